Source: an optimization exercise on an open RTL-to-GDS flow (aim: small area, a short achievable clock period and few clock cycles per item). Production flows keep margins and buffers that such runs may drop.
Only simulation tests tie the RTL to the original design; equivalence was not proved.
Runs are listed by start time; runs that overlapped did not see each other's results, and the first one shown may already differ from the original design.
Not every run is shown, and edits may drop behaviour that the tests do not exercise.

[config.mk]
export PLATFORM = sky130hd
export DESIGN_NAME = mnist_head
export DESIGN_NICKNAME = mnist_head
export VERILOG_FILES = /design/flow/design.v
export SDC_FILE = /design/flow/constraint.sdc
export NUM_CORES = 4
export LEC_CHECK = 0
export CAP_MARGIN = 20
export CORE_MARGIN = 2
export CORE_UTILIZATION = 40
export SLEW_MARGIN = 20
[constraint.sdc]
create_clock -name core_clock -period 10.0 [get_ports {clk}]
set_input_delay 2.0000 -clock core_clock [delete_from_list [all_inputs] [get_ports {clk}]]
set_output_delay 2.0000 -clock core_clock [all_outputs]
set_load 0.01 [all_outputs]
[design.v]
module relu
#(
    parameter       DATA_WIDTH       = 16 ,
                    WEIGHT_INT_WIDTH = 4  
)
(
    input                               clk       ,
    input       [2*DATA_WIDTH-1:0]      data_in   ,
    output  reg [DATA_WIDTH-1:0]        data_out  
);
always @(posedge clk)
begin        
    if($signed(data_in) >= 0)
    begin   
        if(|data_in[2*DATA_WIDTH-1-:WEIGHT_INT_WIDTH+1])    
            data_out <= {1'b0,{(DATA_WIDTH-1){1'b1}}};  
        else     
            data_out <= data_in[2*DATA_WIDTH-1-WEIGHT_INT_WIDTH-:DATA_WIDTH];
    end
    else 
        data_out <= 0;      
end
endmodule
module weight_memory 
#(
    parameter   WEIGHT_NUM  = 3  ,           
                NEURON_NO   = 5  ,           
                LAYER_NO    = 1  ,           
                ADDR_WIDTH  = 10 ,           
                DATA_WIDTH  = 16 ,           
                WEIGHT_FILE = "w_1_15.mif"   
)   
(
    input       clk         , 
    input                        wr_en   ,       
    input       [ADDR_WIDTH-1:0] wr_addr ,       
    input       [DATA_WIDTH-1:0] wr_data ,       
    input                        rd_en   ,       
    input       [ADDR_WIDTH-1:0] rd_addr ,       
    output reg  [DATA_WIDTH-1:0] rd_data        
);
reg [DATA_WIDTH-1 :0] mem [WEIGHT_NUM-1 :0];    
generate
    if (NEURON_NO == 0) begin : g_rom0
        initial $readmemb("w_4_0.mem", mem);
    end
    if (NEURON_NO == 1) begin : g_rom1
        initial $readmemb("w_4_1.mem", mem);
    end
    if (NEURON_NO == 2) begin : g_rom2
        initial $readmemb("w_4_2.mem", mem);
    end
    if (NEURON_NO == 3) begin : g_rom3
        initial $readmemb("w_4_3.mem", mem);
    end
    if (NEURON_NO == 4) begin : g_rom4
        initial $readmemb("w_4_4.mem", mem);
    end
    if (NEURON_NO == 5) begin : g_rom5
        initial $readmemb("w_4_5.mem", mem);
    end
    if (NEURON_NO == 6) begin : g_rom6
        initial $readmemb("w_4_6.mem", mem);
    end
    if (NEURON_NO == 7) begin : g_rom7
        initial $readmemb("w_4_7.mem", mem);
    end
    if (NEURON_NO == 8) begin : g_rom8
        initial $readmemb("w_4_8.mem", mem);
    end
    if (NEURON_NO == 9) begin : g_rom9
        initial $readmemb("w_4_9.mem", mem);
    end
endgenerate
always @(posedge clk)
    begin
        if (rd_en)
        begin
            rd_data <= mem[rd_addr];
        end
    end 
endmodule
module neuron
#(
    parameter   LAYER_NO     = 0       ,     
                NEURON_NO    = 0       ,     
                WEIGHT_NUM   = 784     ,     
                DATA_WIDTH   = 16      ,     
                SIGMOID_SIZE = 5       ,     
                WEIGHT_INT_WIDTH = 4   ,     
                ACT_TYPE     = "RELU"  ,     
                BIAS_FILE    = ""      ,     
                WEIGHT_FILE  = ""            
)
(   
    input           clk         ,
    input           rst_n       ,
    input   [DATA_WIDTH-1:0]  my_input          ,
    input                     input_valid       ,
    input   [31:0]            weight_value      ,
    input                     weight_valid      ,
    input   [31:0]            bias_value        , 
    input                     bias_valid        ,
    input   [31:0]            config_layer_num  ,
    input   [31:0]            config_neuron_num ,
    output  [DATA_WIDTH-1:0]  my_output      ,
    output reg                output_valid
);
localparam ADDR_WIDTH = $clog2(WEIGHT_NUM);     
reg     [ADDR_WIDTH-1:0]    wr_addr     ;   
reg     [DATA_WIDTH-1:0]    weight_in   ; 
reg                         wr_en       ;
reg     [ADDR_WIDTH-1:0]    rd_addr     ;  
wire    [DATA_WIDTH-1:0]   weight_out  ;  
wire                        rd_en       ;
reg     [31:0]              bias_reg    [0:0];
reg     [DATA_WIDTH-1:0]    my_input_delay0     ;
reg                         weight_data_valid   ;    
reg                         mul_data_valid      ;    
reg                         sum_data_valid      ;    
reg                         sigmoid_in_valid    ;    
wire                        sum_data_down       ;    
reg     [2*DATA_WIDTH-1:0]  mul         ;       
reg     [2*DATA_WIDTH-1:0]  sum         ;
reg     [2*DATA_WIDTH-1:0]  bias        ;
wire    [2*DATA_WIDTH-1:0]  sum_temp    ;    
wire    [2*DATA_WIDTH-1:0]  bias_sum_temp   ;   
always @(posedge clk or negedge rst_n) begin
    if(~rst_n) begin
        wr_addr <= {ADDR_WIDTH{1'b1}};   
        wr_en   <= 1'b0;
    end
    else if (weight_valid &&
            (config_layer_num == LAYER_NO) &&
            (config_neuron_num == NEURON_NO))     
    begin
        weight_in <= weight_value ;
        wr_addr   <= wr_addr + 1  ;
        wr_en     <= 1'b1         ;
    end 
end
generate
    if (NEURON_NO == 0) begin : g_bias0
        initial $readmemb("b_4_0.mem", bias_reg);
    end
    if (NEURON_NO == 1) begin : g_bias1
        initial $readmemb("b_4_1.mem", bias_reg);
    end
    if (NEURON_NO == 2) begin : g_bias2
        initial $readmemb("b_4_2.mem", bias_reg);
    end
    if (NEURON_NO == 3) begin : g_bias3
        initial $readmemb("b_4_3.mem", bias_reg);
    end
    if (NEURON_NO == 4) begin : g_bias4
        initial $readmemb("b_4_4.mem", bias_reg);
    end
    if (NEURON_NO == 5) begin : g_bias5
        initial $readmemb("b_4_5.mem", bias_reg);
    end
    if (NEURON_NO == 6) begin : g_bias6
        initial $readmemb("b_4_6.mem", bias_reg);
    end
    if (NEURON_NO == 7) begin : g_bias7
        initial $readmemb("b_4_7.mem", bias_reg);
    end
    if (NEURON_NO == 8) begin : g_bias8
        initial $readmemb("b_4_8.mem", bias_reg);
    end
    if (NEURON_NO == 9) begin : g_bias9
        initial $readmemb("b_4_9.mem", bias_reg);
    end
endgenerate
    always @(posedge clk)
    begin
        bias <= {bias_reg[0][DATA_WIDTH-1:0],{DATA_WIDTH{1'b0}}};
    end
always @(posedge clk or negedge rst_n) begin
    if(~rst_n)  begin
        my_input_delay0 <= 0   ;
        weight_data_valid <= 1'b0;
        mul_data_valid    <= 1'b0;
        sum_data_valid    <= 1'b0;
        sigmoid_in_valid  <= 1'b0;
        output_valid      <= 1'b0;
    end
    else begin
        my_input_delay0   <= my_input          ;
        weight_data_valid <= input_valid       ;
        mul_data_valid    <= weight_data_valid ;
        sum_data_valid    <= mul_data_valid    ;
        sigmoid_in_valid  <= sum_data_down     ;
        output_valid      <= sigmoid_in_valid  ;
    end
end
always @(posedge clk ) begin
    if (~rst_n || output_valid)
        rd_addr <= 0;
    else if (input_valid)
        rd_addr <= rd_addr + 1'b1;
end
assign rd_en = input_valid;
weight_memory 
#(
    .WEIGHT_NUM  (WEIGHT_NUM) ,           
    .NEURON_NO   (NEURON_NO ) ,           
    .LAYER_NO    (LAYER_NO  ) ,           
    .ADDR_WIDTH  (ADDR_WIDTH) ,           
    .DATA_WIDTH  (DATA_WIDTH) ,           
    .WEIGHT_FILE (WEIGHT_FILE)   
)   
u_weight_memory
(
    .clk         (clk), 
    .wr_en       (wr_en     ),       
    .wr_addr     (wr_addr   ),       
    .wr_data     (weight_in ),       
    .rd_en       (rd_en      ),       
    .rd_addr     (rd_addr    ),       
    .rd_data     (weight_out )       
);
always @(posedge clk or negedge rst_n) begin
    if(~rst_n)
        mul <= 0;
    else if(weight_data_valid)
        mul <= $signed(my_input_delay0) * $signed(weight_out);
end
assign sum_temp = sum + mul ;
assign bias_sum_temp = bias + sum;
assign sum_data_down = ~mul_data_valid && sum_data_valid; 
always @(posedge clk or negedge rst_n) begin
    if(~rst_n)
        sum <= 0;
    else if (output_valid)
        sum <= 0;
    else if ((rd_addr == WEIGHT_NUM) & sum_data_down)begin
        if(!bias[2*DATA_WIDTH-1] && !sum[2*DATA_WIDTH-1] && bias_sum_temp[2*DATA_WIDTH-1]) 
        begin
            sum[2*DATA_WIDTH-1] <= 1'b0;
            sum[2*DATA_WIDTH-2:0] <= {2*DATA_WIDTH-1{1'b1}};
        end
        else if(bias[2*DATA_WIDTH-1] && sum[2*DATA_WIDTH-1] && !bias_sum_temp[2*DATA_WIDTH-1]) 
        begin
            sum[2*DATA_WIDTH-1] <= 1'b1;
            sum[2*DATA_WIDTH-2:0] <= {2*DATA_WIDTH-1{1'b0}};
        end
        else
            sum <= bias_sum_temp; 
    end
    else if (mul_data_valid) begin
        if(!mul[2*DATA_WIDTH-1] && !sum[2*DATA_WIDTH-1] && sum_temp[2*DATA_WIDTH-1])       
        begin    
            sum[2*DATA_WIDTH-1] <= 1'b0;
            sum[2*DATA_WIDTH-2:0] <= {2*DATA_WIDTH-1{1'b1}};
        end
        else if(mul[2*DATA_WIDTH-1] && sum[2*DATA_WIDTH-1] && !sum_temp[2*DATA_WIDTH-1])
        begin    
            sum[2*DATA_WIDTH-1] <= 1'b1;
            sum[2*DATA_WIDTH-2:0] <= {2*DATA_WIDTH-1{1'b0}};
        end
        else
            sum <= sum_temp; 
    end
end
generate
    if(1)
    begin:ReLUinst
        relu 
        #(
            .DATA_WIDTH(DATA_WIDTH),
            .WEIGHT_INT_WIDTH(WEIGHT_INT_WIDTH)
        ) 
        u_relu 
        (
        .clk(clk),
        .data_in(sum),
        .data_out(my_output)
        );
    end
endgenerate
endmodule
module layer4
#(
    parameter       NEURON_NUM = 30      ,       
                    WEIGHT_NUM = 784     ,       
                    DATA_WIDTH = 16      ,       
                    LAYER_NO   = 3       ,       
                    SIGMOID_SIZE = 10    ,       
                    WEIGHT_INT_WIDTH = 4 ,       
                    ACT_TYPE   = "relu"          
)                   
(
    input           clk         ,
    input           rst_n       ,
    input   [DATA_WIDTH-1:0]  layer4_input             ,
    input                     layer4_input_valid       ,
    input   [31:0]            weight_value      ,
    input                     weight_valid      ,
    input   [31:0]            bias_value        , 
    input                     bias_valid        ,
    input   [31:0]            config_layer_num  ,
    input   [31:0]            config_neuron_num ,
    output  [NEURON_NUM*DATA_WIDTH-1:0]  layer4_output       ,   
    output  [NEURON_NUM -1:0 ]             layer4_output_valid
);
neuron #(
    .LAYER_NO          (LAYER_NO)           ,                
    .NEURON_NO         (0)                  ,                
    .WEIGHT_NUM        (WEIGHT_NUM)         ,                
    .DATA_WIDTH        (DATA_WIDTH)         ,    
    .SIGMOID_SIZE      (SIGMOID_SIZE)       ,    
    .WEIGHT_INT_WIDTH  (WEIGHT_INT_WIDTH)   ,   
    .ACT_TYPE          (ACT_TYPE)           ,     
    .BIAS_FILE         ("b_4_0.mem")  ,    
    .WEIGHT_FILE       ("w_4_0.mem")     
)
neuron0 (   
    .clk               (clk)                ,
    .rst_n             (rst_n)              ,
    .my_input          (layer4_input)       ,
    .input_valid       (layer4_input_valid) ,
    .weight_value      (weight_value)       ,
    .weight_valid      (weight_valid)       ,      
    .bias_value        (bias_value)         , 
    .bias_valid        (bias_valid)         ,
    .config_layer_num  (config_layer_num)   ,
    .config_neuron_num (config_neuron_num)  ,
    .my_output         (layer4_output[0*DATA_WIDTH+:DATA_WIDTH]),
    .output_valid      (layer4_output_valid[0]));
neuron #(
    .LAYER_NO          (LAYER_NO)           ,                
    .NEURON_NO         (1)                  ,                
    .WEIGHT_NUM        (WEIGHT_NUM)         ,                
    .DATA_WIDTH        (DATA_WIDTH)         ,    
    .SIGMOID_SIZE      (SIGMOID_SIZE)       ,    
    .WEIGHT_INT_WIDTH  (WEIGHT_INT_WIDTH)   ,   
    .ACT_TYPE          (ACT_TYPE)           ,     
    .BIAS_FILE         ("b_4_1.mem")  ,    
    .WEIGHT_FILE       ("w_4_1.mem")     
)
neuron1 (   
    .clk               (clk)                ,
    .rst_n             (rst_n)              ,
    .my_input          (layer4_input)       ,
    .input_valid       (layer4_input_valid) ,
    .weight_value      (weight_value)       ,
    .weight_valid      (weight_valid)       ,      
    .bias_value        (bias_value)         , 
    .bias_valid        (bias_valid)         ,
    .config_layer_num  (config_layer_num)   ,
    .config_neuron_num (config_neuron_num)  ,
    .my_output         (layer4_output[1*DATA_WIDTH+:DATA_WIDTH]),
    .output_valid      (layer4_output_valid[1]));
neuron #(
    .LAYER_NO          (LAYER_NO)           ,                
    .NEURON_NO         (2)                  ,                
    .WEIGHT_NUM        (WEIGHT_NUM)         ,                
    .DATA_WIDTH        (DATA_WIDTH)         ,    
    .SIGMOID_SIZE      (SIGMOID_SIZE)       ,    
    .WEIGHT_INT_WIDTH  (WEIGHT_INT_WIDTH)   ,   
    .ACT_TYPE          (ACT_TYPE)           ,     
    .BIAS_FILE         ("b_4_2.mem")  ,    
    .WEIGHT_FILE       ("w_4_2.mem")     
)
neuron2 (   
    .clk               (clk)                ,
    .rst_n             (rst_n)              ,
    .my_input          (layer4_input)       ,
    .input_valid       (layer4_input_valid) ,
    .weight_value      (weight_value)       ,
    .weight_valid      (weight_valid)       ,      
    .bias_value        (bias_value)         , 
    .bias_valid        (bias_valid)         ,
    .config_layer_num  (config_layer_num)   ,
    .config_neuron_num (config_neuron_num)  ,
    .my_output         (layer4_output[2*DATA_WIDTH+:DATA_WIDTH]),
    .output_valid      (layer4_output_valid[2]));
neuron #(
    .LAYER_NO          (LAYER_NO)           ,                
    .NEURON_NO         (3)                  ,                
    .WEIGHT_NUM        (WEIGHT_NUM)         ,                
    .DATA_WIDTH        (DATA_WIDTH)         ,    
    .SIGMOID_SIZE      (SIGMOID_SIZE)       ,    
    .WEIGHT_INT_WIDTH  (WEIGHT_INT_WIDTH)   ,   
    .ACT_TYPE          (ACT_TYPE)           ,     
    .BIAS_FILE         ("b_4_3.mem")  ,    
    .WEIGHT_FILE       ("w_4_3.mem")     
)
neuron3 (   
    .clk               (clk)                ,
    .rst_n             (rst_n)              ,
    .my_input          (layer4_input)       ,
    .input_valid       (layer4_input_valid) ,
    .weight_value      (weight_value)       ,
    .weight_valid      (weight_valid)       ,      
    .bias_value        (bias_value)         , 
    .bias_valid        (bias_valid)         ,
    .config_layer_num  (config_layer_num)   ,
    .config_neuron_num (config_neuron_num)  ,
    .my_output         (layer4_output[3*DATA_WIDTH+:DATA_WIDTH]),
    .output_valid      (layer4_output_valid[3]));
neuron #(
    .LAYER_NO          (LAYER_NO)           ,                
    .NEURON_NO         (4)                  ,                
    .WEIGHT_NUM        (WEIGHT_NUM)         ,                
    .DATA_WIDTH        (DATA_WIDTH)         ,    
    .SIGMOID_SIZE      (SIGMOID_SIZE)       ,    
    .WEIGHT_INT_WIDTH  (WEIGHT_INT_WIDTH)   ,   
    .ACT_TYPE          (ACT_TYPE)           ,     
    .BIAS_FILE         ("b_4_4.mem")  ,    
    .WEIGHT_FILE       ("w_4_4.mem")     
)
neuron4 (   
    .clk               (clk)                ,
    .rst_n             (rst_n)              ,
    .my_input          (layer4_input)       ,
    .input_valid       (layer4_input_valid) ,
    .weight_value      (weight_value)       ,
    .weight_valid      (weight_valid)       ,      
    .bias_value        (bias_value)         , 
    .bias_valid        (bias_valid)         ,
    .config_layer_num  (config_layer_num)   ,
    .config_neuron_num (config_neuron_num)  ,
    .my_output         (layer4_output[4*DATA_WIDTH+:DATA_WIDTH]),
    .output_valid      (layer4_output_valid[4]));
neuron #(
    .LAYER_NO          (LAYER_NO)           ,                
    .NEURON_NO         (5)                  ,                
    .WEIGHT_NUM        (WEIGHT_NUM)         ,                
    .DATA_WIDTH        (DATA_WIDTH)         ,    
    .SIGMOID_SIZE      (SIGMOID_SIZE)       ,    
    .WEIGHT_INT_WIDTH  (WEIGHT_INT_WIDTH)   ,   
    .ACT_TYPE          (ACT_TYPE)           ,     
    .BIAS_FILE         ("b_4_5.mem")  ,    
    .WEIGHT_FILE       ("w_4_5.mem")     
)
neuron5 (   
    .clk               (clk)                ,
    .rst_n             (rst_n)              ,
    .my_input          (layer4_input)       ,
    .input_valid       (layer4_input_valid) ,
    .weight_value      (weight_value)       ,
    .weight_valid      (weight_valid)       ,      
    .bias_value        (bias_value)         , 
    .bias_valid        (bias_valid)         ,
    .config_layer_num  (config_layer_num)   ,
    .config_neuron_num (config_neuron_num)  ,
    .my_output         (layer4_output[5*DATA_WIDTH+:DATA_WIDTH]),
    .output_valid      (layer4_output_valid[5]));
neuron #(
    .LAYER_NO          (LAYER_NO)           ,                
    .NEURON_NO         (6)                  ,                
    .WEIGHT_NUM        (WEIGHT_NUM)         ,                
    .DATA_WIDTH        (DATA_WIDTH)         ,    
    .SIGMOID_SIZE      (SIGMOID_SIZE)       ,    
    .WEIGHT_INT_WIDTH  (WEIGHT_INT_WIDTH)   ,   
    .ACT_TYPE          (ACT_TYPE)           ,     
    .BIAS_FILE         ("b_4_6.mem")  ,    
    .WEIGHT_FILE       ("w_4_6.mem")     
)
neuron6 (   
    .clk               (clk)                ,
    .rst_n             (rst_n)              ,
    .my_input          (layer4_input)       ,
    .input_valid       (layer4_input_valid) ,
    .weight_value      (weight_value)       ,
    .weight_valid      (weight_valid)       ,      
    .bias_value        (bias_value)         , 
    .bias_valid        (bias_valid)         ,
    .config_layer_num  (config_layer_num)   ,
    .config_neuron_num (config_neuron_num)  ,
    .my_output         (layer4_output[6*DATA_WIDTH+:DATA_WIDTH]),
    .output_valid      (layer4_output_valid[6]));
neuron #(
    .LAYER_NO          (LAYER_NO)           ,                
    .NEURON_NO         (7)                  ,                
    .WEIGHT_NUM        (WEIGHT_NUM)         ,                
    .DATA_WIDTH        (DATA_WIDTH)         ,    
    .SIGMOID_SIZE      (SIGMOID_SIZE)       ,    
    .WEIGHT_INT_WIDTH  (WEIGHT_INT_WIDTH)   ,   
    .ACT_TYPE          (ACT_TYPE)           ,     
    .BIAS_FILE         ("b_4_7.mem")  ,    
    .WEIGHT_FILE       ("w_4_7.mem")     
)
neuron7 (   
    .clk               (clk)                ,
    .rst_n             (rst_n)              ,
    .my_input          (layer4_input)       ,
    .input_valid       (layer4_input_valid) ,
    .weight_value      (weight_value)       ,
    .weight_valid      (weight_valid)       ,      
    .bias_value        (bias_value)         , 
    .bias_valid        (bias_valid)         ,
    .config_layer_num  (config_layer_num)   ,
    .config_neuron_num (config_neuron_num)  ,
    .my_output         (layer4_output[7*DATA_WIDTH+:DATA_WIDTH]),
    .output_valid      (layer4_output_valid[7]));
neuron #(
    .LAYER_NO          (LAYER_NO)           ,                
    .NEURON_NO         (8)                  ,                
    .WEIGHT_NUM        (WEIGHT_NUM)         ,                
    .DATA_WIDTH        (DATA_WIDTH)         ,    
    .SIGMOID_SIZE      (SIGMOID_SIZE)       ,    
    .WEIGHT_INT_WIDTH  (WEIGHT_INT_WIDTH)   ,   
    .ACT_TYPE          (ACT_TYPE)           ,     
    .BIAS_FILE         ("b_4_8.mem")  ,    
    .WEIGHT_FILE       ("w_4_8.mem")     
)
neuron8 (   
    .clk               (clk)                ,
    .rst_n             (rst_n)              ,
    .my_input          (layer4_input)       ,
    .input_valid       (layer4_input_valid) ,
    .weight_value      (weight_value)       ,
    .weight_valid      (weight_valid)       ,      
    .bias_value        (bias_value)         , 
    .bias_valid        (bias_valid)         ,
    .config_layer_num  (config_layer_num)   ,
    .config_neuron_num (config_neuron_num)  ,
    .my_output         (layer4_output[8*DATA_WIDTH+:DATA_WIDTH]),
    .output_valid      (layer4_output_valid[8]));
neuron #(
    .LAYER_NO          (LAYER_NO)           ,                
    .NEURON_NO         (9)                  ,                
    .WEIGHT_NUM        (WEIGHT_NUM)         ,                
    .DATA_WIDTH        (DATA_WIDTH)         ,    
    .SIGMOID_SIZE      (SIGMOID_SIZE)       ,    
    .WEIGHT_INT_WIDTH  (WEIGHT_INT_WIDTH)   ,   
    .ACT_TYPE          (ACT_TYPE)           ,     
    .BIAS_FILE         ("b_4_9.mem")  ,    
    .WEIGHT_FILE       ("w_4_9.mem")     
)
neuron9 (   
    .clk               (clk)                ,
    .rst_n             (rst_n)              ,
    .my_input          (layer4_input)       ,
    .input_valid       (layer4_input_valid) ,
    .weight_value      (weight_value)       ,
    .weight_valid      (weight_valid)       ,      
    .bias_value        (bias_value)         , 
    .bias_valid        (bias_valid)         ,
    .config_layer_num  (config_layer_num)   ,
    .config_neuron_num (config_neuron_num)  ,
    .my_output         (layer4_output[9*DATA_WIDTH+:DATA_WIDTH]),
    .output_valid      (layer4_output_valid[9]));
endmodule
module maxfinder
#(
    parameter       INPUT_NUM   =   10   ,
                    DATA_WIDTH  =   16   
)             
(
    input           clk         ,
    input           rst_n       ,
    input   [INPUT_NUM*DATA_WIDTH-1:0]  data_in     ,
    input                               data_valid  ,
    output  reg   [DATA_WIDTH-1:0]  output_data     ,
    output  reg                     output_valid    ,
    output  [INPUT_NUM*DATA_WIDTH-1:0]  output_scores   );
localparam  IDLE   =  1'b0,
            JUDGE  =  1'b1;
reg  state                       ;
reg  [DATA_WIDTH-1:0]   max      ;    
reg  [INPUT_NUM*DATA_WIDTH-1:0]  data_in_reg    ;    
reg  [15:0]     cnt;   
assign output_scores = data_in_reg;
always @(posedge clk or negedge rst_n) begin
    if(~rst_n) begin
        max <= 0;
        data_in_reg  <= 0;
        cnt <= 16'd0;
        state <= IDLE;
        output_data <= 0;
        output_valid <= 1'b0;
    end
    else begin
        case(state)
            IDLE: begin
                output_valid <= 1'b0;
                output_data <= 0;
                if(data_valid) begin
                    max <= data_in[DATA_WIDTH-1:0];
                    data_in_reg <= data_in;
                    cnt <= 16'd1;
                    state <= JUDGE;
                end 
            end
            JUDGE :begin
                cnt <= cnt + 1'b1   ;
                if (cnt == INPUT_NUM) begin
                    cnt <= 1'b0;
                    output_valid <= 1'b1;
                    state <= IDLE;
                end
                else if (data_in_reg[cnt*DATA_WIDTH+:DATA_WIDTH] > max)
                    begin
                        output_data <= cnt ;
                        max <= data_in_reg[cnt*DATA_WIDTH+:DATA_WIDTH];
                    end
            end
        endcase
    end
end
endmodule
module mnist_head(
    input               clk         ,
    input               rst_n       ,
    input  [16-1:0]      my_input      ,
    input                         input_valid   ,
    output [16:0]        output_data   ,
    output [10*16-1:0] output_scores ,
    output                        output_valid    );
wire    [10*16-1:0]  layer4_output          ;
wire    [10 -1:0]             layer4_output_valid    ;
wire    [16-1:0]                     max_index              ;
layer4 #(
    .NEURON_NUM         (10)      ,
    .WEIGHT_NUM         (10)      ,
    .DATA_WIDTH         (16)             ,
    .LAYER_NO           (4)                       ,
    .SIGMOID_SIZE       (10)           ,
    .WEIGHT_INT_WIDTH   (4)       ,
    .ACT_TYPE           ("relu")
)
layer_4
(    .clk        (clk) ,
    .rst_n       (rst_n) ,
    .layer4_input          (my_input)     ,
    .layer4_input_valid    (input_valid)  ,
    .weight_value      (32'd0),
    .weight_valid      (1'b0),
    .bias_value        (32'd0),
    .bias_valid        (1'b0),
    .config_layer_num  (32'd0),
    .config_neuron_num (32'd0),
    .layer4_output       (layer4_output),
    .layer4_output_valid (layer4_output_valid));
maxfinder
#(
    .INPUT_NUM   (10)   ,
    .DATA_WIDTH  (16)
)
u_maxfinder
(
    .clk    (clk)     ,
    .rst_n  (rst_n)     ,
    .data_in     (layer4_output),
    .data_valid  (layer4_output_valid[0]),
    .output_data    (max_index) ,
    .output_valid   (output_valid),
    .output_scores  (output_scores)     );
assign output_data = {1'b0, max_index};
endmodule
[b_4_0.mem]
1111111111010111
[b_4_1.mem]
111000
[b_4_2.mem]
1111111111010010
[b_4_3.mem]
11000
[b_4_4.mem]
1111111111010111
[b_4_5.mem]
1111111111011101
[b_4_6.mem]
110001
[b_4_7.mem]
10110
[b_4_8.mem]
1111111111100101
[b_4_9.mem]
11000
[w_4_0.mem]
100111010110
10100011010
1111111100101000
11010111001
1001111001
1111000111101110
1111000100110000
1111010101011111
1111110001111011
1111010100011000
[w_4_1.mem]
1111110010010010
1111001010110011
1111010100000110
1111111110110010
1110001110
1111011100111100
11011100111
10111010011
1111111010100100
110011011011
[w_4_2.mem]
100000011100
1111111010010101
1111110000101010
1111111101000101
1001000001
1111001101001110
1111010011100110
10011100100
110001110101
1111110011001010
[w_4_3.mem]
1111110010001001
1111101000010101
11000101010
1111101011010001
1111011110101001
11100010
100010001
110001001001
1111110110000011
1111001011100100
[w_4_4.mem]
1111010111001101
1111011100100111
11110010100
1111100010000011
101111000000
100110111
1111110101101011
11101110
10000111100
1111101111110101
[w_4_5.mem]
11000111
1000000001
100001000000
1111100101110001
1111100110101101
10100000101
100001000111
1111100011111100
1000000000
1111101011111000
[w_4_6.mem]
1111100011000101
101111111110
100010111
1111111011110110
1111111011000000
1111001010000111
1111010010100101
1111011011110001
110110011
1111111110100111
[w_4_7.mem]
101110010010
1111010010110010
1111011000100100
1111100101110001
100111010000
1111110110111100
1010010101
1000000101
1001010000
1111110000110011
[w_4_8.mem]
1111110100010010
1111101011111110
111010001
110100000100
1111011111010110
1000011011
1111011101000010
1001100101
1111011111001011
110010100
[w_4_9.mem]
1111110000000101
1111001010
1111011101010000
10100101001
10001000010
101111110100
1111010111110010
1111101100100100
10100111
1111011100100110
[run.sh]
#!/bin/bash
# synth_recipe.tcl (not shown) runs the flow's synth.tcl, then flattens the netlist and writes it again
# the make line also repeats each setting of config.mk as NAME=value (left out here)
make -C /OpenROAD-flow-scripts/flow DESIGN_CONFIG=/design/flow/config.mk WORK_HOME=/design/flow/orfs CLKGATE_MAP_FILE= SYNTH_SCRIPT=/design/flow/synth_recipe.tcl finish
==> flow_metrics.tcl, run 1 <==
set metrics [dict create \
    routed_wl_um 448000 \
    fp-row-count 233 \
    drt-met1-wl_um 193000 \
    synth_cells 17529 \
    dr.first_iter.drc_count 8352 \
    flow.area_growth_from_synthesis_pct 7.87 \
    dr_wl_met3_um 23600 \
    grt_start_max_net_pins 162 \
    setup_viol 0 \
    yosys-top-cells-count "3176 x inv_1, 2564 x fa_1, 2269 x nand2_1" \
    numCtsBuffers 152 \
    path_max_fanout 67 \
    post_cts_buffers 0 \
    reg2reg_depth 23 \
    cts_tree "built" \
    critPathArrivalTime_ps 8700 \
    grt_pass1_wl_um 719000 \
    clock_path_buffers 4 \
    wl_met2_um 211000 \
    min_path_cells 0 \
    clk_latency_ps 860 \
    antenna_found_initial 25 \
    htree_levels 4 \
    slew_headroom_pct 24.3 \
    gp_congestion 0.897 \
    report.final.slew_viol_count 0 \
    coreArea_mm2 0.402 \
    ys_types 104 \
    synth_area_leaders "fa_1 32%, dfrtp_1 14%, ha_1 9.8%" \
    cts_root_buffer "clkbuf_16" \
    synth_top_cell_area_share_pct 31.9 \
    outcome "complete, no violations" \
    yosysMostFrequentCell "inv_1" \
    drc 0 \
    cts.sinks 1199 \
    num_vias 118850 \
    pin_count 197 \
    place_area_mm2 0.168 \
    hold_path.class "flop to flop" \
    ys_async_sr_fraction_pct 72.6 \
    skew_ps 60.0 \
    fmax_ghz 0.125 \
    die-area_mm2 0.408 \
    wl_per_cell_um 19.7 \
    path_clk_slew_ps 70 \
    netlist_area_mm2 0.161 \
    hold_violations 0 \
    synth_edf_count 128 \
    worst-slew-pin-transition_ps 1130 \
    layout.cells.non_filler 22744 \
    period_needed_ps 7990 \
    overflow 0 \
    post_cts_resized 0 \
    grt_pass1_vias 124189 \
    required_ps 10710 \
    yosysWarningCount 22 \
    finalInstanceArea_mm2 0.174 \
    antenna_left 0 \
    rsz0062_at_grt "false" \
    cts_hold_buf 0 \
    final.period_utilization_pct 79.9 \
    synth_top_area_cell "fa_1" \
    die_height_um 638 \
    max_cap_violations 0 \
    portBuffers 195 \
    largest_reg_flops 160 \
    avgSynthCellArea_um2 9.19 \
    start_util_pct 40.1 \
    dr.max_layer_used "met5" \
    path_class "flop to flop" \
    whs_ps 348 \
    synth_seq_cells 1199 \
    startpoint_type "flop" \
    finalNetCount 21170 \
    drive_gt1_share_pct 4.64 \
    worstSetupEndpointType "flop" \
    place_inst 22456 \
    synthFlopType "dfrtp_1" \
    first_pass_iters 7 \
    finalSetupTns_ps 0 \
    grtUsageTotal_pct 22.5 \
    dp_hpwl_um 344000 \
    die_w_um 638 \
    ys_seq_area_share_pct 18.4 \
    routed_via_density 5.23 \
]
==> layout by cell type (no fill, tap or decap), types with 193 or more instances in the layout <==
| master | instances |
|---|---|
| inv_1 | 3176 |
| fa_1 | 2564 |
| nand2_1 | 2268 |
| ha_1 | 1264 |
| and2_1 | 950 |
| nor2_1 | 880 |
| dfrtp_1 | 852 |
| a21oi_1 | 813 |
| o21ai_0 | 601 |
| xnor2_1 | 465 |
| a21o_1 | 301 |
| mux2_2 | 250 |
| xor2_1 | 214 |
| dfxtp_1 | 200 |
| clkdlybuf4s50_1 | 193 |
==> logic make-up after synthesis <==
family                   count (synthesis)  share of synthesized area (%)
other                                    1                        0.00233
buffers and inverters                 3907                           9.13
AND/OR/NAND/NOR                       4912                           14.1
multiplexers                           364                           2.71
XOR/XNOR                               683                           3.71
adder cells (fa/ha/maj)               3829                           41.7
AO/OA/AOI/OAI                         2634                           10.3
flip-flops                            1199                           18.4
==> per-stage QoR <==
stage                     worst slack [ps]  utilization (%)
final                                 2010             43.2
after global routing                  1540             43.2
after CTS                             2010             43.2
after detailed placement              2030             41.9
after global placement                2090             41.9
after floorplan                       3090                -
==> area by class of cell <==
class	count	area (µm²)
antenna	19	47.5
clock buffer	198	4350
clock inverter	71	816
fill	39436	228000
inverter	3192	12000
multi-input combinational	12433	117000
sequential	1199	29700
tap	5287	6620
timing repair buffer	345	3310
==> metal layers <==
layer / vias up / global-route usage, %
li1: 54786 / -
met1: 60348 / 30.1
met2: 3022 / 37.2
met3: 684 / 2.64
met4: 10 / 8.75
met5: - / 0
==> worst max-delay path, stage by stage (launching register included) <==
cell and delay, ps:
dfrtp_4 860, buf_12 470, nand2_1 130, fa_1 480
fa_1 540, inv_1 50, fa_1 500, inv_1 60
fa_1 550, fa_1 430, fa_1 490, inv_1 40
ha_1 350, a21oi_1 170, o221ai_1 140, a211oi_1 370
o21ai_0 270, a211oi_1 560, o31ai_1 180, a2111oi_0 400
or3_1 200, o21ai_0 110, xor2_1 150, mux2_2 260
==> worst paths after layout <==
| kind | start | to | slack [ps] |
|---|---|---|---|
| max in group asynchronous | rst_n | layer_4.neuron7.mul[12]$_DFFE_PN0P_ | 6440 |
| worst max register to register | layer_4.neuron0.my_input_delay0[8]$_DFF_PN0_ | layer_4.neuron8.mul[30]$_DFFE_PN0P_ | 2010 |
| worst min-delay path | layer_4.neuron4.sigmoid_in_valid$_DFF_PN0_ | layer_4.neuron4.output_valid$_DFF_PN0_ | 350 |
| worst max-delay path | layer_4.neuron0.my_input_delay0[8]$_DFF_PN0_ | layer_4.neuron8.mul[30]$_DFFE_PN0P_ | 2010 |
| worst min register to register | layer_4.neuron4.sigmoid_in_valid$_DFF_PN0_ | layer_4.neuron4.output_valid$_DFF_PN0_ | 350 |
| min in group asynchronous | rst_n | layer_4.neuron2.mul[2]$_DFFE_PN0P_ | 1120 |
Testbench counts, summed over its fixed seeds: cycles 60,000, items 2,400.
Power of run 1 is left out: the tool's default activity adds up to more than one toggle a clock period on the data nets, which glitch-free logic cannot reach.
==> run 2: too many edits to list; what changed since run 1 <==
design.v: 653 -> 3618 lines; modules unchanged: 0
  mnist_head: edited, 49 -> 3618 lines, shown in part
  removed: relu, weight_memory, neuron, layer4, maxfinder
==> module mnist_head, changes in run 2, first 54 of 3666 lines <==
@@ -1,49 +1,3618 @@
 module mnist_head(
-    input               clk         ,
-    input               rst_n       ,
-    input  [16-1:0]      my_input      ,
-    input                         input_valid   ,
-    output [16:0]        output_data   ,
-    output [10*16-1:0] output_scores ,
-    output                        output_valid    );
-wire    [10*16-1:0]  layer4_output          ;
-wire    [10 -1:0]             layer4_output_valid    ;
-wire    [16-1:0]                     max_index              ;
-layer4 #(
-    .NEURON_NUM         (10)      ,
-    .WEIGHT_NUM         (10)      ,
-    .DATA_WIDTH         (16)             ,
-    .LAYER_NO           (4)                       ,
-    .SIGMOID_SIZE       (10)           ,
-    .WEIGHT_INT_WIDTH   (4)       ,
-    .ACT_TYPE           ("relu")
-)
-layer_4
-(    .clk        (clk) ,
-    .rst_n       (rst_n) ,
-    .layer4_input          (my_input)     ,
-    .layer4_input_valid    (input_valid)  ,
-    .weight_value      (32'd0),
-    .weight_valid      (1'b0),
-    .bias_value        (32'd0),
-    .bias_valid        (1'b0),
-    .config_layer_num  (32'd0),
-    .config_neuron_num (32'd0),
-    .layer4_output       (layer4_output),
-    .layer4_output_valid (layer4_output_valid));
-maxfinder
-#(
-    .INPUT_NUM   (10)   ,
-    .DATA_WIDTH  (16)
-)
-u_maxfinder
-(
-    .clk    (clk)     ,
-    .rst_n  (rst_n)     ,
-    .data_in     (layer4_output),
-    .data_valid  (layer4_output_valid[0]),
-    .output_data    (max_index) ,
-    .output_valid   (output_valid),
-    .output_scores  (output_scores)     );
-assign output_data = {1'b0, max_index};
+    input               clk,
+    input               rst_n,
+    input  [15:0]       my_input,
+    input               input_valid,
+    output [16:0]       output_data,
removed: b_4_0.mem
removed: b_4_1.mem
removed: b_4_2.mem
removed: b_4_3.mem
removed: b_4_4.mem
removed: b_4_5.mem
removed: b_4_6.mem
removed: b_4_7.mem
removed: b_4_8.mem
removed: b_4_9.mem
removed: w_4_0.mem
removed: w_4_1.mem
removed: w_4_2.mem
removed: w_4_3.mem
removed: w_4_4.mem
removed: w_4_5.mem
removed: w_4_6.mem
removed: w_4_7.mem
removed: w_4_8.mem
removed: w_4_9.mem
removed: run.sh
==> flow/run.sh (new file) <==
#!/bin/bash
# Own layout flow: the standard layout (standard.sh) with two changes to how
# the layout is made, none to the constraints:
#  - synthesis uses the reference script with Yosys's fine-stage "abc -fast"
#    skipped (synth -noabc), so that the carry-save adder trees written in the RTL
#    map onto full-adder cells without inverters between them; the final ABC
#    mapping, the registers and their names are unchanged;
#  - repair_timing aims for a larger setup slack (SETUP_SLACK_MARGIN).
# Each tool's output goes to the ORFS logs under orfs/logs; make's own output to
# flow_standard.log here.
set -euo pipefail
W=$PWD
sed 's/yosys synth -nofsm -noshare/yosys synth -nofsm -noshare -noabc/' synth_recipe.tcl > flow_synth.tcl
grep -q -- '-noabc' flow_synth.tcl
sed "s|SYNTH_SCRIPT=[^ ]*|SYNTH_SCRIPT=$W/flow_synth.tcl|" standard.sh > flow_standard.sh
grep -q "SYNTH_SCRIPT=$W/flow_synth.tcl" flow_standard.sh
export SETUP_SLACK_MARGIN=${FLOW_SETUP_MARGIN:-6.6}
bash flow_standard.sh > flow_standard.log 2>&1
==> standard.sh (new file) <==
#!/bin/bash
# synth_recipe.tcl (not shown) runs the flow's synth.tcl, then flattens the netlist and writes it again
# the make line also repeats each setting of config.mk as NAME=value (left out here)
make -C /OpenROAD-flow-scripts/flow DESIGN_CONFIG=/design/flow/config.mk WORK_HOME=/design/flow/orfs CLKGATE_MAP_FILE= SYNTH_SCRIPT=/design/flow/synth_recipe.tcl "${@:-finish}"
--- a/config.mk
+++ b/config.mk
@@ -8,4 +8,4 @@
 export CAP_MARGIN = 20
 export CORE_MARGIN = 2
-export CORE_UTILIZATION = 40
+export CORE_UTILIZATION = 55
 export SLEW_MARGIN = 20
==> flow_metrics.tcl, run 2 <==
set metrics [dict create \
    min_from "d3$_DFF_PN0_" \
    synth_cells 8511 \
    grt_start_max_net_pins 137 \
    fp-row-count 146 \
    slew_headroom_pct 32.0 \
    worst-slew-pin-transition_ps 1020 \
    routed_via_density 6.23 \
    min_path_cells 0 \
    path_max_fanout 8 \
    grt_pass1_wl_um 445000 \
    path_class "flop to flop" \
    yosysWarningCount 1 \
    required_ps 10630 \
    antenna_left 0 \
    skew_ps 46.4 \
    layout.cells.non_filler 10694 \
    synth_area_leaders "fa_1 28%, dfxtp_1 22%, xnor2_1 12%" \
    reg2reg_depth 18 \
    setup_viol 0 \
    synth_edf_count 0 \
    ys_seq_area_share_pct 22.6 \
    ys_async_sr_fraction_pct 1.41 \
    final.period_utilization_pct 38.5 \
    num_vias 66669 \
    ff2ff_setup_slack_ps 6150 \
    flow.area_growth_from_synthesis_pct 16.0 \
    largestRegisters "as0 (31), as1 (31)" \
    die_height_um 404 \
    avgSynthCellArea_um2 10.4 \
    htree_levels 3 \
    place_area_mm2 0.0908 \
    coreArea_mm2 0.159 \
    die_w_um 404 \
    netlist_area_mm2 0.0881 \
    fillers 12724 \
    drc 0 \
    synth_top_cell_area_share_pct 28.0 \
    dp_hpwl_um 187000 \
    period_needed_ps 3850 \
    finalNetCount 10325 \
    synth_seq_cells 990 \
    gp_congestion 0.898 \
    place_inst 10144 \
    critPathSlowestCell "o31a_4" \
    rsz0062_at_grt "true" \
    die-area_mm2 0.163 \
    dr.first_iter.drc_count 6312 \
    worstReg2RegEnd "r2_1[8]$_DFF_P_" \
    path_clk_slew_ps 60 \
    numCtsBuffers 117 \
    path_buf_inv 6 \
    cts.sinks 990 \
    clock_path_buffers 3 \
    overflow 0 \
    yosysMostFrequentCell "fa_1" \
    cpLargestDelayFamily "compound AO/OA/AOI/OAI gates" \
    layout_commonest_cell "xnor2_1" \
    synthFlopType "dfxtp_1" \
    portBuffers 173 \
    cpPeakStageDelay_ps 370 \
    synth_top_area_cell "fa_1" \
    hold_violations 0 \
    max_cap_violations 0 \
    first_pass_iters 8 \
    holdPathEnd "ov$_DFF_PN0_" \
    finalInstanceArea_mm2 0.102 \
    yosys-top-cells-count "1232 x fa_1, 1211 x xnor2_1, 976 x dfxtp_1" \
    start_util_pct 55.5 \
    ys_types 96 \
    crit_chain "inv_1 -> ha_1 -> nand4_1 -> or2_4 -> buf_4 -> o31a_4 -> buf_6 -> buf_4 -> mux2i_2 -> ha_1 -> nor2b_1 -> o21ai_1 -> nand2b_1 -> a221oi_4 -> a31oi_4 -> buf_12 -> buf_12 -> mux2i_1" \
    worstSetupEndpointType "flop" \
    final_cell_mix "1190 x xnor2_1, 1170 x fa_1, 781 x a22oi_1, 739 x dfxtp_1, 521 x ha_1" \
    antenna_found_initial 9 \
    wl_per_cell_um 28.9 \
    routed_wl_um 309000 \
    report.final.slew_viol_count 0 \
    critPathArrivalTime_ps 4480 \
    clk_latency_ps 790 \
    pin_count 197 \
    cts_root_buffer "clkbuf_16" \
    hold_path.class "flop to flop" \
    cp-startpoint "score4[8]$_SDFF_PP0_" \
    drive_gt1_share_pct 18.9 \
    r2r_start "score4[8]$_SDFF_PP0_" \
    finalSetupTns_ps 0 \
    cts_tree "built" \
    grtUsageTotal_pct 36.1 \
    startpoint_type "flop" \
    grt_pass1_vias 69971 \
    outcome "complete, no violations" \
    fmax_ghz 0.260 \
]
==> run 2: logic make-up (layout without fill, tap and decap cells) <==
| kind of cell | after synthesis | count (layout) | synth area share, % |
|---|---|---|---|
| compound gates | 1728 | 1733 | 13.7 |
| mux | 84 | 84 | 0.961 |
| fa+ha+maj | 1790 | 1790 | 35.9 |
| simple gates | 1640 | 1641 | 9.61 |
| buf+inv | 989 | 1068 | 4.38 |
| flops | 990 | 990 | 22.6 |
| xor+xnor | 1289 | 1289 | 12.9 |
| other cells | 1 | 27 | 0.00426 |
==> run 2: worst max-delay path by stage <==
| stage | endpoint | cells past startpoint |
|---|---|---|
| after global placement | n7_neg3$_DFF_P_ | 5 |
| after floorplan | r2_1[0]$_DFF_P_ | 24 |
| after detailed placement | n7_neg3$_DFF_P_ | 5 |
| after global routing | r2_1[11]$_DFF_P_ | 20 |
| final | r2_1[8]$_DFF_P_ | 18 |
| after CTS | r2_1[8]$_DFF_P_ | 21 |
==> run 2: repair_timing <==
action,CTS,global route
endpoints found under the setup margin,928,460
hold buffers,0,0
buffers inserted,156,109
pin swaps,82,186
gates cloned,29,31
resized for setup,1153,360
==> run 2: layout make-up <==
type | count | area (µm²) | area share (%)
well taps | 2072 | 2590 | 2.54
flip-flops and latches | 990 | 20400 | 19.9
multi-input cells | 6560 | 66800 | 65.4
repair buffers | 623 | 7370 | 7.21
diodes | 4 | 10.0 | 0.00979
inverters | 224 | 862 | 0.843
clock buffers | 145 | 3200 | 3.14
clock inverters | 76 | 995 | 0.973
==> run 2: stage by stage <==
step	hold WS, ps	setup slack, ps	util, %
after CTS	364	6290	62.4
final	359	6150	64.4
after global placement	338	5050	57.2
after detailed placement	340	4940	57.2
after global routing	364	5970	64.4
after floorplan	331	6310	-
==> run 2: layer usage <==
layer,up-vias,wire length (µm),GRT usage (%)
li1,28586,-,-
met1,33674,120000,47.3
met2,3536,136000,55.5
met3,861,32000,8.48
met4,12,21500,19.4
met5,-,106,0
==> run 2: worst register-to-register path, delay by kind of cell, from the launching register on <==
kind / cells / cell delay, ps
AO/OA/AOI/OAI: 4 / 910
buffers and inverters: 6 / 770
AND/OR/NAND/NOR: 4 / 670
adder cells (fa/ha/maj): 2 / 610
multiplexers: 2 / 420
flip-flops: 1 / 350
Testbench counts for the RTL of run 2, summed over its fixed seeds: cycles 33,600, items 2,400.
Power of run 2 is not shown: the default activity estimate is doubtful for this run.
==> run 3: changes to the inputs <==
--- a/design.v
+++ b/design.v
@@ -12,5 +12,6 @@
 always @(posedge clk) xr1 <= my_input;
 reg [9:0] kh;
-reg       d1, d2, d3, ov;
+reg       d1, d2, ov;
+reg       d3;
 wire [9:0] kn;    
 assign kn[0] = input_valid & ~(|kh[8:0]);
@@ -20,4 +21,6 @@
     else kh <= kn;
 wire first = kh[0];
+wire kn_idle = ~(|kn);
+wire kh_idle = ~(|kh);
 wire [17:0] xs0 = {{2{xr0[15]}}, xr0};
 reg [30:0] as0, ac0;
@@ -3578,36 +3581,46 @@
 always @(posedge clk) score9 <= sc9;
 assign output_scores[159:144] = {1'b0, score9};
-function [18:0] pick;   
-    input [18:0] a, b;   
-    pick = (b[14:0] > a[14:0]) ? b : a;
-endfunction
-wire [18:0] e0 = {4'd0, score0};
-wire [18:0] e1 = {4'd1, score1};
-wire [18:0] e2 = {4'd2, score2};
-wire [18:0] e3 = {4'd3, score3};
-wire [18:0] e4 = {4'd4, score4};
-wire [18:0] e5 = {4'd5, score5};
-wire [18:0] e6 = {4'd6, score6};
-wire [18:0] e7 = {4'd7, score7};
-wire [18:0] e8 = {4'd8, score8};
-wire [18:0] e9 = {4'd9, score9};
-wire [18:0] l1_0 = pick(e0, e1);
-wire [18:0] l1_1 = pick(e2, e3);
-wire [18:0] l1_2 = pick(e4, e5);
-wire [18:0] l1_3 = pick(e6, e7);
-wire [18:0] l1_4 = pick(e8, e9);
-wire [18:0] l2_0 = pick(l1_0, l1_1);
-wire [18:0] l2_1 = pick(l1_2, l1_3);
-reg [18:0] r2_0, r2_1, r2_2;
-always @(posedge clk) begin r2_0 <= l2_0; r2_1 <= l2_1; r2_2 <= l1_4; end
-wire [18:0] l3_0 = pick(r2_0, r2_1);
-wire [18:0] l4 = pick(l3_0, r2_2);
+wire hi0 = score1 > score0;    
+reg [15:0] pr0;    
+always @(posedge clk) pr0 <= hi0 ? {1'b1, score1} : {1'b0, score0};
+wire hi1 = score3 > score2;    
+reg [15:0] pr1;    
+always @(posedge clk) pr1 <= hi1 ? {1'b1, score3} : {1'b0, score2};
+wire hi2 = score5 > score4;    
+reg [15:0] pr2;    
+always @(posedge clk) pr2 <= hi2 ? {1'b1, score5} : {1'b0, score4};
+wire hi3 = score7 > score6;    
+reg [15:0] pr3;    
+always @(posedge clk) pr3 <= hi3 ? {1'b1, score7} : {1'b0, score6};
+wire hi4 = score9 > score8;    
+reg [15:0] pr4;    
+always @(posedge clk) pr4 <= hi4 ? {1'b1, score9} : {1'b0, score8};
+wire gt1_0 = pr1[14:0] > pr0[14:0];    
+wire gt2_0 = pr2[14:0] > pr0[14:0];    
+wire gt3_0 = pr3[14:0] > pr0[14:0];    
+wire gt4_0 = pr4[14:0] > pr0[14:0];    
+wire gt2_1 = pr2[14:0] > pr1[14:0];    
+wire gt3_1 = pr3[14:0] > pr1[14:0];    
+wire gt4_1 = pr4[14:0] > pr1[14:0];    
+wire gt3_2 = pr3[14:0] > pr2[14:0];    
+wire gt4_2 = pr4[14:0] > pr2[14:0];    
+wire gt4_3 = pr4[14:0] > pr3[14:0];    
+wire win0 = ~gt1_0 & ~gt2_0 & ~gt3_0 & ~gt4_0;
+wire win1 = ~gt2_1 & ~gt3_1 & ~gt4_1 & gt1_0;
+wire win2 = ~gt3_2 & ~gt4_2 & gt2_0 & gt2_1;
+wire win3 = ~gt4_3 & gt3_0 & gt3_1 & gt3_2;
+wire win4 = gt4_0 & gt4_1 & gt4_2 & gt4_3;
+wire [3:0] widx =
+    ({4{win0}} & {3'd0, pr0[15]}) | ({4{win1}} & {3'd1, pr1[15]}) |
+    ({4{win2}} & {3'd2, pr2[15]}) | ({4{win3}} & {3'd3, pr3[15]}) |
+    ({4{win4}} & {3'd4, pr4[15]});
 reg [3:0] idx;
-always @(posedge clk) idx <= l4[18:15];
+always @(posedge clk) idx <= widx;
 assign output_data = {13'd0, idx};
 assign output_valid = ov;
 always @(posedge clk or negedge rst_n)
     if (!rst_n) begin
-        d1 <= 1'b0; d2 <= 1'b0; d3 <= 1'b0; ov <= 1'b0;
+        d1 <= 1'b0; d2 <= 1'b0; ov <= 1'b0;
+        d3 <= 1'b0;
     end else begin
         d1 <= kh[9];
==> flow_metrics.tcl, run 3 <==
set metrics [dict create \
    outcome "complete, no violations" \
    numCtsBuffers 120 \
    antenna_found_initial 27 \
    avgSynthCellArea_um2 10.4 \
    drive_gt1_share_pct 14.7 \
    finalInstanceArea_mm2 0.101 \
    grtUsageTotal_pct 34.8 \
    grt_pass1_wl_um 442000 \
    required_ps 10670 \
    r2r_start "xr1[4]$_DFF_P_" \
    clock_path_buffers 3 \
    ys_seq_area_share_pct 22.7 \
    use_met2_pct 54.7 \
    postLayoutCoreUtil_pct 62.3 \
    reg2reg_depth 7 \
    synthFlopType "dfxtp_1" \
    skew_ps 51.4 \
    start_util_pct 55.4 \
    synth_seq_cells 1020 \
    largestRegisters "as0 (31), as1 (31)" \
    synth_area_leaders "fa_1 27%, dfxtp_1 22%, xnor2_1 12%" \
    grt.busiest_layer "met2" \
    hold_path.class "flop to flop" \
    path_max_fanout 31 \
    fp-row-count 148 \
    synth_cells 8674 \
    critPathCapture "ac1[7]$_DFF_P_" \
    use_met1_pct 46.3 \
    worst_slack_ps 6590 \
    hold_violations 0 \
    synth_top_area_cell "fa_1" \
    die_w_um 409 \
    htree_levels 3 \
    finalSetupTns_ps 0 \
    gp_congestion 0.909 \
    yosysWarningCount 1 \
    clk_latency_ps 810 \
    final.period_utilization_pct 34.1 \
    ys_types 86 \
    drc 0 \
    die-area_mm2 0.167 \
    worst-slew-pin-transition_ps 1060 \
    netlist_area_mm2 0.0901 \
    worstSetupEndpointType "flop" \
    ff2ff_setup_slack_ps 6590 \
    rsz0062_at_grt "true" \
    yosysMostFrequentCell "fa_1" \
    worstReg2RegEnd "ac1[7]$_DFF_P_" \
    grtUsageMet3_pct 7.97 \
    setup_viol 0 \
    max_cap_violations 0 \
    grt_pass1_vias 69868 \
    dp_slack_ps 4970 \
    cts_hold_buf 0 \
    layout_commonest_cell "fa_1" \
    startpoint_type "flop" \
    final_cell_mix "1229 x fa_1, 1204 x xnor2_1, 798 x a22oi_1, 757 x dfxtp_1, 655 x ha_1" \
    cts_tree "built" \
    place_area_mm2 0.0930 \
    cts.sinks 1020 \
    dr.first_iter.drc_count 6487 \
    ys_async_sr_fraction_pct 1.37 \
    synth_edf_count 0 \
    report.final.slew_viol_count 0 \
    fmax_ghz 0.293 \
    path_class "flop to flop" \
    first_pass_iters 8 \
    period_needed_ps 3410 \
    grt_start_max_net_pins 168 \
    fillers 13389 \
    pin_count 197 \
    wl_per_cell_um 28.0 \
    portBuffers 173 \
    cts_root_buffer "clkbuf_16" \
    finalNetCount 10495 \
    dp_hpwl_um 193000 \
    routed_via_density 6.16 \
    die_height_um 409 \
    num_vias 67060 \
    coreArea_mm2 0.163 \
    flow.area_growth_from_synthesis_pct 12.5 \
    path_clk_slew_ps 60 \
    critPathArrivalTime_ps 4080 \
    routed_wl_um 305000 \
    overflow 0 \
    yosys-top-cells-count "1232 x fa_1, 1214 x xnor2_1, 1006 x dfxtp_1" \
    antenna_left 0 \
    synth_top_cell_area_share_pct 27.4 \
    cp-startpoint "xr1[4]$_DFF_P_" \
    slew_headroom_pct 28.8 \
]
==> run 3: cells by family (layout without fill, tap and decap cells) <==
group | Yosys count | in the layout | share of synthesized area (%)
compound gates | 1737 | 1737 | 13.4
xor+xnor | 1283 | 1283 | 12.5
fa+ha+maj | 1887 | 1887 | 36.5
buf+inv | 984 | 984 | 4.21
flops | 1020 | 1020 | 22.7
mux | 77 | 77 | 0.953
other cells | 1 | 35 | 0.00416
simple gates | 1685 | 1685 | 9.78
==> run 3: repair_timing <==
item,CTS,global route
pin swaps,7,39
resized for setup,904,127
endpoints found under the setup margin,788,412
setup buffers,119,47
gates cloned,6,27
==> run 3: critical path: stages (launching register included) <==
cell and delay [ps]:
dfxtp_4 490, clkbuf_16 380, and2_1 300, a21oi_1 80, xnor2_1 520, fa_1 540, fa_1 530, fa_1 420
==> run 3: metrics by stage <==
stage | hold WS [ps] | cells
floorplan | 331 | 8696
detailed placement | 337 | 10443
CTS | 352 | 10797
finish | 350 | 10883
global route | 363 | 10871
global placement | 334 | 10442
==> run 3: worst min path at each step <==
stage / from / endpoint / slack [ps] / cells after the start
floorplan: kh[9]$_DFF_PN0_ / d1$_DFF_PN0_ / 330 / 0
global placement: d2$_DFF_PN0_ / d3$_DFF_PN0_ / 330 / 0
detailed placement: d3$_DFF_PN0_ / ov$_DFF_PN0_ / 340 / 0
CTS: d3$_DFF_PN0_ / ov$_DFF_PN0_ / 350 / 0
global route: d3$_DFF_PN0_ / ov$_DFF_PN0_ / 360 / 0
finish: d3$_DFF_PN0_ / ov$_DFF_PN0_ / 350 / 0
==> run 3: cell type report <==
class | count | area, µm² | area share (%)
flip-flops and latches | 1020 | 21000 | 20.7
clock inverters | 78 | 1050 | 1.03
diodes | 12 | 30.0 | 0.0296
well taps | 2175 | 2720 | 2.69
clock buffers | 151 | 3430 | 3.38
inverters | 249 | 938 | 0.926
multi-input cells | 6692 | 66300 | 65.4
repair buffers | 506 | 5910 | 5.83
==> run 3: per-layer routing <==
layer  routed length [µm]  vias up
met2               136000     3369
met3                30700      744
met1               123000    33892
met4                15300       26
met5                  154        -
li1                     -    29029
Testbench counts for the RTL of run 3, summed over its fixed seeds: cycles 33,600, items 2,400.
Power of run 3 is not shown: the default activity estimate is doubtful for this run.
==> run 4: changes to the inputs <==
--- a/design.v
+++ b/design.v
@@ -3581,29 +3581,29 @@
 always @(posedge clk) score9 <= sc9;
 assign output_scores[159:144] = {1'b0, score9};
-wire hi0 = score1 > score0;    
-reg [15:0] pr0;    
-always @(posedge clk) pr0 <= hi0 ? {1'b1, score1} : {1'b0, score0};
-wire hi1 = score3 > score2;    
-reg [15:0] pr1;    
-always @(posedge clk) pr1 <= hi1 ? {1'b1, score3} : {1'b0, score2};
-wire hi2 = score5 > score4;    
-reg [15:0] pr2;    
-always @(posedge clk) pr2 <= hi2 ? {1'b1, score5} : {1'b0, score4};
-wire hi3 = score7 > score6;    
-reg [15:0] pr3;    
-always @(posedge clk) pr3 <= hi3 ? {1'b1, score7} : {1'b0, score6};
-wire hi4 = score9 > score8;    
-reg [15:0] pr4;    
-always @(posedge clk) pr4 <= hi4 ? {1'b1, score9} : {1'b0, score8};
-wire gt1_0 = pr1[14:0] > pr0[14:0];    
-wire gt2_0 = pr2[14:0] > pr0[14:0];    
-wire gt3_0 = pr3[14:0] > pr0[14:0];    
-wire gt4_0 = pr4[14:0] > pr0[14:0];    
-wire gt2_1 = pr2[14:0] > pr1[14:0];    
-wire gt3_1 = pr3[14:0] > pr1[14:0];    
-wire gt4_1 = pr4[14:0] > pr1[14:0];    
-wire gt3_2 = pr3[14:0] > pr2[14:0];    
-wire gt4_2 = pr4[14:0] > pr2[14:0];    
-wire gt4_3 = pr4[14:0] > pr3[14:0];    
+reg hr0;    
+always @(posedge clk) hr0 <= score1 > score0;
+wire [14:0] pw0 = hr0 ? score1 : score0;
+reg hr1;    
+always @(posedge clk) hr1 <= score3 > score2;
+wire [14:0] pw1 = hr1 ? score3 : score2;
+reg hr2;    
+always @(posedge clk) hr2 <= score5 > score4;
+wire [14:0] pw2 = hr2 ? score5 : score4;
+reg hr3;    
+always @(posedge clk) hr3 <= score7 > score6;
+wire [14:0] pw3 = hr3 ? score7 : score6;
+reg hr4;    
+always @(posedge clk) hr4 <= score9 > score8;
+wire [14:0] pw4 = hr4 ? score9 : score8;
+wire gt1_0 = pw1 > pw0;    
+wire gt2_0 = pw2 > pw0;    
+wire gt3_0 = pw3 > pw0;    
+wire gt4_0 = pw4 > pw0;    
+wire gt2_1 = pw2 > pw1;    
+wire gt3_1 = pw3 > pw1;    
+wire gt4_1 = pw4 > pw1;    
+wire gt3_2 = pw3 > pw2;    
+wire gt4_2 = pw4 > pw2;    
+wire gt4_3 = pw4 > pw3;    
 wire win0 = ~gt1_0 & ~gt2_0 & ~gt3_0 & ~gt4_0;
 wire win1 = ~gt2_1 & ~gt3_1 & ~gt4_1 & gt1_0;
@@ -3612,7 +3612,7 @@
 wire win4 = gt4_0 & gt4_1 & gt4_2 & gt4_3;
 wire [3:0] widx =
-    ({4{win0}} & {3'd0, pr0[15]}) | ({4{win1}} & {3'd1, pr1[15]}) |
-    ({4{win2}} & {3'd2, pr2[15]}) | ({4{win3}} & {3'd3, pr3[15]}) |
-    ({4{win4}} & {3'd4, pr4[15]});
+    ({4{win0}} & {3'd0, hr0}) | ({4{win1}} & {3'd1, hr1}) |
+    ({4{win2}} & {3'd2, hr2}) | ({4{win3}} & {3'd3, hr3}) |
+    ({4{win4}} & {3'd4, hr4});
 reg [3:0] idx;
 always @(posedge clk) idx <= widx;
--- a/config.mk
+++ b/config.mk
@@ -9,3 +9,5 @@
 export CORE_MARGIN = 2
 export CORE_UTILIZATION = 55
+export CTS_CLUSTER_DIAMETER = 100
+export CTS_CLUSTER_SIZE = 30
 export SLEW_MARGIN = 20
==> flow_metrics.tcl, run 4 <==
set metrics [dict create \
    synth_seq_cells 945 \
    overflow 0 \
    yosys-top-cells-count "1232 x fa_1, 1213 x xnor2_1, 931 x dfxtp_1" \
    antenna_found_initial 16 \
    die_w_um 405 \
    hold_violations 0 \
    outcome "complete, no violations" \
    routed_wl_um 303000 \
    dp_slack_ps 5040 \
    clk_latency_ps 770 \
    ys_seq_area_share_pct 21.5 \
    wl_per_cell_um 28.6 \
    avgSynthCellArea_um2 10.2 \
    critPathArrivalTime_ps 4020 \
    layout.cells.non_filler 10602 \
    holdPathEnd "d2$_DFF_PN0_" \
    portBuffers 173 \
    die-area_mm2 0.164 \
    yosysMostFrequentCell "fa_1" \
    coreArea_mm2 0.160 \
    num_vias 66190 \
    whs_ps 365 \
    grtUsageMet3_pct 6.68 \
    cts_tree "built" \
    max_cap_violations 0 \
    gp_congestion 0.910 \
    antenna_left 0 \
    synthFlopType "dfxtp_1" \
    drc 0 \
    path_class "flop to flop" \
    fp-row-count 147 \
    slew_headroom_pct 18.1 \
    synth_area_leaders "fa_1 28%, dfxtp_1 21%, xnor2_1 12%" \
    grt_start_max_net_pins 84 \
    fmax_ghz 0.294 \
    first_pass_iters 9 \
    synth_top_cell_area_share_pct 27.9 \
    worstReg2RegEnd "score6[6]$_SDFF_PP0_" \
    r2r_start "as6[21]$_DFF_P_" \
    netlist_area_mm2 0.0883 \
    min_path_cells 0 \
    finalNetCount 10373 \
    use_met1_pct 48.9 \
    grt.busiest_layer "met2" \
    synth_top_area_cell "fa_1" \
    final.period_utilization_pct 34.0 \
    startpoint_type "flop" \
    grt_pass1_vias 67985 \
    synth_edf_count 0 \
    die_height_um 405 \
    hold_path.class "flop to flop" \
    place_inst 10284 \
    ff2ff_setup_slack_ps 6600 \
    path_clk_slew_ps 110 \
    worst_slack_ps 6600 \
    skew_ps 61.2 \
    period_needed_ps 3400 \
    min_from "d1$_DFF_PN0_" \
    yosysWarningCount 1 \
    drive_gt1_share_pct 12.9 \
    final_cell_mix "1217 x fa_1, 1203 x xnor2_1, 797 x a22oi_1, 679 x dfxtp_1, 654 x ha_1" \
    use_met2_pct 56.0 \
    worst-slew-pin-transition_ps 1220 \
    layout_commonest_cell "fa_1" \
    ys_async_sr_fraction_pct 1.48 \
    dr.first_iter.drc_count 7037 \
    grtUsageTotal_pct 35.8 \
    finalSetupTns_ps 0 \
    start_util_pct 55.2 \
    ys_types 87 \
    report.final.slew_viol_count 0 \
    setup_viol 0 \
    numCtsBuffers 50 \
    clock_path_buffers 3 \
    reg2reg_depth 14 \
    rsz0062_at_grt "true" \
    fillers 13492 \
    largestRegisters "as0 (31), as1 (31)" \
    synth_cells 8617 \
    cts.sinks 945 \
    routed_via_density 6.24 \
    flow.area_growth_from_synthesis_pct 10.5 \
    worstSetupEndpointType "flop" \
    grt_pass1_wl_um 440000 \
    required_ps 10620 \
    cts_root_buffer "clkbuf_16" \
    dp_hpwl_um 193000 \
    pin_count 197 \
    path_max_fanout 8 \
    htree_levels 2 \
]
## run 4: cell count changes after synthesis, sizes merged, moves of 16 or more
cell,delta
dfxtp,-75
mux2,-70
nand2,+49
o21ai,+28
nand2b,+21
a21boi,+16
## run 4: per-layer routing
metal	share of wire (%)	vias up
li1	-	28588
met1	40	33459
met2	44	3396
met3	9.7	739
met4	5.4	8
met5	0.020	-
## run 4: timing repair
action	in CTS	in global routing
gates resized for setup	842	191
setup endpoints to repair	899	406
hold buffers	0	0
pin swaps	17	77
cloned	14	20
setup buffers	117	66
## run 4: layout make-up
cell class	instances	area, µm²	area share (%)
Antenna cell	9	22.5	0.0231
Clock buffer	56	1320	1.35
Clock inverter	36	547	0.561
Inverter	245	920	0.943
Multi-Input combinational cell	6705	66500	68.2
Sequential cell	945	19500	20.0
Tap cell	2086	2610	2.68
Timing Repair Buffer	520	6120	6.28
## run 4: worst max path at each step
stage,slack [ps],from,to,cells after the start
detailed placement,5040,input_valid,n9_one5$_DFF_P_,6
global placement,5130,input_valid,n9_one5$_DFF_P_,6
floorplan,6600,xr1[15]$_DFF_P_,ac5[18]$_DFF_P_,9
finish,6600,as6[21]$_DFF_P_,score6[6]$_SDFF_PP0_,14
CTS,6530,as6[2]$_DFF_P_,score6[6]$_SDFF_PP0_,11
global route,6440,as6[8]$_DFF_P_,score6[6]$_SDFF_PP0_,14
## run 4: critical path, stage by stage (launching register included)
cell and delay, ps:
dfxtp_1 330, ha_1 360, a21o_1 180, a21o_1 170, a21o_1 180, a21o_1 180
a221o_1 370, a21oi_2 200, o21ai_4 130, a2111oi_4 300, buf_4 200, a311oi_4 40
buf_4 220, buf_12 130, a41oi_4 290
## run 4: cell families (layout without fill, tap and decap cells)
logic type / after synthesis / count (layout) / share of synthesized area, %
adder cells (fa/ha/maj): 1887 / 1887 / 37.2
AO/OA/AOI/OAI: 1745 / 1746 / 13.7
AND/OR/NAND/NOR: 1751 / 1752 / 10.3
other: 1 / 32 / 0.00425
buffers and inverters: 992 / 857 / 4.34
XOR/XNOR: 1276 / 1277 / 12.7
flip-flops: 945 / 945 / 21.5
multiplexers: 20 / 20 / 0.227
## run 4: through the flow
stage | util, % | area (µm²)
2_1_floorplan | - | 88300
3_3_place_gp | 56.8 | 90900
3_5_place_dp | 56.8 | 90900
4_1_cts | 59.8 | 95700
5_1_grt | 60.9 | 97500
6_report | 60.9 | 97500
Testbench counts for the RTL of run 4, summed over its fixed seeds: cycles 33,600, items 2,400.
Power of run 4 is not shown: the default activity estimate is doubtful for this run.
==> run 5: changes to the inputs <==
--- a/config.mk
+++ b/config.mk
@@ -10,4 +10,4 @@
 export CORE_UTILIZATION = 55
 export CTS_CLUSTER_DIAMETER = 100
-export CTS_CLUSTER_SIZE = 30
+export CTS_CLUSTER_SIZE = 26
 export SLEW_MARGIN = 20
==> flow_metrics.tcl, run 5 <==
set metrics [dict create \
    skew_ps 58.9 \
    startpoint_type "flop" \
    dr.first_iter.drc_count 6777 \
    finalNetCount 10360 \
    layout.cells.non_filler 10587 \
    clk_latency_ps 760 \
    gp_congestion 0.910 \
    antenna_found_initial 14 \
    clock_path_buffers 3 \
    place_area_mm2 0.0909 \
    grtUsageTotal_pct 35.8 \
    pin_count 197 \
    outcome "complete, no violations" \
    dp_hpwl_um 193000 \
    htree_levels 2 \
    worstSetupEndpointType "flop" \
    overflow 0 \
    routed_wl_um 303000 \
    max_cap_violations 0 \
    path_max_fanout 13 \
    drive_gt1_share_pct 12.7 \
    ys_types 87 \
    final_cell_mix "1218 x fa_1, 1204 x xnor2_1, 797 x a22oi_1, 683 x dfxtp_1, 652 x ha_1" \
    ff2ff_setup_slack_ps 6550 \
    synth_cells 8617 \
    ys_async_sr_fraction_pct 1.48 \
    synthFlopType "dfxtp_1" \
    synth_edf_count 0 \
    hold_path.class "flop to flop" \
    die-area_mm2 0.164 \
    dp_slack_ps 5040 \
    antenna_left 0 \
    synth_seq_cells 945 \
    finalInstanceArea_mm2 0.0972 \
    portBuffers 173 \
    layout_commonest_cell "fa_1" \
    num_vias 66128 \
    place_inst 10284 \
    netlist_area_mm2 0.0883 \
    worst-slew-pin-transition_ps 1220 \
    period_needed_ps 3450 \
    largestRegisters "as0 (31), as1 (31)" \
    grt_start_max_net_pins 84 \
    wl_per_cell_um 28.7 \
    cts_tree "built" \
    fmax_ghz 0.290 \
    yosysMostFrequentCell "fa_1" \
    synth_top_cell_area_share_pct 27.9 \
    yosys-top-cells-count "1232 x fa_1, 1213 x xnor2_1, 931 x dfxtp_1" \
    critPathArrivalTime_ps 4070 \
    grt_pass1_wl_um 440000 \
    rsz0062_at_grt "true" \
    yosysWarningCount 1 \
    path_class "flop to flop" \
    hold_violations 0 \
    coreArea_mm2 0.160 \
    required_ps 10630 \
    fp-row-count 147 \
    final.period_utilization_pct 34.5 \
    routed_via_density 6.25 \
    start_util_pct 55.2 \
    report.final.slew_viol_count 0 \
    die_height_um 405 \
    slew_headroom_pct 18.2 \
    cts.sinks 945 \
    fillers 13555 \
    grt_pass1_vias 67937 \
    path_clk_slew_ps 100 \
    numCtsBuffers 51 \
    synth_top_area_cell "fa_1" \
    cts_root_buffer "clkbuf_16" \
    drc 0 \
    first_pass_iters 6 \
    flow.area_growth_from_synthesis_pct 10.1 \
    die_w_um 405 \
    cts_hold_buf 0 \
    finalSetupTns_ps 0 \
    synth_area_leaders "fa_1 28%, dfxtp_1 21%, xnor2_1 12%" \
    setup_viol 0 \
    avgSynthCellArea_um2 10.2 \
    ys_seq_area_share_pct 21.5 \
    worst_slack_ps 6550 \
]
==> run 5: cell count changes in the layout (fill, tap and decap cells not counted), sizes merged <==
cell           before   now
buf               350   330
inv               268   253
clkbuf             78    91
clkdlybuf4s15     105   115
dlygate4sd2        20    10
clkinv             11    17
bufinv              2     3
clkinvlp            0     1
xnor2            1214  1213
==> run 5: per-stage QoR <==
| stage | util (%) | hold WS, ps |
|---|---|---|
| 6_report | 60.7 | 364 |
| 5_1_grt | 60.7 | 369 |
| 4_1_cts | 59.7 | 367 |
| 3_5_place_dp | 56.8 | 336 |
| 3_3_place_gp | 56.8 | 340 |
| 2_1_floorplan | - | 331 |
==> run 5: cells by family after synthesis <==
kind of cell	synth area share (%)
buffers and inverters	4.34
multiplexers	0.227
other	0.00425
AND/OR/NAND/NOR	10.3
flip-flops	21.5
AO/OA/AOI/OAI	13.7
adder cells (fa/ha/maj)	37.2
XOR/XNOR	12.7
==> run 5: area by class of cell <==
cell class	instances	area (µm²)	share of cell area, %
Antenna cell	9	22.5	0.0232
Clock buffer	62	1360	1.40
Clock inverter	29	444	0.457
Inverter	245	920	0.946
Multi-Input combinational cell	6704	66300	68.3
Sequential cell	945	19500	20.1
Tap cell	2086	2610	2.69
Timing Repair Buffer	507	6000	6.17
==> run 5: worst paths after layout <==
path                       cells past startpoint       startpoint              end
min reg2reg                                    0     d1$_DFF_PN0_     d2$_DFF_PN0_
min in group asynchronous                      1            rst_n  kh[8]$_DFF_PN0_
max reg2reg                                    9  xr1[15]$_DFF_P_  ac3[22]$_DFF_P_
max in group asynchronous                      1            rst_n  kh[0]$_DFF_PN0_
min                                            0     d1$_DFF_PN0_     d2$_DFF_PN0_
max                                            9  xr1[15]$_DFF_P_  ac3[22]$_DFF_P_
==> run 5: critical path, stage by stage, from the launching register on <==
cell	delay, ps
dfxtp_4	540
buf_4	220
clkbuf_16	220
o21ai_0	130
xnor2_1	160
buf_4	160
fa_1	540
fa_1	430
fa_1	510
fa_1	410
==> run 5: repair_timing <==
item / in CTS / in global routing
setup endpoints to repair: 897 / 399
gates cloned: 13 / 20
gates resized for setup: 839 / 178
setup buffers: 117 / 53
pin swaps: 20 / 51
hold endpoints to repair: 0 / 0
==> run 5: routing by layer <==
layer	vias to the layer above	share of wire, %	track usage (%)	routed length (µm)
li1	28544	-	-	-
met1	33616	41	48.9	124000
met4	4	5.1	14.2	15400
met5	-	0.013	0	40
met2	3243	45	56.4	136000
met3	721	9.5	6.86	28700
Power of run 5 is not shown: the default activity estimate is doubtful for this run.

## afterwards: timing with drivers on the ports
The flow's constraints put no driver on any port. The routed layouts listed below were extracted and timed again, unchanged, in two steps. Step 1 (the two cells are an assumption about what drives the block):
set clk [get_ports {clk}]
set_driving_cell -lib_cell sky130_fd_sc_hd__clkbuf_16 $clk
set_driving_cell -lib_cell sky130_fd_sc_hd__buf_2 [delete_from_list [all_inputs] $clk]
Step 2 adds t to the input delays and takes it off the output delays; t is the mean of the earliest and latest rising clock arrival at the registers after step 1. Input paths then give back, and output paths get back, about the clock's delay inside the block. Three values: no drivers, after step 1, after step 2; two values: the first two.
| run | shift t [ns] | slack for setup (ns) | worst slew at a driven data input, ns |
|---|---|---|---|
| run 1 | 0.938 | 2.007 / 2.007 / 2.007 | 0.15 |
| run 2 | 0.863 | 6.148 / 6.148 / 5.711 | 0.18 |
| run 3 | 0.877 | 6.590 / 6.500 / 5.890 | 0.16 |
| run 4 | 0.825 | 6.598 / 6.534 / 5.969 | 0.16 |
| run 5 | 0.816 | 6.554 / 6.549 / 5.924 | 0.17 |
After both steps setup and hold are still met in every run listed. The setup slack of run 3, which loses most, moves by -0.090 ns with the drivers and by -0.700 ns with both steps.
